This is an optimization exercise on Yosys and OpenROAD, whose aim is a short achievable clock period and few clock cycles, not a production implementation.
RTL that was checked went through simulation tests only; none was proved equivalent to the original.
Runs are listed by start time; runs that overlapped did not see each other's results, and the first one shown may already differ from the original design.
Not every run is shown, and edits may drop behaviour that the tests do not exercise.
No functional check of the RTL was part of runs 3 and 6.
Power is estimated from default activity; no workload was simulated.

[flow/design.v]
module smm(input clk, reset,
           input [7:0] readdata,
           output we,
           output [15:0] address,
           output [7:0] writedata);
  reg s_op, s_hi, s_lo, s_ld, s_st;
  reg k_ld, k_st;           
  reg [15:0] A;             
  reg [15:0] P;             
  reg [7:0] H;              
  reg [7:0] AC, R;
  reg we_q;
  wire [7:0] op = readdata;
  wire valid = (op[7:4] == 4'h0);
  wire z = (AC == 8'h00);
  wire [15:0] A1 = A + 16'd1;
  wire [15:0] A3 = A + 16'd3;
  wire o_ld = valid & (op[3:0] == 4'h1);
  wire o_st = valid & (op[3:0] == 4'h2);
  wire o_jp = valid & (op[3:0] == 4'h5);
  wire o_jz = valid & (op[3:0] == 4'h6);
  wire o_jn = valid & (op[3:0] == 4'h7);
  wire three = o_ld | o_st | o_jp | (o_jz & z) | (o_jn & ~z);
  wire nt = (o_jz & ~z) | (o_jn & z);
  wire simple = valid & ~three & ~nt;
  reg [7:0] acs;
  always @(*)
    case (op[3:0])
      4'h4: acs = R;
      4'h8: acs = AC + R;
      4'h9: acs = AC - R;
      4'hA: acs = AC + 8'd1;
      4'hB: acs = 8'h00;
      4'hC: acs = AC & R;
      4'hD: acs = AC | R;
      4'hE: acs = AC ^ R;
      4'hF: acs = ~AC;
      default: acs = AC;
    endcase
  always @(posedge clk, posedge reset)
    if (reset) begin
      s_op <= 1'b1; s_hi <= 1'b0; s_lo <= 1'b0; s_ld <= 1'b0; s_st <= 1'b0;
      k_ld <= 1'b0; k_st <= 1'b0;
      A <= 16'h0000; P <= 16'h0000; H <= 8'h00;
      AC <= 8'h00; R <= 8'h00; we_q <= 1'b0;
    end else begin
      s_op <= (s_op & (simple | nt)) | (s_lo & ~k_ld & ~k_st) | s_ld | s_st;
      s_hi <= s_op & three;
      s_lo <= s_hi;
      s_ld <= s_lo & k_ld;
      s_st <= s_lo & k_st;
      we_q <= s_lo & k_st;
      if (s_op & three) begin
        k_ld <= o_ld;
        k_st <= o_st;
      end
      if (s_op & (simple | three)) A <= A1;
      else if (s_op & nt) A <= A3;
      else if (s_hi) A <= A1;
      else if (s_lo) A <= {H, readdata};
      else if (s_ld | s_st) A <= P;
      if (s_hi) H <= readdata;
      if (s_lo) P <= A1;
      if (s_op & simple) AC <= acs;
      else if (s_ld) AC <= readdata;
      if (s_op & simple & (op[3:0] == 4'h3)) R <= AC;
    end
  assign we = we_q;
  assign address = A;
  assign writedata = AC;
endmodule
[flow/run.sh]
#!/bin/bash
# synth_recipe.tcl (not shown) runs the flow's synth.tcl, then flattens the netlist and writes it again
# the make line also repeats each setting of config.mk as NAME=value (left out here)
make -C /OpenROAD-flow-scripts/flow DESIGN_CONFIG=/design/flow/config.mk WORK_HOME=/design/flow/orfs CLKGATE_MAP_FILE= SYNTH_SCRIPT=/design/flow/synth_recipe.tcl finish
[flow/config.mk]
export PLATFORM = sky130hd
export DESIGN_NAME = smm
export DESIGN_NICKNAME = smm
export VERILOG_FILES = /design/flow/design.v
export SDC_FILE = /design/flow/constraint.sdc
export NUM_CORES = 4
export LEC_CHECK = 0
export CAP_MARGIN = 20
export CORE_MARGIN = 2
export CORE_UTILIZATION = 40
export PLACE_DENSITY = 0.6
export SLEW_MARGIN = 20
[flow/constraint.sdc]
create_clock -name core_clock -period 5.0 [get_ports {clk}]
set_input_delay 1.0000 -clock core_clock [delete_from_list [all_inputs] [get_ports {clk}]]
set_output_delay 1.0000 -clock core_clock [all_outputs]
set_load 0.01 [all_outputs]
==> impl_metrics.yaml, run 1 <==
run_status:
  status: "complete, no violations"
grt:
  grt_max_degree: 55
  grt_usage_pct: 22.1
  grt_pass1_wl_mm: 22.0
  grt_pass1_vias: 3988
  antenna_found_initial: 0
  grt-ovfl-total: 0
clocking:
  path_clk_slew_ns: 0.06
  hold_buffers: 0
  root_buffer: "clkbuf_16"
  cts_max_level: 3
  cts_tree: "yes"
  postCtsSetupBuffers: 0
  cts_resized: 0
  clock_path_buffers: 2
  cts_inserted_buffers: 9
  clock_latency_ns: 0.34
  clock_sinks: 63
yosys:
  synth_seq_cells: 63
  synthCells: 536
  muxShareOfSynthArea_pct: 8.95
  synth_area_leaders: "dfrtp_1 (33%), ha_1 (6.9%), a21oi_1 (4.5%)"
  synth_most_common_cell: "dfrtp_1"
  synth_async_sr_flop_share_pct: 100
  syn_area_per_cell_um2: 8.77
  synth_top_cell_by_area: "dfrtp_1"
  synthXorXnorAreaFrac_pct: 5.22
  synth_compound_area_share_pct: 21.2
  synthDistinctLibCells: 63
  synth_common_cells: "dfrtp_1 (62), a21oi_1 (42), nor2_1 (42)"
  synth_edf_count: 0
  synthSimpleGateAreaFrac_pct: 17.8
  yosys_warnings: 1
  synth_top_family_by_area: "compound AO/OA/AOI/OAI gates"
  ys.flop_type: "dfrtp_1"
  mappedNetlistArea_mm2: 0.00470
  synth_fa_ha_area_share_pct: 7.35
  synth_top_area_share_pct: 33.0
  ys_seq_area_share_pct: 33.6
floorplan:
  start_util_pct: 41.2
  dieWidth_um: 112
  pin_count: 35
  die_y_um: 112
  core_mm2: 0.0114
  dieArea_mm2: 0.0126
  rows: 39
timing:
  finalHoldViolations: 0
  slew_headroom_pct: 36.7
  fin_crit_ns: 4.01
  holdWs_ns: 0.500
  final_max_slew_viol_count: 0
  post-route-period-util_pct: 80.2
  tightest_slew_ns: 0.941
  tns_ns: 0
  finClkSkew_ns: 0.00810
  rsz0062_at_grt: "no"
  setup_viol: 0
  max_freq_mhz: 249
power_and_ir_drop:
  swShare_pct: 24.9
  power_frac_clock_pct: 50.4
  p_seq_share_pct: 38.7
  p_sw_uw: 349
  vdd_drop_max_mv: 0.162
  p_int_uw: 1050
  combPwrFrac_pct: 10.9
  p_per_area_mw_per_mm2: 256
  leakagePower_uw: 0.00218
layout:
  drive_above_1_share_pct: 10.3
  nFillCells: 1113
  synthToLayoutAreaGrowth_pct: 16.7
  nNetsFinal: 593
  stdcell_count: 704
  diodes: 0
  fin_util_pct: 48.0
detailed_routing:
  num_vias: 4176
  postRouteWirelength_mm: 13.4
  avgViaCountPerCell: 5.93
  wl_per_cell_um: 19.0
  drtPass1Iterations: 5
  drtIter0Drc: 389
  drcViolationCount: 0
  antenna_left: 0
run:
  maxCapViolations: 0
setup_path:
  path_class: "primary input to flip-flop"
  cp-start-kind: "primary input"
  worstPathArrival_ns: 4.24
  cp_slowest_stage_delay_ns: 0.73
  crit_required_ns: 5.23
  end_kind: "flip-flop"
  cp_max_fo: 13
  slowest_stage: "clkdlybuf4s50_1"
  cp_cell_sequence: "clkdlybuf4s50_1, nand4bb_1, and2_0, a22o_1, ha_1, a21oi_1, o2111ai_1, xor2_1, a221oi_1, o32ai_1, a21o_1"
placement:
  dp.cells: 688
  io_buffer_count: 34
  place_congestion: 0.873
  hpwl_mm: 9.28
hold_path:
  hold_class: "flip-flop to flip-flop"
-- cells in the final DEF (no fill, tap or decap), types with 4 or more instances in the layout --
master | synthesis | layout
dfrtp_1 | 62 | 62
ha_1 | 26 | 26
xnor2_1 | 14 | 14
o211ai_1 | 6 | 6
or2_2 | 4 | 4
mux4_2 | 4 | 4
nand4_1 | 7 | 7
nor2_1 | 42 | 42
nand3_1 | 18 | 18
clkdlybuf4s50_1 | 0 | 34
nor3_1 | 9 | 9
buf_4 | 0 | 10
mux2i_1 | 15 | 15
o221ai_1 | 4 | 4
and3_1 | 4 | 4
o32ai_1 | 4 | 4
a21oi_1 | 42 | 42
nor2b_1 | 5 | 5
nand2_1 | 39 | 39
a31oi_1 | 5 | 5
a22oi_1 | 10 | 10
a221oi_1 | 6 | 6
xor2_1 | 14 | 14
nor4_1 | 6 | 6
o21ai_0 | 30 | 30
inv_1 | 36 | 35
clkbuf_16 | 0 | 9
mux2_2 | 16 | 16
and2_1 | 7 | 7
a211oi_1 | 4 | 4
o22ai_1 | 5 | 5
-- critical path, delay by kind of cell --
family | cells | cell delay [ns]
compound gates | 6 | 1.23
xor+xnor | 1 | 0.17
fa+ha+maj | 1 | 0.28
buf+inv | 1 | 0.73
simple gates | 2 | 0.82
-- metal layers --
layer	routed length, µm	global-route usage, %	up-vias
met5	0	0	-
met3	803	4.37	26
met4	228	6.91	0
li1	-	-	2001
met1	6470	33.6	2019
met2	5850	31.6	130
-- registers in the layout, summed over array words and instances (netlist names), 8 cells and up --
name and count:
P 16, R 8, H 8, AC 8
A 16
-- logic make-up after synthesis --
logic type               count (synthesis)
AND/OR/NAND/NOR                        162
AO/OA/AOI/OAI                          150
buffers and inverters                   71
flip-flops                              63
multiplexers                            35
XOR/XNOR                                28
adder cells (fa/ha/maj)                 27
-- power by group through the flow --
stage | sequential [µW] | combinational [µW] | clock [µW]
after floorplan | 547 | 94.2 | 0
final | 543 | 153 | 707
after global placement | 551 | 151 | 0
after detailed placement | 551 | 152 | 0
after CTS | 542 | 154 | 717
after global routing | 545 | 168 | 739
-- per-stage QoR --
step | worst slack, ns | cell area (µm²) | power (µW)
2_1_floorplan | 1.40 | 4700 | 641
3_3_place_gp | 0.777 | 5150 | 702
3_5_place_dp | 0.688 | 5150 | 704
4_1_cts | 1.06 | 5480 | 1410
5_1_grt | 0.779 | 5480 | 1450
6_report | 0.990 | 5480 | 1400
-- path summary, 6_finish.rpt --
path                                  start     to  slack, ns  cells past startpoint
worst max-delay path            readdata[0]  AC[5]       0.99                     11
worst min-delay path                   k_ld   s_ld       0.50                      1
worst max register to register        AC[5]  A[13]       1.95                      7
worst min register to register         k_ld   s_ld       0.50                      1
max in group asynchronous             reset   s_op       2.89                      3
min in group asynchronous             reset  AC[4]       1.16                      2
-- final cells by class --
type                            count  area, µm²  share of cell area [%]
Timing Repair Buffer               44        415                    7.57
Tap cell                          143        179                    3.26
Multi-Input combinational cell    402       2840                    51.9
Clock inverter                      4       76.3                    1.39
Sequential cell                    63       1580                    28.8
Inverter                           36        135                    2.46
Clock buffer                       12        256                    4.68
Testbench counts, summed over its fixed seeds: cycles 73,420.
==> inputs of run 2 (changes only) <==
--- a/flow/config.mk
+++ b/flow/config.mk
@@ -5,8 +5,11 @@
 export SDC_FILE = /design/flow/constraint.sdc
 export NUM_CORES = 4
 export LEC_CHECK = 0
+export ABC_CLOCK_PERIOD_IN_PS = 2000
 export CAP_MARGIN = 20
 export CORE_MARGIN = 2
 export CORE_UTILIZATION = 40
 export PLACE_DENSITY = 0.6
+export SETUP_SLACK_MARGIN = 3.0
 export SLEW_MARGIN = 20
+export TNS_END_PERCENT = 100
==> impl_metrics.yaml, run 2 <==
placement:
  io_buffer_count: 34
  hpwl_mm: 9.66
  place_congestion: 0.878
power_and_ir_drop:
  p_per_area_mw_per_mm2: 210
  combPwrFrac_pct: 16.1
  p_sw_uw: 383
  swShare_pct: 26.9
  p_int_uw: 1040
  power_frac_clock_pct: 46.6
  p_seq_share_pct: 37.3
  leakagePower_uw: 0.00277
  vdd_drop_max_mv: 0.158
detailed_routing:
  postRouteWirelength_mm: 16.6
  avgViaCountPerCell: 5.94
  num_vias: 4736
  drtIter0Drc: 437
  drtPass1Iterations: 6
  antenna_left: 0
  wl_per_cell_um: 20.8
  drcViolationCount: 0
grt:
  grt_max_degree: 55
  grt_pass1_vias: 4583
  grt_pass1_wl_mm: 25.2
  grt-ovfl-total: 0
  grt_usage_pct: 25.7
  antenna_found_initial: 0
timing:
  fin_crit_ns: 3.02
  tightest_slew_ns: 0.907
  tns_ns: 0
  post-route-period-util_pct: 60.3
  slew_headroom_pct: 39.2
  setup_viol: 0
  rsz0062_at_grt: "yes"
  final_max_slew_viol_count: 0
  finalHoldViolations: 0
  holdWs_ns: 0.482
  max_freq_mhz: 331
  finClkSkew_ns: 0.00821
layout:
  drive_above_1_share_pct: 39.6
  nNetsFinal: 686
  synthToLayoutAreaGrowth_pct: 44.3
  nFillCells: 1003
  diodes: 0
  final_common_cell: "buf_4"
  final_cell_mix: "buf_4 (67), dfrtp_1 (41), nand2_1 (37)"
  reg.largest.list: "A (16), P (16)"
clocking:
  root_buffer: "clkbuf_16"
  clock_sinks: 63
  path_clk_slew_ns: 0.06
  cts_max_level: 3
  cts_tree: "yes"
  cts_inserted_buffers: 9
  clock_latency_ns: 0.34
  clock_path_buffers: 2
  hold_buffers: 0
setup_path:
  cp-start-kind: "primary input"
  worstPathArrival_ns: 3.24
  reg2regPathDepth: 11
  slowest_stage: "ha_2"
  end_kind: "flip-flop"
  cp_slowest_stage_delay_ns: 0.42
  crit_required_ns: 5.22
  path_class: "primary input to flip-flop"
  cp_max_fo: 8
  cp_cell_sequence: "buf_12, nand4bb_4, o211ai_1, o31ai_1, ha_2, o21a_1, o31a_1, a21oi_1, a221o_1, a211oi_2, a21oi_1"
  crit_path_frequent_cell: "a21oi_1"
run_status:
  status: "complete, no violations"
yosys:
  syn_area_per_cell_um2: 8.77
  synth_seq_cells: 63
  synth_edf_count: 0
  mappedNetlistArea_mm2: 0.00470
  synthCells: 536
  synth_top_cell_by_area: "dfrtp_1"
  ys.flop_type: "dfrtp_1"
  yosys_warnings: 1
  ys_seq_area_share_pct: 33.6
  synthDistinctLibCells: 63
  synth_area_leaders: "dfrtp_1 (33%), ha_1 (6.9%), a21oi_1 (4.5%)"
  synth_common_cells: "dfrtp_1 (62), a21oi_1 (42), nor2_1 (42)"
  synth_most_common_cell: "dfrtp_1"
  synth_top_area_share_pct: 33.0
  synth_async_sr_flop_share_pct: 100
floorplan:
  core_mm2: 0.0114
  dieWidth_um: 112
  pin_count: 35
  dieArea_mm2: 0.0126
  die_y_um: 112
  rows: 39
  start_util_pct: 41.2
run:
  maxCapViolations: 0
hold_path:
  min_path_cells: 1
  hold_class: "flip-flop to flip-flop"
==> run 2: cell counts after synthesis <==
Identical to the previous run, type by type.
==> run 2: area by class of cell <==
cell class / count / area (µm²) / area share [%]
clock buffers: 12 / 256 / 3.78
clock inverters: 4 / 53.8 / 0.793
inverters: 36 / 146 / 2.16
multi-input cells: 403 / 3230 / 47.6
flip-flops and latches: 63 / 1600 / 23.7
well taps: 143 / 179 / 2.64
repair buffers: 135 / 1310 / 19.3
repair inverters: 1 / 5.00 / 0.0738
==> run 2: logic make-up after synthesis <==
logic type / count (synthesis) / share of synthesized area, %
and+or+nand+nor: 162 / 17.8
AOI/OAI and AO/OA: 150 / 21.2
buffers and inverters: 71 / 5.91
DFF: 63 / 33.6
muxes: 35 / 8.95
xor gates and xnor gates: 28 / 5.22
adders and majority gates: 27 / 7.35
==> run 2: what timing repair did <==
item	4_1_cts	5_1_grt
setup endpoints to repair	97	85
pin swaps	42	36
setup buffers	75	15
resized for setup	217	52
cloned	2	2
==> run 2: through the flow <==
step / total power, µW / instances / instance area, µm² / util (%) / worst slack [ns]
after CTS: 1410 / 780 / 6520 / 57.1 / 2.08
after global placement: 706 / 687 / 5220 / 45.7 / 0.962
final: 1420 / 797 / 6780 / 59.4 / 1.98
after floorplan: 651 / 536 / 4880 / - / 1.83
after detailed placement: 708 / 687 / 5220 / 45.7 / 0.981
after global routing: 1470 / 797 / 6780 / 59.4 / 1.95
==> run 2: routing by layer <==
metal / up-vias / wire, µm / track usage (%)
li1: 2189 / - / -
met1: 2310 / 7660 / 37.1
met2: 186 / 7300 / 38.6
met3: 51 / 1090 / 4.54
met4: 0 / 520 / 9.67
met5: - / 0 / 0
==> run 2: power by group through the flow <==
stage,sequential (µW),combinational (µW),clock (µW)
2_1_floorplan,548,104,0
3_3_place_gp,552,154,0
3_5_place_dp,552,156,0
4_1_cts,531,210,669
5_1_grt,532,245,692
6_report,531,229,664
==> run 2: final timing paths <==
check                      slack, ns    end   startpoint
min reg2reg                     0.48   s_ld         k_ld
min in group asynchronous       1.14  AC[6]        reset
min                             0.48   s_ld         k_ld
max in group asynchronous       3.17   s_op        reset
max reg2reg                     2.21  AC[5]         R[0]
max                             1.98  AC[4]  readdata[1]
==> run 2: worst max-delay path, delay by kind of cell <==
family	cells	cell delay, ns
fa+ha+maj	1	0.42
buf+inv	1	0.11
simple gates	1	0.30
compound gates	8	1.39
==> inputs of run 3 (changes only) <==
==> flow/design.v (replaced) <==
module smm #(parameter N = 32, parameter LN = 5)
          (input clk, reset,
           input [7:0] readdata,
           output we,
           output [15:0] address,
           output [7:0] writedata);
  reg s_f, s_hi, s_lo, s_ld, s_st;
  reg k_ld, k_st;           
  reg [2:0] kj;             
  reg [15:0] PC;            
  reg [15:0] A;             
  reg [7:0] H;              
  reg [7:0] AC, R;
  reg we_q;
  reg hq;                   
  reg [2:0] kq;             
  reg [15:0] tq;            
  reg [N-1:0] cv;
  reg [15:0] ctag [0:N-1];
  reg [2:0] cop [0:N-1];
  reg [15:0] caddr [0:N-1];
  reg [LN-1:0] ptr;
  wire [7:0] op = readdata;
  wire valid = (op[7:4] == 4'h0);
  wire z = (AC == 8'h00);
  wire [15:0] PC1 = PC + 16'd1;
  wire [15:0] PC2 = PC + 16'd2;
  wire [15:0] PC3 = PC + 16'd3;
  wire o_ld = valid & (op[3:0] == 4'h1);
  wire o_st = valid & (op[3:0] == 4'h2);
  wire o_jp = valid & (op[3:0] == 4'h5);
  wire o_jz = valid & (op[3:0] == 4'h6);
  wire o_jn = valid & (op[3:0] == 4'h7);
  wire three = o_ld | o_st | o_jp | (o_jz & z) | (o_jn & ~z);
  wire nt = (o_jz & ~z) | (o_jn & z);
  wire simple = valid & ~three & ~nt;
  wire c_ld = (kq == 3'd1);
  wire c_st = (kq == 3'd2);
  wire c_tk = (kq == 3'd5) | ((kq == 3'd6) & z) | ((kq == 3'd7) & ~z);
  reg [7:0] acs;
  always @(*)
    case (op[3:0])
      4'h4: acs = R;
      4'h8: acs = AC + R;
      4'h9: acs = AC - R;
      4'hA: acs = AC + 8'd1;
      4'hB: acs = 8'h00;
      4'hC: acs = AC & R;
      4'hD: acs = AC | R;
      4'hE: acs = AC ^ R;
      4'hF: acs = ~AC;
      default: acs = AC;
    endcase
  wire [15:0] npc_hit = c_tk ? tq : PC3;
  wire [15:0] lpc = (s_f & hq) ? npc_hit : (s_f ? PC1 : PC3);
  wire [15:0] Am1 = A - 16'd1;
  wire [15:0] Am2 = A - 16'd2;
  reg [N-1:0] inv, m;
  integer i;
  always @(*)
    for (i = 0; i < N; i = i + 1) begin
      inv[i] = we_q & ((ctag[i] == A) | (ctag[i] == Am1) | (ctag[i] == Am2));
      m[i] = cv[i] & ~inv[i] & (ctag[i] == lpc);
    end
  reg [2:0] lop;
  reg [15:0] laddr;
  always @(*) begin
    lop = 3'd0; laddr = 16'h0000;
    for (i = 0; i < N; i = i + 1) begin
      lop = lop | ({3{m[i]}} & cop[i]);
      laddr = laddr | ({16{m[i]}} & caddr[i]);
    end
  end
  wire lhit = |m;
  wire lmem = lhit & ((lop == 3'd1) | (lop == 3'd2));
  wire use_l = (s_f & (hq | simple)) | s_ld | s_st;
  wire [15:0] npc = s_f ? (hq ? npc_hit : (nt ? PC3 : PC1)) : PC3;
  wire fill = s_lo;
  always @(posedge clk, posedge reset)
    if (reset) begin
      s_f <= 1'b1; s_hi <= 1'b0; s_lo <= 1'b0; s_ld <= 1'b0; s_st <= 1'b0;
      k_ld <= 1'b0; k_st <= 1'b0; kj <= 3'd0;
      PC <= 16'h0000; A <= 16'h0000; H <= 8'h00;
      AC <= 8'h00; R <= 8'h00; we_q <= 1'b0;
      hq <= 1'b0; kq <= 3'd0; tq <= 16'h0000;
      cv <= {N{1'b0}}; ptr <= {LN{1'b0}};
    end else begin
      s_f <= (s_f & (hq | simple | nt)) | (s_lo & ~k_ld & ~k_st) | s_ld | s_st;
      s_hi <= s_f & ~hq & three;
      s_lo <= s_hi;
      s_ld <= s_lo & k_ld;
      s_st <= s_lo & k_st;
      we_q <= (s_lo & k_st) | (use_l & lhit & (lop == 3'd2));
      if (s_f & ~hq & three) begin
        k_ld <= o_ld;
        k_st <= o_st;
        kj <= op[2:0];
      end
      if (use_l) begin
        hq <= lhit;
        kq <= lop;
        tq <= laddr;
        PC <= npc;
        A <= lmem ? laddr : npc;
      end else if (s_f & ~hq & nt) begin
        hq <= 1'b0;
        PC <= PC3;
        A <= PC3;
      end else if (s_f & ~hq & three) begin
        A <= PC1;
      end else if (s_hi) begin
        A <= PC2;
      end else if (s_lo) begin
        hq <= 1'b0;
        A <= {H, readdata};
        if (~k_ld & ~k_st) PC <= {H, readdata};
      end
      if (s_hi) H <= readdata;
      if (s_f & ~hq & simple) AC <= acs;
      else if (s_ld | (s_f & hq & c_ld)) AC <= readdata;
      if (s_f & ~hq & simple & (op[3:0] == 4'h3)) R <= AC;
      for (i = 0; i < N; i = i + 1)
        cv[i] <= (fill & (ptr == i)) | (cv[i] & ~inv[i]);
      if (fill) ptr <= ptr + 1'b1;
    end
  always @(posedge clk)
    if (fill) begin
      ctag[ptr] <= PC;
      cop[ptr] <= kj;
      caddr[ptr] <= {H, readdata};
    end
  assign we = we_q;
  assign address = A;
  assign writedata = AC;
endmodule
==> impl_metrics.yaml, run 3 <==
detailed_routing:
  wl_per_cell_um: 39.9
  drtIter0Drc: 11100
  num_vias: 68900
  antenna_left: 0
  avgViaCountPerCell: 6.53
  drtPass1Iterations: 8
  postRouteWirelength_mm: 421
  drcViolationCount: 0
hold_path:
  hold_class: "flip-flop to flip-flop"
run:
  maxCapViolations: 0
yosys:
  synthDistinctLibCells: 110
  synth_common_cells: "edfxtp_1 (1120), xnor2_1 (855), xor2_1 (819)"
  mappedNetlistArea_mm2: 0.0741
  synth_edf_count: 1120
  synth_top_area_share_pct: 45.4
  synth_seq_cells: 1244
  synthCells: 6595
  yosys_warnings: 1
  synth_area_leaders: "edfxtp_1 (45%), xnor2_1 (10%), xor2_1 (9.7%)"
  ys_seq_area_share_pct: 49.5
  syn_area_per_cell_um2: 11.2
  synth_most_common_cell: "edfxtp_1"
  ys.flop_type: "edfxtp_1"
  synth_async_sr_flop_share_pct: 9.97
  synth_top_cell_by_area: "edfxtp_1"
timing:
  setup_viol: 24
  tightest_slew_ns: 1.20
  finClkSkew_ns: 0.0588
  tns_ns: -6.90
  finalHoldViolations: 0
  post-route-period-util_pct: 110
  fin_crit_ns: 5.51
  rsz0062_at_grt: "yes"
  holdWs_ns: 0.510
  max_freq_mhz: 181
  final_max_slew_viol_count: 0
  slew_headroom_pct: 20.1
  timing.final.ws_setup_ns: -0.510
grt:
  grt_max_degree: 50
  grt_pass1_wl_mm: 557
  grt_pass1_vias: 64500
  grt-ovfl-total: 0
  grt_usage_pct: 43.5
  antenna_found_initial: 29
clocking:
  root_buffer: "clkbuf_16"
  cts_max_level: 4
  cts_tree: "yes"
  clock_sinks: 1244
  clock_latency_ns: 0.86
  clock_path_buffers: 3
  path_clk_slew_ns: 0.06
  cts_inserted_buffers: 147
layout:
  final_common_cell: "buf_4"
  final_cell_mix: "buf_4 (1203), edfxtp_1 (1120), xnor2_1 (828)"
  regArea_mm2: 0.0368
  fin_area_mm2: 0.101
  synthToLayoutAreaGrowth_pct: 36.2
  nFillCells: 15700
  multi_input_area_mm2: 0.0390
  drive_above_1_share_pct: 32.1
  fin_util_pct: 54.6
  reg.largest.list: "caddr (512), ctag (512), cop (96)"
  nNetsFinal: 7979
floorplan:
  dieArea_mm2: 0.189
  dieWidth_um: 435
  die_y_um: 435
  start_util_pct: 40.1
  pin_count: 35
  rows: 158
  core_mm2: 0.185
placement:
  io_buffer_count: 34
  place_area_mm2: 0.0892
  hpwl_mm: 296
  place_congestion: 1.05
setup_path:
  worstPathArrival_ns: 6.20
  cp-start-kind: "flip-flop"
  path_class: "flip-flop to flip-flop"
  end_kind: "flip-flop"
  crit_required_ns: 5.69
  cp_max_fo: 11
run_status:
  status: "failed layout checks"
  so.violations: "negative setup slack"
[run 3: repair_timing]
item / CTS / global route
pin swaps: 148 / 138
resized for setup: 598 / 305
endpoints found under the setup margin: 1253 / 1214
gates cloned: 13 / 3
hold buffers: 0 / 0
buffers inserted: 149 / 81
[run 3: cell type report]
class | instances | area share (%)
diodes | 23 | 0.0570
clock buffers | 179 | 3.86
clock inverters | 91 | 0.953
inverters | 89 | 0.342
multi-input cells | 4791 | 38.6
flip-flops and latches | 1244 | 36.5
well taps | 2480 | 3.07
repair buffers | 1659 | 16.6
[run 3: routing by layer]
layer | wire (µm) | part of all wire (%) | track usage (%) | vias to the layer above
met3 | 52400 | 12 | 11.6 | 1586
met5 | 20 | 0.0047 | 0 | -
li1 | - | - | - | 27300
met2 | 177000 | 42 | 63.7 | 5641
met4 | 39700 | 9.4 | 32.9 | 4
met1 | 152000 | 36 | 54.9 | 34400
[run 3: worst paths after layout]
kind / slack, ns / endpoint / startpoint / cells past startpoint
max in group asynchronous: 3.26 / A[9] / reset / 3
min: 0.51 / kj[2] / kj[2] / 2
max reg2reg: -0.51 / A[0] / AC[4] / 20
max: -0.51 / A[0] / AC[4] / 20
min in group asynchronous: 0.79 / A[1] / reset / 2
min reg2reg: 0.51 / kj[2] / kj[2] / 2
[run 3: logic make-up (layout without fill, tap and decap cells)]
family | count (synthesis) | count (layout) | synth area share, %
simple gates | 1767 | 1767 | 13.0
xor+xnor | 1700 | 1700 | 20.5
flops | 1244 | 1244 | 49.5
compound gates | 1208 | 1208 | 11.7
buf+inv | 560 | 2018 | 3.45
mux | 79 | 79 | 1.20
fa+ha+maj | 37 | 37 | 0.634
other cells | 0 | 23 | 0
[run 3: per-stage QoR]
stage | cells | worst slack [ns]
final | 10600 | -0.510
after global routing | 10500 | -0.574
after CTS | 10400 | -0.314
after detailed placement | 10000 | -1.50
after global placement | 10000 | -1.57
after floorplan | 6595 | 0.306
[run 3: critical path: stages, from the launching register on]
cell      delay, ns
dfrtp_1        0.38
or4_4          0.55
o311a_4        0.38
buf_4          0.21
o21ai_4        0.20
o221ai_4       0.21
buf_12         0.21
buf_4          0.14
xor2_1         0.16
nor4_4         0.78
buf_4          0.27
buf_6          0.11
nand3_4        0.07
o32ai_4        0.25
nor4_4         0.09
nand4_4        0.15
xor2_4         0.24
nand2_8        0.09
buf_8          0.14
mux2_4         0.31
a221oi_4       0.40
Power of run 3 is not shown: the default activity estimate is doubtful for this run.
==> inputs of run 4 (changes only) <==
==> flow/design.v (replaced) <==
module smm(input clk, reset,
           input [7:0] readdata,
           output we,
           output [15:0] address,
           output [7:0] writedata);
  reg s_op, s_hi, s_lo, s_ld, s_st;
  reg k_ld, k_st;           
  reg [15:0] A;             
  reg [15:0] P;             
  reg [7:0] H;              
  reg [7:0] AC, R;
  reg we_q;
  wire [7:0] op = readdata;
  wire valid = (op[7:4] == 4'h0);
  wire z = (AC == 8'h00);
  wire [15:0] A1 = A + 16'd1;
  wire [15:0] A3 = A + 16'd3;
  wire o_ld = valid & (op[3:0] == 4'h1);
  wire o_st = valid & (op[3:0] == 4'h2);
  wire o_jp = valid & (op[3:0] == 4'h5);
  wire o_jz = valid & (op[3:0] == 4'h6);
  wire o_jn = valid & (op[3:0] == 4'h7);
  wire three = o_ld | o_st | o_jp | (o_jz & z) | (o_jn & ~z);
  wire nt = (o_jz & ~z) | (o_jn & z);
  wire simple = valid & ~three & ~nt;
  wire [7:0] r_add, r_sub, r_inc, r_and, r_or, r_xor, r_not;
  smm_alu alu(.ac(AC), .r(R), .add(r_add), .sub(r_sub), .inc(r_inc),
              .and_(r_and), .or_(r_or), .xor_(r_xor), .not_(r_not));
  reg [7:0] acs;
  always @(*)
    case (op[3:0])
      4'h4: acs = R;
      4'h8: acs = r_add;
      4'h9: acs = r_sub;
      4'hA: acs = r_inc;
      4'hB: acs = 8'h00;
      4'hC: acs = r_and;
      4'hD: acs = r_or;
      4'hE: acs = r_xor;
      4'hF: acs = r_not;
      default: acs = AC;
    endcase
  always @(posedge clk, posedge reset)
    if (reset) begin
      s_op <= 1'b1; s_hi <= 1'b0; s_lo <= 1'b0; s_ld <= 1'b0; s_st <= 1'b0;
      k_ld <= 1'b0; k_st <= 1'b0;
      A <= 16'h0000; P <= 16'h0000; H <= 8'h00;
      AC <= 8'h00; R <= 8'h00; we_q <= 1'b0;
    end else begin
      s_op <= (s_op & (simple | nt)) | (s_lo & ~k_ld & ~k_st) | s_ld | s_st;
      s_hi <= s_op & three;
      s_lo <= s_hi;
      s_ld <= s_lo & k_ld;
      s_st <= s_lo & k_st;
      we_q <= s_lo & k_st;
      if (s_op & three) begin
        k_ld <= o_ld;
        k_st <= o_st;
      end
      if (s_op & (simple | three)) A <= A1;
      else if (s_op & nt) A <= A3;
      else if (s_hi) A <= A1;
      else if (s_lo) A <= {H, readdata};
      else if (s_ld | s_st) A <= P;
      if (s_hi) H <= readdata;
      if (s_lo) P <= A1;
      if (s_op & simple) AC <= acs;
      else if (s_ld) AC <= readdata;
      if (s_op & simple & (op[3:0] == 4'h3)) R <= AC;
    end
  assign we = we_q;
  assign address = A;
  assign writedata = AC;
endmodule
module smm_alu(input [7:0] ac, r,
               output [7:0] add, sub, inc, and_, or_, xor_, not_);
  assign add = ac + r;
  assign sub = ac - r;
  assign inc = ac + 8'd1;
  assign and_ = ac & r;
  assign or_ = ac | r;
  assign xor_ = ac ^ r;
  assign not_ = ~ac;
endmodule
--- a/flow/config.mk
+++ b/flow/config.mk
@@ -12,4 +12,5 @@
 export PLACE_DENSITY = 0.6
 export SETUP_SLACK_MARGIN = 3.0
 export SLEW_MARGIN = 20
+export SYNTH_HIERARCHICAL = 1
 export TNS_END_PERCENT = 100
==> impl_metrics.yaml, run 4 <==
clocking:
  clock_path_buffers: 2
  clock_sinks: 63
  path_clk_slew_ns: 0.05
  clock_latency_ns: 0.34
  cts_inserted_buffers: 9
  root_buffer: "clkbuf_16"
  hold_buffers: 0
  cts_tree: "yes"
  cts_max_level: 3
timing:
  holdWs_ns: 0.513
  fin_crit_ns: 2.76
  rsz0062_at_grt: "yes"
  post-route-period-util_pct: 55.1
  tightest_slew_ns: 1.36
  tns_ns: 0
  finalHoldViolations: 0
  setup_viol: 0
  slew_headroom_pct: 9.21
  final_max_slew_viol_count: 0
  finClkSkew_ns: 0.00730
  max_freq_mhz: 363
setup_path:
  cpLargestDelayFamily: "compound AO/OA/AOI/OAI gates"
  worstPathArrival_ns: 3.02
  crit_buf_inv: 3
  end_kind: "flip-flop"
  startpoint: "AC[0]"
  cp-start-kind: "flip-flop"
  cp_max_fo: 3
  cp_slowest_stage_delay_ns: 0.41
  r2r-start: "AC[0]"
  slowest_stage: "dfrtp_2"
  path_class: "flip-flop to flip-flop"
  crit_required_ns: 5.26
  cp_cell_sequence: "buf_4, buf_6, ha_4, inv_2, fa_2, nor2b_2, nor3_2, o21bai_1, a21oi_1, xnor2_1, mux2i_1, o21ai_2, a21oi_2, a211oi_2, nor2_1, o21ai_1"
yosys:
  synth_most_common_cell: "dfrtp_1"
  synth_area_leaders: "dfrtp_1 (30%), ha_1 (6.5%), a21oi_1 (4.6%)"
  ys_seq_area_share_pct: 30.4
  synth_common_cells: "dfrtp_1 (62), nor2_1 (51), a21oi_1 (48)"
  synthDistinctLibCells: 73
  synth_top_cell_by_area: "dfrtp_1"
  mappedNetlistArea_mm2: 0.00520
  synth_seq_cells: 63
  synth_edf_count: 0
  yosys_warnings: 7
  ys.flop_type: "dfrtp_1"
  syn_area_per_cell_um2: 8.58
  synth_async_sr_flop_share_pct: 100
  synthCells: 606
  synth_top_area_share_pct: 29.9
power_and_ir_drop:
  leakagePower_uw: 0.00332
  vdd_drop_max_mv: 0.148
  p_per_area_mw_per_mm2: 173
detailed_routing:
  drtIter0Drc: 544
  drtPass1Iterations: 7
  drcViolationCount: 0
  antenna_left: 0
  avgViaCountPerCell: 5.79
  postRouteWirelength_mm: 17.4
  num_vias: 5173
  wl_per_cell_um: 19.5
placement:
  hpwl_mm: 9.78
  io_buffer_count: 34
  place_congestion: 0.852
hold_path:
  min-delay-start: "H[7]"
  hold_class: "flip-flop to flip-flop"
floorplan:
  start_util_pct: 41.0
  rows: 41
  dieArea_mm2: 0.0139
  die_y_um: 118
  dieWidth_um: 118
  pin_count: 35
  core_mm2: 0.0127
layout:
  drive_above_1_share_pct: 39.8
  final_common_cell: "buf_4"
  reg.largest.list: "A (16), P (16)"
  nNetsFinal: 756
  final_cell_mix: "buf_4 (63), nor2_1 (47), dfrtp_1 (38), buf_6 (38), a21oi_1 (37)"
  synthToLayoutAreaGrowth_pct: 44.5
  diodes: 0
grt:
  grt_pass1_wl_mm: 24.8
  grt_pass1_vias: 4727
  grt_usage_pct: 22.2
  antenna_found_initial: 0
  grt-ovfl-total: 0
  grt_max_degree: 54
run:
  maxCapViolations: 0
run_status:
  status: "complete, no violations"
run 4: cell types whose count changed in the layout (fill, tap and decap cells not counted), sizes merged, moves of 175 or more:
cell / delta
buf: -1512
nor4: -214
a22oi: -199
nand4: -175
nand2: -278
nor2: -272
edfxtp: -1120
nand3: -220
xnor2: -829
xor2: -801
run 4: final timing paths:
check                             end  slack [ns]  cells after the start
min in group asynchronous        A[5]        1.12                      2
max in group asynchronous        s_op        3.19                      3
worst min-delay path             H[7]        0.51                      1
worst max register to register  AC[6]        2.24                     16
worst min register to register   H[7]        0.51                      1
worst max-delay path            AC[6]        2.24                     16
run 4: per-module statistics from Yosys, one instance, submodules excluded:
module	cells	area (µm²)
smm	484	4320
smm_alu	122	876
run 4: where the power goes:
group	leakage, µW	switching [µW]	internal (µW)
Clock	0.000129	226	345
Combinational	0.00239	113	87.5
Sequential	0.000794	7.04	520
run 4: per-stage QoR:
stage,setup WS [ns],std cells,utilization (%),total power (µW),instance area [µm²]
2_1_floorplan,2.41,606,-,637,5420
3_3_place_gp,1.34,772,45.4,685,5750
3_5_place_dp,1.30,772,45.4,685,5750
4_1_cts,2.21,844,52.5,1270,6650
5_1_grt,2.09,893,59.3,1340,7510
6_report,2.24,893,59.3,1300,7510
run 4: final cells by class:
class	instances	area (µm²)
Multi-Input combinational cell	457	3810
Timing Repair inverter	1	5.00
Clock inverter	2	10.0
Inverter	40	161
Fill cell	1030	5160
Timing Repair Buffer	145	1450
Tap cell	172	215
Sequential cell	63	1610
Clock buffer	13	250
run 4: per-layer routing:
| metal | vias to the layer above | global-route usage (%) | routed length [µm] |
|---|---|---|---|
| li1 | 2365 | - | - |
| met1 | 2545 | 30.5 | 7500 |
| met2 | 225 | 35.5 | 8270 |
| met3 | 38 | 4.41 | 1190 |
| met4 | 0 | 6.33 | 416 |
| met5 | - | 0 | 0 |
run 4: worst register-to-register path, stage by stage, from the launching register on:
cell and delay (ns):
dfrtp_2 0.41, buf_4 0.13, buf_6 0.10, ha_4 0.15
inv_2 0.04, fa_2 0.36, nor2b_2 0.16, nor3_2 0.06
o21bai_1 0.22, a21oi_1 0.12, xnor2_1 0.14, mux2i_1 0.09
o21ai_2 0.14, a21oi_2 0.08, a211oi_2 0.29, nor2_1 0.07
o21ai_1 0.13
run 4: kinds of logic after synthesis:
kind of cell	synth area share, %
flip-flops	30.4
AND/OR/NAND/NOR	17.8
AO/OA/AOI/OAI	20.6
XOR/XNOR	7.75
buffers and inverters	6.98
adder cells (fa/ha/maj)	7.27
multiplexers	9.20
run 4: timing repair:
item,CTS,global route
pin swaps,18,51
endpoints found under the setup margin,102,86
resized for setup,148,143
buffers inserted,55,44
gates cloned,2,5
Testbench counts for the RTL of run 4, summed over its fixed seeds: cycles 73,420.
==> inputs of run 5 (changes only) <==
==> flow/design.v (replaced) <==
module smm #(parameter N = 16, parameter LN = 4)
          (input clk, reset,
           input [7:0] readdata,
           output we,
           output [15:0] address,
           output [7:0] writedata);
  reg s_f, s_hi, s_lo, s_ld, s_st;
  reg k_ld, k_st;           
  reg [4:0] kj;             
  reg [15:0] PC;            
  reg [15:0] PC1, PC3;      
  reg [15:0] A;             
  reg [7:0] H;              
  reg [7:0] AC, R;
  reg zq;                   
  reg we_q;
  reg hq;                   
  reg [4:0] kq;             
  reg [15:0] tq;            
  reg [N-1:0] cv;
  reg [15:0] ctag [0:N-1];
  reg [21:0] cdat [0:N-1];  
  reg [LN-1:0] ptr;
  wire [7:0] op = readdata;
  wire valid = (op[7:4] == 4'h0);
  wire z = zq;
  wire o_ld = valid & (op[3:0] == 4'h1);
  wire o_st = valid & (op[3:0] == 4'h2);
  wire o_jp = valid & (op[3:0] == 4'h5);
  wire o_jz = valid & (op[3:0] == 4'h6);
  wire o_jn = valid & (op[3:0] == 4'h7);
  wire three = o_ld | o_st | o_jp | (o_jz & z) | (o_jn & ~z);
  wire nt = (o_jz & ~z) | (o_jn & z);
  wire simple = valid & ~three & ~nt;
  wire c_ld = kq[0];
  wire c_tk = kq[2] | (kq[3] & z) | (kq[4] & ~z);
  wire [7:0] r_add, r_sub, r_inc, r_and, r_or, r_xor, r_not;
  wire z_r, z_add, z_sub, z_inc, z_and, z_or, z_xor, z_not;
  smm_alu alu(.ac(AC), .r(R), .add(r_add), .sub(r_sub), .inc(r_inc),
              .and_(r_and), .or_(r_or), .xor_(r_xor), .not_(r_not),
              .z_r(z_r), .z_add(z_add), .z_sub(z_sub), .z_inc(z_inc),
              .z_and(z_and), .z_or(z_or), .z_xor(z_xor), .z_not(z_not));
  reg [7:0] acs;
  reg zs;
  always @(*)
    case (op[3:0])
      4'h4: begin acs = R;     zs = z_r;   end
      4'h8: begin acs = r_add; zs = z_add; end
      4'h9: begin acs = r_sub; zs = z_sub; end
      4'hA: begin acs = r_inc; zs = z_inc; end
      4'hB: begin acs = 8'h00; zs = 1'b1;  end
      4'hC: begin acs = r_and; zs = z_and; end
      4'hD: begin acs = r_or;  zs = z_or;  end
      4'hE: begin acs = r_xor; zs = z_xor; end
      4'hF: begin acs = r_not; zs = z_not; end
      default: begin acs = AC; zs = zq;    end
    endcase
  wire [16*N-1:0] tags;
  wire [22*N-1:0] dats;
  genvar g;
  generate
    for (g = 0; g < N; g = g + 1) begin : pk
      assign tags[16*g +: 16] = ctag[g];
      assign dats[22*g +: 22] = cdat[g];
    end
  endgenerate
  wire haz;
  smm_haz hz(.a(A), .b(PC3), .we(we_q), .haz(haz));
  wire h1, h3, ht;
  wire [21:0] d1, d3, dt;
  smm_look #(N) l1(.tags(tags), .v(cv), .dats(dats), .a(PC1), .kill(1'b0), .hit(h1), .d(d1));
  smm_look #(N) l3(.tags(tags), .v(cv), .dats(dats), .a(PC3), .kill(haz), .hit(h3), .d(d3));
  smm_look #(N) lt(.tags(tags), .v(cv), .dats(dats), .a(tq), .kill(1'b0), .hit(ht), .d(dt));
  wire [15:0] a1 = (h1 & d1[21]) ? d1[15:0] : PC1;
  wire [15:0] a3 = (h3 & d3[21]) ? d3[15:0] : PC3;
  wire [15:0] at = (ht & dt[21]) ? dt[15:0] : tq;
  wire sel_t = s_f & hq & c_tk;
  wire sel_1 = s_f & ~hq & ~nt;
  wire lhit = sel_t ? ht : (sel_1 ? h1 : h3);
  wire [21:0] ldat = sel_t ? dt : (sel_1 ? d1 : d3);
  wire [15:0] anext = sel_t ? at : (sel_1 ? a1 : a3);
  wire [15:0] npc = sel_t ? tq : (sel_1 ? PC1 : PC3);
  wire [15:0] Am1 = A - 16'd1;
  wire [15:0] Am2 = A - 16'd2;
  reg [N-1:0] inv;
  integer i;
  always @(*)
    for (i = 0; i < N; i = i + 1)
      inv[i] = we_q & ((ctag[i] == A) | (ctag[i] == Am1) | (ctag[i] == Am2));
  wire use_l = (s_f & (hq | simple | nt)) | s_ld | s_st;
  wire fill = s_lo;
  wire [15:0] jt = {H, readdata};
  always @(posedge clk, posedge reset)
    if (reset) begin
      s_f <= 1'b1; s_hi <= 1'b0; s_lo <= 1'b0; s_ld <= 1'b0; s_st <= 1'b0;
      k_ld <= 1'b0; k_st <= 1'b0; kj <= 5'd0;
      PC <= 16'h0000; PC1 <= 16'h0001; PC3 <= 16'h0003;
      A <= 16'h0000; H <= 8'h00;
      AC <= 8'h00; R <= 8'h00; zq <= 1'b1; we_q <= 1'b0;
      hq <= 1'b0; kq <= 5'd0; tq <= 16'h0000;
      cv <= {N{1'b0}}; ptr <= {LN{1'b0}};
    end else begin
      s_f <= (s_f & (hq | simple | nt)) | (s_lo & ~k_ld & ~k_st) | s_ld | s_st;
      s_hi <= s_f & ~hq & three;
      s_lo <= s_hi;
      s_ld <= s_lo & k_ld;
      s_st <= s_lo & k_st;
      we_q <= (s_lo & k_st) | (use_l & lhit & ldat[17]);
      if (s_f & ~hq & three) begin
        k_ld <= o_ld;
        k_st <= o_st;
        kj <= {o_jn, o_jz, o_jp, o_st, o_ld};
      end
      if (use_l) begin
        hq <= lhit;
        kq <= ldat[20:16];
        tq <= ldat[15:0];
        PC <= npc;
        PC1 <= sel_t ? tq + 16'd1 : (sel_1 ? PC + 16'd2 : PC + 16'd4);
        PC3 <= sel_t ? tq + 16'd3 : (sel_1 ? PC + 16'd4 : PC + 16'd6);
        A <= anext;
      end else if (s_f & ~hq & three) begin
        A <= PC1;
      end else if (s_hi) begin
        A <= PC + 16'd2;
      end else if (s_lo) begin
        hq <= 1'b0;
        A <= jt;
        if (~k_ld & ~k_st) begin
          PC <= jt;
          PC1 <= jt + 16'd1;
          PC3 <= jt + 16'd3;
        end
      end
      if (s_hi) H <= readdata;
      if (s_f & ~hq & simple) begin
        AC <= acs;
        zq <= zs;
      end else if (s_ld | (s_f & hq & c_ld)) begin
        AC <= readdata;
        zq <= (readdata == 8'h00);
      end
      if (s_f & ~hq & simple & (op[3:0] == 4'h3)) R <= AC;
      for (i = 0; i < N; i = i + 1)
        cv[i] <= (fill & (ptr == i)) | (cv[i] & ~inv[i]);
      if (fill) ptr <= ptr + 1'b1;
    end
  always @(posedge clk)
    if (fill) begin
      ctag[ptr] <= PC;
      cdat[ptr] <= {kj[1] | kj[0], kj, jt};
    end
  assign we = we_q;
  assign address = A;
  assign writedata = AC;
endmodule
module smm_alu(input [7:0] ac, r,
               output [7:0] add, sub, inc, and_, or_, xor_, not_,
               output z_r, z_add, z_sub, z_inc, z_and, z_or, z_xor, z_not);
  assign add = ac + r;
  assign sub = ac - r;
  assign inc = ac + 8'd1;
  assign and_ = ac & r;
  assign or_ = ac | r;
  assign xor_ = ac ^ r;
  assign not_ = ~ac;
  assign z_r = (r == 8'h00);
  assign z_add = ((ac ^ r) == {ac[6:0] | r[6:0], 1'b0});
  assign z_sub = (ac == r);
  assign z_inc = (ac == 8'hFF);
  assign z_and = ((ac & r) == 8'h00);
  assign z_or = ((ac | r) == 8'h00);
  assign z_xor = (ac == r);
  assign z_not = (ac == 8'hFF);
endmodule
module smm_haz(input [15:0] a, b, input we, output haz);
  wire [15:0] d = a - b;
  assign haz = we & (d[15:2] == 14'd0) & (d[1:0] != 2'd3);
endmodule
module smm_look #(parameter N = 16)
                (input [16*N-1:0] tags, input [N-1:0] v,
                 input [22*N-1:0] dats, input [15:0] a, input kill,
                 output hit, output reg [21:0] d);
  reg [N-1:0] m;
  integer i;
  always @(*) begin
    d = 22'd0;
    for (i = 0; i < N; i = i + 1) begin
      m[i] = v[i] & (tags[16*i +: 16] == a);
      d = d | ({22{m[i]}} & dats[22*i +: 22]);
    end
  end
  assign hit = (|m) & ~kill;
endmodule
==> impl_metrics.yaml, run 5 <==
detailed_routing:
  wl_per_cell_um: 36.1
  drtPass1Iterations: 11
  drcViolationCount: 0
  avgViaCountPerCell: 6.62
  drtIter0Drc: 10800
  postRouteWirelength_mm: 348
  antenna_left: 0
  num_vias: 63800
setup_path:
  crit_buf_inv: 2
  cp_cell_sequence: "buf_4, xor2_1, nor4_2, nand4_2, buf_6, nor3_1, a2111oi_0, nand4_1, a21oi_1, o21ai_1"
  cpLargestDelayFamily: "compound AO/OA/AOI/OAI gates"
  path_class: "flip-flop to flip-flop"
  reg2regPathDepth: 10
  end_kind: "flip-flop"
  worstPathArrival_ns: 4.46
  crit_required_ns: 5.56
  r2r_setup_slack_ns: 1.09
  cp-start-kind: "flip-flop"
  cp_max_fo: 15
  r2r-start: "tq[9]"
  reg2reg_to: "kq[2]"
  cp_slowest_stage_delay_ns: 0.84
  slowest_stage: "a2111oi_0"
floorplan:
  rows: 143
  die_y_um: 395
  core_mm2: 0.152
  dieWidth_um: 395
  dieArea_mm2: 0.156
  pin_count: 35
  start_util_pct: 40.3
clocking:
  cts_max_level: 3
  root_buffer: "clkbuf_16"
  clock_latency_ns: 0.75
  hold_buffers: 0
  cts_tree: "yes"
  cts_inserted_buffers: 90
  clock_sinks: 748
  clock_path_buffers: 3
  path_clk_slew_ns: 0.06
power_and_ir_drop:
  leakagePower_uw: 0.0319
  vdd_drop_max_mv: 0.238
  p_per_area_mw_per_mm2: 207
timing:
  finClkSkew_ns: 0.0616
  post-route-period-util_pct: 78.1
  finalHoldViolations: 0
  max_freq_mhz: 256
  fin_crit_ns: 3.91
  holdWs_ns: 0.482
  tightest_slew_ns: 1.14
  slew_headroom_pct: 23.8
  rsz0062_at_grt: "yes"
  final_max_slew_viol_count: 0
  tns_ns: 0
  setup_viol: 0
grt:
  grt_pass1_vias: 59500
  grt_max_degree: 141
  grt_usage_pct: 42.6
  grt.busiest_layer: "met2"
  grt-ovfl-total: 0
  use_met2_pct: 60.5
  grt_use_met1_pct: 52.4
  grt.met3_usage_pct: 13.7
  antenna_found_initial: 22
  grt_pass1_wl_mm: 473
yosys:
  mappedNetlistArea_mm2: 0.0613
  ys_seq_area_share_pct: 35.5
  yosys_warnings: 8
  synth_common_cells: "xor2_1 (886), inv_1 (880), nor3_1 (879)"
  synth_area_leaders: "edfxtp_1 (30%), xor2_1 (13%), xnor2_1 (8.9%)"
  synth_top_area_share_pct: 29.8
  synth_seq_cells: 748
  synth_most_common_cell: "xor2_1"
  synth_top_cell_by_area: "edfxtp_1"
  synthDistinctLibCells: 105
  ys.flop_type: "edfxtp_1"
  synth_async_sr_flop_share_pct: 18.7
  synth_edf_count: 608
  synthCells: 6951
  syn_area_per_cell_um2: 8.82
run_status:
  status: "complete, no violations"
layout:
  largest_register_ffs: 352
  reg.largest.list: "cdat (352), ctag (256)"
  stdcell_count: 9640
  nNetsFinal: 7595
  final_cell_mix: "xor2_1 (883), nor3_1 (861), inv_1 (850)"
  drive_above_1_share_pct: 22.8
  registers.top_by_ff_count: "cdat"
  final_common_cell: "xor2_1"
  synthToLayoutAreaGrowth_pct: 27.2
run:
  maxCapViolations: 0
placement:
  place_congestion: 1.05
  dp.cells: 9041
  io_buffer_count: 34
  hpwl_mm: 229
hold_path:
  min-delay-start: "kq[0]"
  min_path_cells: 2
  hold_class: "flip-flop to flip-flop"
  hold_path_end: "kq[0]"
-- run 5: kinds of logic (layout without fill, tap and decap cells) --
group           after synthesis  count (layout)  synth area share (%)
buf+inv                    1410            2052                  10.2
xor+xnor                   1519            1519                  21.9
simple gates               2230            2232                  19.0
other cells                   1              11               0.00612
fa+ha+maj                    62              62                  1.30
compound gates              925             930                  11.1
mux                          56              56                 0.972
flops                       748             748                  35.5
-- run 5: metrics by stage --
step | util, % | power [µW] | worst slack [ns] | area, µm²
after detailed placement | 43.9 | 8610 | 0.492 | 66800
after global placement | 43.9 | 8610 | 0.364 | 66700
final | 51.3 | 16200 | 1.09 | 78000
after global routing | 51.3 | 16400 | 1.01 | 78000
after CTS | 49.9 | 15900 | 1.17 | 75900
after floorplan | - | 7940 | 1.78 | 62400
-- run 5: final cells by class --
class	count	area [µm²]
Clock inverter	54	644
Multi-Input combinational cell	4801	36600
Timing Repair Buffer	1002	10500
Inverter	881	3360
Clock buffer	115	2470
Fill cell	13900	74100
Sequential cell	748	21900
Tap cell	2030	2540
Antenna cell	9	22.5
-- run 5: worst register-to-register path, delay by kind of cell (launching register included) --
| kind | cells | cell delay (ns) |
|---|---|---|
| flip-flops | 1 | 0.64 |
| AO/OA/AOI/OAI | 3 | 1.58 |
| AND/OR/NAND/NOR | 4 | 0.66 |
| buffers and inverters | 2 | 0.59 |
| XOR/XNOR | 1 | 0.27 |
-- run 5: routing by layer --
| layer | up-vias | wire (µm) |
|---|---|---|
| met5 | - | 207 |
| met4 | 22 | 37300 |
| met3 | 1789 | 48300 |
| met2 | 5710 | 140000 |
| met1 | 30600 | 122000 |
| li1 | 25600 | - |
-- run 5: where the power goes --
group	total [µW]	switching, µW	internal [µW]
sequential	6790	79.7	6710
combinational	2250	1390	858
clock	7120	2980	4130
total	16200	4460	11700
-- run 5: how the worst max path moves through the flow --
stage	end	slack (ns)	cells past startpoint	start
final	kq[2]	1.09	10	tq[9]
after global routing	A[15]	1.01	18	A[1]
after CTS	A[13]	1.17	16	PC1[0]
after detailed placement	tq[2]	0.49	9	readdata[1]
after global placement	A[10]	0.36	13	PC3[2]
after floorplan	A[2]	1.78	18	A[0]
-- run 5: repair_timing --
item	in CTS	in global routing
resized for setup	809	292
setup endpoints to repair	753	312
cloned	27	7
setup buffers	299	88
pin swaps	159	144
-- run 5: per-module statistics from Yosys (local to each module, per instance), excerpt --
module | flip-flops and latches | cells
smm_haz | 0 | 140
smm_alu | 0 | 158
smm | 748 | 3368
Testbench counts for the RTL of run 5, summed over its fixed seeds: cycles 46,254.
==> inputs of run 6 (changes only) <==
--- a/flow/design.v
+++ b/flow/design.v
@@ -8,7 +8,6 @@
   reg k_ld, k_st;           
   reg [4:0] kj;             
   reg [15:0] PC;            
-  reg [15:0] PC1, PC3;      
   reg [15:0] A;             
   reg [7:0] H;              
   reg [7:0] AC, R;
@@ -17,10 +16,30 @@
   reg hq;                   
   reg [4:0] kq;             
   reg [15:0] tq;            
+  reg hzq;                  
+  reg [N-1:0] E;            
   reg [N-1:0] cv;
   reg [15:0] ctag [0:N-1];
-  reg [21:0] cdat [0:N-1];  
+  reg [22:0] cdat [0:N-1];  
   reg [LN-1:0] ptr;
+  reg [N-1:0] R1, R3;       
+  reg [N*N-1:0] ST;         
+  function [15:0] add16(input [15:0] a, b, input cin);
+    reg [15:0] g, p, pp;
+    integer k, s;
+    begin
+      g = a & b;
+      p = a ^ b;
+      pp = p;
+      g[0] = g[0] | (p[0] & cin);
+      for (s = 1; s < 16; s = s * 2)
+        for (k = 15; k >= s; k = k - 1) begin
+          g[k] = g[k] | (pp[k] & g[k-s]);
+          pp[k] = pp[k] & pp[k-s];
+        end
+      add16 = p ^ {g[14:0], cin};
+    end
+  endfunction
   wire [7:0] op = readdata;
   wire valid = (op[7:4] == 4'h0);
   wire z = zq;
@@ -56,49 +75,76 @@
       default: begin acs = AC; zs = zq;    end
     endcase
   wire [16*N-1:0] tags;
-  wire [22*N-1:0] dats;
+  wire [16*N-1:0] addrs;
+  wire [23*N-1:0] dats;
   genvar g;
   generate
     for (g = 0; g < N; g = g + 1) begin : pk
       assign tags[16*g +: 16] = ctag[g];
-      assign dats[22*g +: 22] = cdat[g];
+      assign addrs[16*g +: 16] = cdat[g][15:0];
+      assign dats[23*g +: 23] = cdat[g];
     end
   endgenerate
-  wire haz;
-  smm_haz hz(.a(A), .b(PC3), .we(we_q), .haz(haz));
+  wire [15:0] PC1 = add16(PC, 16'd1, 1'b0);
+  wire [15:0] PC3 = add16(PC, 16'd3, 1'b0);
+  wire haz = we_q & hzq;
+  wire [N-1:0] rt;
+  smm_row #(N) rowt(.e(E), .st(ST), .row(rt));
   wire h1, h3, ht;
-  wire [21:0] d1, d3, dt;
-  smm_look #(N) l1(.tags(tags), .v(cv), .dats(dats), .a(PC1), .kill(1'b0), .hit(h1), .d(d1));
-  smm_look #(N) l3(.tags(tags), .v(cv), .dats(dats), .a(PC3), .kill(haz), .hit(h3), .d(d3));
-  smm_look #(N) lt(.tags(tags), .v(cv), .dats(dats), .a(tq), .kill(1'b0), .hit(ht), .d(dt));
+  wire [22:0] d1, d3, dt;
+  wire [N-1:0] m1 = R1 & cv;
+  wire [N-1:0] m3 = R3 & cv & {N{~haz}};
+  wire [N-1:0] mt = rt & cv;
+  smm_sel #(N) l1(.m(m1), .dats(dats), .hit(h1), .d(d1));
+  smm_sel #(N) l3(.m(m3), .dats(dats), .hit(h3), .d(d3));
+  smm_sel #(N) lt(.m(mt), .dats(dats), .hit(ht), .d(dt));
   wire [15:0] a1 = (h1 & d1[21]) ? d1[15:0] : PC1;
   wire [15:0] a3 = (h3 & d3[21]) ? d3[15:0] : PC3;
   wire [15:0] at = (ht & dt[21]) ? dt[15:0] : tq;
   wire sel_t = s_f & hq & c_tk;
   wire sel_1 = s_f & ~hq & ~nt;
   wire lhit = sel_t ? ht : (sel_1 ? h1 : h3);
-  wire [21:0] ldat = sel_t ? dt : (sel_1 ? d1 : d3);
+  wire [22:0] ldat = sel_t ? dt : (sel_1 ? d1 : d3);
+  wire [N-1:0] lm = sel_t ? mt : (sel_1 ? m1 : m3);
   wire [15:0] anext = sel_t ? at : (sel_1 ? a1 : a3);
   wire [15:0] npc = sel_t ? tq : (sel_1 ? PC1 : PC3);
-  wire [15:0] Am1 = A - 16'd1;
-  wire [15:0] Am2 = A - 16'd2;
+  wire [N-1:0] q_t1, q_t3, q_p2, q_p3, q_p4, q_p6;
+  smm_cmp #(N) ct1(.tags(tags), .a(add16(tq, 16'd1, 1'b0)), .m(q_t1));
+  smm_cmp #(N) ct3(.tags(tags), .a(add16(tq, 16'd3, 1'b0)), .m(q_t3));
+  smm_cmp #(N) cp2(.tags(tags), .a(add16(PC, 16'd2, 1'b0)), .m(q_p2));
+  smm_cmp #(N) cp3(.tags(tags), .a(PC3), .m(q_p3));
+  smm_cmp #(N) cp4(.tags(tags), .a(add16(PC, 16'd4, 1'b0)), .m(q_p4));
+  smm_cmp #(N) cp6(.tags(tags), .a(add16(PC, 16'd6, 1'b0)), .m(q_p6));
+  wire r_1 = s_f & ~hq & simple;
+  wire r_w = (s_f & ~hq & three) | s_hi | s_lo;
+  wire [N-1:0] fmask = s_lo ? ~({{(N-1){1'b0}}, 1'b1} << ptr) : {N{1'b1}};
+  wire [N-1:0] r1n = (sel_t ? q_t1 : (r_1 ? q_p2 : q_p4)) & fmask;
+  wire [N-1:0] r3n = (sel_t ? q_t3 : (r_1 ? q_p4 : (r_w ? q_p3 : q_p6))) & fmask;
+  wire [15:0] jt = {H, readdata};
+  wire [N-1:0] col, rown;
+  smm_cmp #(N) cc(.tags(addrs), .a(PC), .m(col));
+  smm_cmp #(N) cr(.tags(tags), .a(jt), .m(rown));
+  wire self = (jt == PC);
+  wire [15:0] jd = add16(jt, ~PC, 1'b1);
+  wire hzf = k_st & (jd[15:3] == 13'd0) & ((jd[2:0] == 3'd3) | (jd[2:0] == 3'd4) | (jd[2:0] == 3'd5));
+  wire [15:0] Am1 = add16(A, 16'hFFFF, 1'b0);
+  wire [15:0] Am2 = add16(A, 16'hFFFE, 1'b0);
   reg [N-1:0] inv;
-  integer i;
+  integer i, j;
   always @(*)
     for (i = 0; i < N; i = i + 1)
       inv[i] = we_q & ((ctag[i] == A) | (ctag[i] == Am1) | (ctag[i] == Am2));
   wire use_l = (s_f & (hq | simple | nt)) | s_ld | s_st;
   wire fill = s_lo;
-  wire [15:0] jt = {H, readdata};
   always @(posedge clk, posedge reset)
     if (reset) begin
       s_f <= 1'b1; s_hi <= 1'b0; s_lo <= 1'b0; s_ld <= 1'b0; s_st <= 1'b0;
       k_ld <= 1'b0; k_st <= 1'b0; kj <= 5'd0;
-      PC <= 16'h0000; PC1 <= 16'h0001; PC3 <= 16'h0003;
-      A <= 16'h0000; H <= 8'h00;
+      PC <= 16'h0000; A <= 16'h0000; H <= 8'h00;
       AC <= 8'h00; R <= 8'h00; zq <= 1'b1; we_q <= 1'b0;
-      hq <= 1'b0; kq <= 5'd0; tq <= 16'h0000;
+      hq <= 1'b0; kq <= 5'd0; tq <= 16'h0000; E <= {N{1'b0}}; hzq <= 1'b0;
       cv <= {N{1'b0}}; ptr <= {LN{1'b0}};
+      R1 <= {N{1'b0}}; R3 <= {N{1'b0}};
     end else begin
       s_f <= (s_f & (hq | simple | nt)) | (s_lo & ~k_ld & ~k_st) | s_ld | s_st;
       s_hi <= s_f & ~hq & three;
@@ -111,26 +157,30 @@
         k_st <= o_st;
         kj <= {o_jn, o_jz, o_jp, o_st, o_ld};
       end
+      if (s_lo & ~k_ld & ~k_st) begin
+        R1 <= {N{1'b0}};
+        R3 <= {N{1'b0}};
+      end else begin
+        R1 <= r1n;
+        R3 <= r3n;
+      end
       if (use_l) begin
         hq <= lhit;
         kq <= ldat[20:16];
         tq <= ldat[15:0];
+        hzq <= ldat[22];
+        E <= lm;
         PC <= npc;
-        PC1 <= sel_t ? tq + 16'd1 : (sel_1 ? PC + 16'd2 : PC + 16'd4);
-        PC3 <= sel_t ? tq + 16'd3 : (sel_1 ? PC + 16'd4 : PC + 16'd6);
         A <= anext;
       end else if (s_f & ~hq & three) begin
         A <= PC1;
       end else if (s_hi) begin
-        A <= PC + 16'd2;
+        A <= add16(PC, 16'd2, 1'b0);
       end else if (s_lo) begin
         hq <= 1'b0;
+        hzq <= hzf;
         A <= jt;
-        if (~k_ld & ~k_st) begin
-          PC <= jt;
-          PC1 <= jt + 16'd1;
-          PC3 <= jt + 16'd3;
-        end
+        if (~k_ld & ~k_st) PC <= jt;
       end
       if (s_hi) H <= readdata;
       if (s_f & ~hq & simple) begin
@@ -148,7 +198,12 @@
   always @(posedge clk)
     if (fill) begin
       ctag[ptr] <= PC;
-      cdat[ptr] <= {kj[1] | kj[0], kj, jt};
+      cdat[ptr] <= {hzf, kj[1] | kj[0], kj, jt};
+      for (i = 0; i < N; i = i + 1)
+        for (j = 0; j < N; j = j + 1)
+          if (i == ptr && j == ptr) ST[N*i+j] <= self;
+          else if (i == ptr) ST[N*i+j] <= rown[j];
+          else if (j == ptr) ST[N*i+j] <= col[i];
     end
   assign we = we_q;
   assign address = A;
@@ -157,9 +212,25 @@
 module smm_alu(input [7:0] ac, r,
                output [7:0] add, sub, inc, and_, or_, xor_, not_,
                output z_r, z_add, z_sub, z_inc, z_and, z_or, z_xor, z_not);
-  assign add = ac + r;
-  assign sub = ac - r;
-  assign inc = ac + 8'd1;
+  function [7:0] add8(input [7:0] a, b, input cin);
+    reg [7:0] g, p, pp;
+    integer k, s;
+    begin
+      g = a & b;
+      p = a ^ b;
+      pp = p;
+      g[0] = g[0] | (p[0] & cin);
+      for (s = 1; s < 8; s = s * 2)
+        for (k = 7; k >= s; k = k - 1) begin
+          g[k] = g[k] | (pp[k] & g[k-s]);
+          pp[k] = pp[k] & pp[k-s];
+        end
+      add8 = p ^ {g[6:0], cin};
+    end
+  endfunction
+  assign add = add8(ac, r, 1'b0);
+  assign sub = add8(ac, ~r, 1'b1);
+  assign inc = add8(ac, 8'd0, 1'b1);
   assign and_ = ac & r;
   assign or_ = ac | r;
   assign xor_ = ac ^ r;
@@ -173,22 +244,32 @@
   assign z_xor = (ac == r);
   assign z_not = (ac == 8'hFF);
 endmodule
-module smm_haz(input [15:0] a, b, input we, output haz);
-  wire [15:0] d = a - b;
-  assign haz = we & (d[15:2] == 14'd0) & (d[1:0] != 2'd3);
-endmodule
-module smm_look #(parameter N = 16)
-                (input [16*N-1:0] tags, input [N-1:0] v,
-                 input [22*N-1:0] dats, input [15:0] a, input kill,
-                 output hit, output reg [21:0] d);
-  reg [N-1:0] m;
+module smm_cmp #(parameter N = 16)
+               (input [16*N-1:0] tags, input [15:0] a, output [N-1:0] m);
+  genvar g;
+  generate
+    for (g = 0; g < N; g = g + 1) begin : c
+      assign m[g] = (tags[16*g +: 16] == a);
+    end
+  endgenerate
+endmodule
+module smm_row #(parameter N = 16)
+               (input [N-1:0] e, input [N*N-1:0] st, output reg [N-1:0] row);
   integer i;
   always @(*) begin
-    d = 22'd0;
-    for (i = 0; i < N; i = i + 1) begin
-      m[i] = v[i] & (tags[16*i +: 16] == a);
-      d = d | ({22{m[i]}} & dats[22*i +: 22]);
-    end
+    row = {N{1'b0}};
+    for (i = 0; i < N; i = i + 1)
+      row = row | ({N{e[i]}} & st[N*i +: N]);
   end
-  assign hit = (|m) & ~kill;
-endmodule
+endmodule
+module smm_sel #(parameter N = 16)
+               (input [N-1:0] m, input [23*N-1:0] dats,
+                output hit, output reg [22:0] d);
+  integer i;
+  assign hit = |m;
+  always @(*) begin
+    d = 23'd0;
+    for (i = 0; i < N; i = i + 1)
+      d = d | ({23{m[i]}} & dats[23*i +: 23]);
+  end
+endmodule
--- a/flow/config.mk
+++ b/flow/config.mk
@@ -5,7 +5,6 @@
 export SDC_FILE = /design/flow/constraint.sdc
 export NUM_CORES = 4
 export LEC_CHECK = 0
-export ABC_CLOCK_PERIOD_IN_PS = 2000
 export CAP_MARGIN = 20
 export CORE_MARGIN = 2
 export CORE_UTILIZATION = 40
==> impl_metrics.yaml, run 6 <==
run_status:
  status: "complete, no violations"
timing:
  finClkSkew_ns: 0.0897
  final_max_slew_viol_count: 0
  rsz0062_at_grt: "yes"
  max_freq_mhz: 256
  tightest_slew_ns: 1.35
  post-route-period-util_pct: 78.2
  finalHoldViolations: 0
  setup_viol: 0
  fin_crit_ns: 3.91
  tns_ns: 0
  slew_headroom_pct: 9.70
yosys:
  synth_top_area_share_pct: 30.8
  synth_async_sr_flop_share_pct: 15.2
  synth_edf_count: 880
  synth_seq_cells: 1038
  mappedNetlistArea_mm2: 0.0859
  ys_seq_area_share_pct: 35.4
  synth_most_common_cell: "xnor2_1"
  yosys_warnings: 10
  syn_area_per_cell_um2: 10.1
  synth_common_cells: "xnor2_1 (2529), edfxtp_1 (880), nand4_1 (667)"
  synth_area_leaders: "edfxtp_1 (31%), xnor2_1 (26%), nand4_1 (4.9%)"
  synthCells: 8469
  synth_top_cell_by_area: "edfxtp_1"
  synthDistinctLibCells: 97
  ys.flop_type: "edfxtp_1"
detailed_routing:
  highest-signal-layer: "met5"
  num_vias: 92600
  postRouteWirelength_mm: 583
  avgViaCountPerCell: 7.35
  route.met2.wl_mm: 218
  drtPass1Iterations: 17
  met1Wirelength_mm: 190
  wl_per_cell_um: 46.3
  drcViolationCount: 0
  drtIter0Drc: 18600
  routed-wl-met3_mm: 103
  antenna_left: 0
layout:
  synthToLayoutAreaGrowth_pct: 38.8
  largest_register_ffs: 368
  reg.largest.list: "cdat (368), ST (256), ctag (256)"
  final_cell_mix: "xnor2_1 (2335), buf_4 (913), edfxtp_1 (880)"
  stdcell_count: 12600
  registers.top_by_ff_count: "cdat"
  final_common_cell: "xnor2_1"
  nNetsFinal: 9657
  drive_above_1_share_pct: 33.8
  fin_area_mm2: 0.119
floorplan:
  pin_count: 35
  dieWidth_um: 467
  core_mm2: 0.214
  die_y_um: 467
  rows: 170
  start_util_pct: 40.1
  dieArea_mm2: 0.218
grt:
  antenna_found_initial: 57
  grt_usage_pct: 50.2
  grt_pass1_wl_mm: 744
  grt-ovfl-total: 0
  grt_max_degree: 56
  grt_pass1_vias: 82300
setup_path:
  startpoint: "PC[8]"
  cp-start-kind: "flip-flop"
  cp_max_fo: 4
  worstPathArrival_ns: 4.66
  path_class: "flip-flop to flip-flop"
  reg2regPathDepth: 14
  end_kind: "flip-flop"
  crit_required_ns: 5.75
  r2r-start: "PC[8]"
placement:
  place_congestion: 1.09
  dp.cells: 11200
  io_buffer_count: 34
  hpwl_mm: 341
  place_area_mm2: 0.0913
clocking:
  cts_max_level: 3
  clock_path_buffers: 3
  clock_latency_ns: 0.87
  clock_sinks: 1038
  cts_tree: "yes"
  path_clk_slew_ns: 0.07
  hold_buffers: 0
  root_buffer: "clkbuf_16"
  cts_inserted_buffers: 120
power_and_ir_drop:
  leakagePower_uw: 0.0418
  p_seq_share_pct: 34.4
  p_sw_uw: 9310
  vdd_drop_max_mv: 0.338
  combPwrFrac_pct: 29.9
  swShare_pct: 33.9
  power_frac_clock_pct: 35.8
  p_per_area_mw_per_mm2: 230
  p_int_uw: 18100
hold_path:
  min_path_cells: 1
  hold_class: "primary input to flip-flop"
  min-delay-start: "readdata[5]"
run:
  maxCapViolations: 0
-- run 6: cell count changes after synthesis, sizes merged, moves of 272 or more --
cell,before,now
a2111oi,292,13
a221oi,18,349
a22o,10,345
edfxtp,608,880
inv,881,114
nand4,233,667
nor3,882,69
xnor2,624,2529
xor2,886,291
-- run 6: final cells by class --
cell class	count	area [µm²]
timing repair buffer	1731	21500
multi-input combinational	6575	58400
tap	2838	3550
inverter	119	773
timing repair inverter	1	6.26
fill	17800	94800
clock inverter	83	1010
clock buffer	142	3250
antenna	66	165
sequential	1038	30600
-- run 6: path summary, 6_finish.rpt --
path	end	slack [ns]
worst min register to register	kq[4]	0.49
worst max register to register	R3[1]	1.09
worst min-delay path	cdat[7][5]	0.45
min in group asynchronous	AC[7]	0.61
max in group asynchronous	E[6]	3.14
worst max-delay path	R3[1]	1.09
-- run 6: metrics by stage --
| step | power (µW) | util (%) | hold WS [ns] | setup WS [ns] |
|---|---|---|---|---|
| after CTS | 26300 | 52.6 | 0.437 | 1.58 |
| after global routing | 27600 | 55.7 | 0.402 | 1.20 |
| after global placement | 15300 | 42.6 | 0.465 | 0.521 |
| after floorplan | 13400 | - | 0.407 | 1.50 |
| after detailed placement | 15300 | 42.7 | 0.471 | 0.563 |
| final | 27500 | 55.7 | 0.451 | 1.09 |
-- run 6: repair_timing --
item / 4_1_cts / 5_1_grt
pin swaps: 449 / 317
setup endpoints to repair: 1318 / 1163
resized for setup: 1797 / 643
buffers inserted: 729 / 276
gates cloned: 90 / 43
endpoints found under the hold margin: 0 / 0
-- run 6: cells by family after synthesis --
group | after synthesis | synth area share [%]
multiplexers | 107 | 1.33
XOR/XNOR | 2820 | 28.8
buffers and inverters | 865 | 6.50
AO/OA/AOI/OAI | 1597 | 14.2
AND/OR/NAND/NOR | 1981 | 12.9
flip-flops | 1038 | 35.4
adder cells (fa/ha/maj) | 61 | 0.915
-- run 6: per-layer routing --
| metal | global-route usage, % | vias up |
|---|---|---|
| li1 | - | 33600 |
| met1 | 57.2 | 45000 |
| met2 | 66.6 | 10300 |
| met3 | 27.5 | 3590 |
| met4 | 44.3 | 48 |
| met5 | 3.82 | - |
-- run 6: critical path, cell delays in order, from the launching register on --
cell and delay, ns:
dfrtp_4 0.45, buf_12 0.12, inv_6 0.03, or4_4 0.58
nor4_4 0.27, xnor2_2 0.21, inv_2 0.09, buf_12 0.15
xnor2_4 0.12, nand4_1 0.79, nor4_2 0.41, mux2i_1 0.15
o21ai_1 0.16, nand2_1 0.09, a21oi_2 0.19
-- run 6: per-module statistics from Yosys, one instance, submodules excluded, excerpt --
module   copies in the design  cell area [µm²]  cells  flops+latches
smm                         1            52000   4458           1038
smm_alu                     1             1130    159              0
-- run 6: power groups by stage --
stage / Combinational, µW / Sequential, µW / Clock, µW
final: 8190 / 9440 / 9820
after global routing: 8140 / 9430 / 10000
after CTS: 7170 / 9430 / 9690
after detailed placement: 5650 / 9680 / 0
after global placement: 5610 / 9680 / 0
after floorplan: 3800 / 9600 / 0
==> inputs of run 7 (changes only) <==
--- a/flow/design.v
+++ b/flow/design.v
@@ -1,4 +1,4 @@
-module smm #(parameter N = 16, parameter LN = 4)
+module smm #(parameter N = 12, parameter LN = 4)
           (input clk, reset,
            input [7:0] readdata,
            output we,
@@ -17,13 +17,16 @@
   reg [4:0] kq;             
   reg [15:0] tq;            
   reg hzq;                  
-  reg [N-1:0] E;            
+  reg [N-1:0] RT;           
   reg [N-1:0] cv;
   reg [15:0] ctag [0:N-1];
   reg [22:0] cdat [0:N-1];  
   reg [LN-1:0] ptr;
   reg [N-1:0] R1, R3;       
   reg [N*N-1:0] ST;         
+  reg [N*N-1:0] SI;         
+  reg [N-1:0] INV;          
+  reg [15:0] PC1, PC3;      
   function [15:0] add16(input [15:0] a, b, input cin);
     reg [15:0] g, p, pp;
     integer k, s;
@@ -85,19 +88,21 @@
       assign dats[23*g +: 23] = cdat[g];
     end
   endgenerate
-  wire [15:0] PC1 = add16(PC, 16'd1, 1'b0);
-  wire [15:0] PC3 = add16(PC, 16'd3, 1'b0);
   wire haz = we_q & hzq;
-  wire [N-1:0] rt;
-  smm_row #(N) rowt(.e(E), .st(ST), .row(rt));
-  wire h1, h3, ht;
+  wire h1, h3r, ht;
   wire [22:0] d1, d3, dt;
-  wire [N-1:0] m1 = R1 & cv;
-  wire [N-1:0] m3 = R3 & cv & {N{~haz}};
-  wire [N-1:0] mt = rt & cv;
-  smm_sel #(N) l1(.m(m1), .dats(dats), .hit(h1), .d(d1));
-  smm_sel #(N) l3(.m(m3), .dats(dats), .hit(h3), .d(d3));
-  smm_sel #(N) lt(.m(mt), .dats(dats), .hit(ht), .d(dt));
+  smm_sel #(N) l1(.m(R1), .dats(dats), .hit(h1), .d(d1));
+  smm_sel #(N) l3(.m(R3), .dats(dats), .hit(h3r), .d(d3));
+  smm_sel #(N) lt(.m(RT), .dats(dats), .hit(ht), .d(dt));
+  wire h3 = h3r & ~haz;
+  wire [N-1:0] t1, t3, tt;
+  smm_row #(N) rw1(.e(R1), .st(ST), .row(t1));
+  smm_row #(N) rw3(.e(R3), .st(ST), .row(t3));
+  smm_row #(N) rwt(.e(RT), .st(ST), .row(tt));
+  wire [N-1:0] i1, i3, it;
+  smm_row #(N) ri1(.e(R1), .st(SI), .row(i1));
+  smm_row #(N) ri3(.e(R3), .st(SI), .row(i3));
+  smm_row #(N) rit(.e(RT), .st(SI), .row(it));
   wire [15:0] a1 = (h1 & d1[21]) ? d1[15:0] : PC1;
   wire [15:0] a3 = (h3 & d3[21]) ? d3[15:0] : PC3;
   wire [15:0] at = (ht & dt[21]) ? dt[15:0] : tq;
@@ -105,7 +110,8 @@
   wire sel_1 = s_f & ~hq & ~nt;
   wire lhit = sel_t ? ht : (sel_1 ? h1 : h3);
   wire [22:0] ldat = sel_t ? dt : (sel_1 ? d1 : d3);
-  wire [N-1:0] lm = sel_t ? mt : (sel_1 ? m1 : m3);
+  wire [N-1:0] rtn = sel_t ? tt : (sel_1 ? t1 : t3);
+  wire [N-1:0] invc = sel_t ? it : (sel_1 ? i1 : i3);
   wire [15:0] anext = sel_t ? at : (sel_1 ? a1 : a3);
   wire [15:0] npc = sel_t ? tq : (sel_1 ? PC1 : PC3);
   wire [N-1:0] q_t1, q_t3, q_p2, q_p3, q_p4, q_p6;
@@ -113,38 +119,56 @@
   smm_cmp #(N) ct3(.tags(tags), .a(add16(tq, 16'd3, 1'b0)), .m(q_t3));
   smm_cmp #(N) cp2(.tags(tags), .a(add16(PC, 16'd2, 1'b0)), .m(q_p2));
   smm_cmp #(N) cp3(.tags(tags), .a(PC3), .m(q_p3));
-  smm_cmp #(N) cp4(.tags(tags), .a(add16(PC, 16'd4, 1'b0)), .m(q_p4));
+  smm_cmp #(N) cp4(.tags(tags), .a(PC4), .m(q_p4));
   smm_cmp #(N) cp6(.tags(tags), .a(add16(PC, 16'd6, 1'b0)), .m(q_p6));
   wire r_1 = s_f & ~hq & simple;
   wire r_w = (s_f & ~hq & three) | s_hi | s_lo;
   wire [N-1:0] fmask = s_lo ? ~({{(N-1){1'b0}}, 1'b1} << ptr) : {N{1'b1}};
   wire [N-1:0] r1n = (sel_t ? q_t1 : (r_1 ? q_p2 : q_p4)) & fmask;
   wire [N-1:0] r3n = (sel_t ? q_t3 : (r_1 ? q_p4 : (r_w ? q_p3 : q_p6))) & fmask;
+  wire use_l = (s_f & (hq | simple | nt)) | s_ld | s_st;
+  wire fill = s_lo;
   wire [15:0] jt = {H, readdata};
+  wire [7:0] H1 = H + 8'd1;
+  wire [8:0] jl1 = {1'b0, readdata} + 9'd1;
+  wire [8:0] jl3 = {1'b0, readdata} + 9'd3;
+  wire [15:0] jt1 = {jl1[8] ? H1 : H, jl1[7:0]};
+  wire [15:0] jt3 = {jl3[8] ? H1 : H, jl3[7:0]};
   wire [N-1:0] col, rown;
   smm_cmp #(N) cc(.tags(addrs), .a(PC), .m(col));
   smm_cmp #(N) cr(.tags(tags), .a(jt), .m(rown));
   wire self = (jt == PC);
-  wire [15:0] jd = add16(jt, ~PC, 1'b1);
-  wire hzf = k_st & (jd[15:3] == 13'd0) & ((jd[2:0] == 3'd3) | (jd[2:0] == 3'd4) | (jd[2:0] == 3'd5));
-  wire [15:0] Am1 = add16(A, 16'hFFFF, 1'b0);
-  wire [15:0] Am2 = add16(A, 16'hFFFE, 1'b0);
-  reg [N-1:0] inv;
+  wire [15:0] PC2 = add16(PC, 16'd2, 1'b0);
+  wire [15:0] PC4 = add16(PC, 16'd4, 1'b0);
+  wire [15:0] PC5 = add16(PC, 16'd5, 1'b0);
+  wire hzf = k_st & ((jt == PC3) | (jt == PC4) | (jt == PC5));
+  wire [N-1:0] q_j1, q_j3;
+  smm_jcmp #(N, 1) cj1(.tags(tags), .h(H), .l(readdata), .m(q_j1));
+  smm_jcmp #(N, 3) cj3(.tags(tags), .h(H), .l(readdata), .m(q_j3));
+  wire [N-1:0] wrow, c0, c1, c2;
+  smm_wcmp #(N) cw(.tags(tags), .h(H), .l(readdata), .m(wrow));
+  smm_cmp #(N) cc0(.tags(addrs), .a(PC), .m(c0));
+  smm_cmp #(N) cc1(.tags(addrs), .a(PC1), .m(c1));
+  smm_cmp #(N) cc2(.tags(addrs), .a(PC2), .m(c2));
+  wire [N-1:0] wcol = c0 | c1 | c2;
+  wire wself = (jt == PC) | (jt == PC1) | (jt == PC2);
+  reg [N-1:0] cvn;
   integer i, j;
   always @(*)
     for (i = 0; i < N; i = i + 1)
-      inv[i] = we_q & ((ctag[i] == A) | (ctag[i] == Am1) | (ctag[i] == Am2));
-  wire use_l = (s_f & (hq | simple | nt)) | s_ld | s_st;
-  wire fill = s_lo;
+      cvn[i] = (fill & (ptr == i)) | (cv[i] & ~(we_q & INV[i]));
+  wire [N-1:0] pmask = {{(N-1){1'b0}}, 1'b1} << ptr;
+  wire [N-1:0] invs = (wrow & ~pmask) | (wself ? pmask : {N{1'b0}});
   always @(posedge clk, posedge reset)
     if (reset) begin
       s_f <= 1'b1; s_hi <= 1'b0; s_lo <= 1'b0; s_ld <= 1'b0; s_st <= 1'b0;
       k_ld <= 1'b0; k_st <= 1'b0; kj <= 5'd0;
       PC <= 16'h0000; A <= 16'h0000; H <= 8'h00;
       AC <= 8'h00; R <= 8'h00; zq <= 1'b1; we_q <= 1'b0;
-      hq <= 1'b0; kq <= 5'd0; tq <= 16'h0000; E <= {N{1'b0}}; hzq <= 1'b0;
+      hq <= 1'b0; kq <= 5'd0; tq <= 16'h0000; RT <= {N{1'b0}}; hzq <= 1'b0;
       cv <= {N{1'b0}}; ptr <= {LN{1'b0}};
-      R1 <= {N{1'b0}}; R3 <= {N{1'b0}};
+      R1 <= {N{1'b0}}; R3 <= {N{1'b0}}; INV <= {N{1'b0}};
+      PC1 <= 16'h0001; PC3 <= 16'h0003;
     end else begin
       s_f <= (s_f & (hq | simple | nt)) | (s_lo & ~k_ld & ~k_st) | s_ld | s_st;
       s_hi <= s_f & ~hq & three;
@@ -158,29 +182,37 @@
         kj <= {o_jn, o_jz, o_jp, o_st, o_ld};
       end
       if (s_lo & ~k_ld & ~k_st) begin
-        R1 <= {N{1'b0}};
-        R3 <= {N{1'b0}};
+        R1 <= q_j1 & fmask & cvn;
+        R3 <= q_j3 & fmask & cvn;
       end else begin
-        R1 <= r1n;
-        R3 <= r3n;
+        R1 <= r1n & cvn;
+        R3 <= r3n & cvn;
       end
       if (use_l) begin
         hq <= lhit;
         kq <= ldat[20:16];
         tq <= ldat[15:0];
         hzq <= ldat[22];
-        E <= lm;
+        RT <= rtn & fmask & cvn;
         PC <= npc;
+        PC1 <= sel_t ? add16(tq, 16'd1, 1'b0) : (sel_1 ? PC2 : PC3 + 16'd1);
+        PC3 <= sel_t ? add16(tq, 16'd3, 1'b0) : (sel_1 ? PC4 : add16(PC, 16'd6, 1'b0));
+        INV <= invc;
         A <= anext;
       end else if (s_f & ~hq & three) begin
         A <= PC1;
       end else if (s_hi) begin
-        A <= add16(PC, 16'd2, 1'b0);
+        A <= PC2;
       end else if (s_lo) begin
         hq <= 1'b0;
         hzq <= hzf;
         A <= jt;
-        if (~k_ld & ~k_st) PC <= jt;
+        INV <= invs;
+        if (~k_ld & ~k_st) begin
+          PC <= jt;
+          PC1 <= jt1;
+          PC3 <= jt3;
+        end
       end
       if (s_hi) H <= readdata;
       if (s_f & ~hq & simple) begin
@@ -191,9 +223,8 @@
         zq <= (readdata == 8'h00);
       end
       if (s_f & ~hq & simple & (op[3:0] == 4'h3)) R <= AC;
-      for (i = 0; i < N; i = i + 1)
-        cv[i] <= (fill & (ptr == i)) | (cv[i] & ~inv[i]);
-      if (fill) ptr <= ptr + 1'b1;
+      cv <= cvn;
+      if (fill) ptr <= (ptr == N - 1) ? {LN{1'b0}} : ptr + 1'b1;
     end
   always @(posedge clk)
     if (fill) begin
@@ -204,6 +235,11 @@
           if (i == ptr && j == ptr) ST[N*i+j] <= self;
           else if (i == ptr) ST[N*i+j] <= rown[j];
           else if (j == ptr) ST[N*i+j] <= col[i];
+      for (i = 0; i < N; i = i + 1)
+        for (j = 0; j < N; j = j + 1)
+          if (i == ptr && j == ptr) SI[N*i+j] <= wself;
+          else if (i == ptr) SI[N*i+j] <= wrow[j];
+          else if (j == ptr) SI[N*i+j] <= wcol[i];
     end
   assign we = we_q;
   assign address = A;
@@ -244,6 +280,40 @@
   assign z_xor = (ac == r);
   assign z_not = (ac == 8'hFF);
 endmodule
+module smm_wcmp #(parameter N = 16)
+                (input [16*N-1:0] tags, input [7:0] h, l, output [N-1:0] m);
+  genvar g;
+  generate
+    for (g = 0; g < N; g = g + 1) begin : c
+      wire [7:0] tl = tags[16*g +: 8];
+      wire [7:0] th = tags[16*g+8 +: 8];
+      wire [7:0] tl1 = tl + 8'd1;
+      wire [7:0] tl2 = tl + 8'd2;
+      wire hs = (h == th);
+      wire hp = (h == th + 8'd1);
+      wire m0 = (l == tl) & hs;
+      wire m1 = (l == tl1) & ((l == 8'd0) ? hp : hs);
+      wire m2 = (l == tl2) & ((l <= 8'd1) ? hp : hs);
+      assign m[g] = m0 | m1 | m2;
+    end
+  endgenerate
+endmodule
+module smm_jcmp #(parameter N = 16, parameter K = 1)
+                (input [16*N-1:0] tags, input [7:0] h, l, output [N-1:0] m);
+  localparam [7:0] LIM = 256 - K;
+  wire [7:0] h1 = h + 8'd1;
+  genvar g;
+  generate
+    for (g = 0; g < N; g = g + 1) begin : c
+      wire [7:0] tl = tags[16*g +: 8];
+      wire [7:0] th = tags[16*g+8 +: 8];
+      wire [7:0] tlk = tl - K;
+      wire hs = (th == h);
+      wire hp = (th == h1);
+      assign m[g] = (l == tlk) & ((l >= LIM) ? hp : hs);
+    end
+  endgenerate
+endmodule
 module smm_cmp #(parameter N = 16)
                (input [16*N-1:0] tags, input [15:0] a, output [N-1:0] m);
   genvar g;
--- a/flow/config.mk
+++ b/flow/config.mk
@@ -7,9 +7,9 @@
 export LEC_CHECK = 0
 export CAP_MARGIN = 20
 export CORE_MARGIN = 2
-export CORE_UTILIZATION = 40
-export PLACE_DENSITY = 0.6
-export SETUP_SLACK_MARGIN = 3.0
+export CORE_UTILIZATION = 50
+export PLACE_DENSITY = 0.65
+export SETUP_SLACK_MARGIN = 2.0
 export SLEW_MARGIN = 20
 export SYNTH_HIERARCHICAL = 1
 export TNS_END_PERCENT = 100
==> impl_metrics.yaml, run 7 <==
detailed_routing:
  drtPass1Iterations: 16
  postRouteWirelength_mm: 598
  num_vias: 109000
  wl_per_cell_um: 43.6
  antenna_left: 0
  avgViaCountPerCell: 7.95
  drtIter0Drc: 23300
  drcViolationCount: 0
power_and_ir_drop:
  power_uw: 21500
  vdd_drop_max_mv: 0.371
  p_per_area_mw_per_mm2: 182
  leakagePower_uw: 0.0413
yosys:
  syn_area_per_cell_um2: 9.25
  synth_async_sr_flop_share_pct: 19.7
  synth_top_cell_by_area: "xnor2_1"
  synth_most_common_cell: "xnor2_1"
  synthCells: 10300
  synth_area_leaders: "xnor2_1 (24%), edfxtp_1 (24%), dfrtp_1 (4.7%)"
  synth_top_area_share_pct: 24.2
  mappedNetlistArea_mm2: 0.0954
  ys_seq_area_share_pct: 28.7
  yosys_warnings: 10
  synth_seq_cells: 942
  synth_common_cells: "xnor2_1 (2640), nand2_1 (851), edfxtp_1 (756)"
  ys.flop_type: "edfxtp_1"
  synthDistinctLibCells: 116
  synth_edf_count: 756
hold_path:
  min-delay-start: "cv[3]"
  min_path_cells: 2
  hold_path_end: "cv[3]"
  hold_class: "flip-flop to flip-flop"
run_status:
  status: "complete, no violations"
floorplan:
  core_mm2: 0.190
  die_y_um: 441
  rows: 160
  dieArea_mm2: 0.194
  dieWidth_um: 441
  pin_count: 35
  start_util_pct: 50.3
layout:
  drive_above_1_share_pct: 23.7
  nNetsFinal: 11100
  final_common_cell: "xnor2_1"
  synthToLayoutAreaGrowth_pct: 23.8
  final_cell_mix: "xnor2_1 (2520), buf_4 (885), edfxtp_1 (756)"
  reg.largest.list: "cdat (276), ctag (192)"
  registers.top_by_ff_count: "cdat"
  largest_register_ffs: 276
  nFillCells: 15300
timing:
  final_max_slew_viol_count: 0
  post-route-period-util_pct: 72.1
  rsz0062_at_grt: "yes"
  tightest_slew_ns: 1.37
  slew_headroom_pct: 8.48
  finClkSkew_ns: 0.0815
  max_freq_mhz: 277
  setup_viol: 0
  fin_crit_ns: 3.60
  finalHoldViolations: 0
  tns_ns: 0
placement:
  place_congestion: 1.18
  io_buffer_count: 34
  hpwl_mm: 357
setup_path:
  reg2regPathDepth: 17
  end_kind: "flip-flop"
  path_class: "flip-flop to flip-flop"
  r2r_setup_slack_ns: 1.40
  crit_path_frequent_cell: "buf_6"
  cp-start-kind: "flip-flop"
  cp_cell_sequence: "clkinvlp_4, buf_6, buf_6, nor4_2, buf_4, buf_6, buf_6, xor2_4, buf_12, buf_4, xnor2_1, nand4_1, nor4_2, nor2_1, a211oi_2, a21oi_2, nor2_1"
  r2r-start: "tq[0]"
  reg2reg_to: "R1[9]"
  cp_max_fo: 6
  slowest_stage: "dfrtp_2"
  worstPathArrival_ns: 4.36
  cp_slowest_stage_delay_ns: 0.40
  crit_required_ns: 5.76
grt:
  grt_pass1_vias: 97500
  grt-ovfl-total: 0
  grt_max_degree: 91
  grt_pass1_wl_mm: 792
  antenna_found_initial: 66
  grt_usage_pct: 58.4
clocking:
  hold_buffers: 0
  root_buffer: "clkbuf_16"
  cts_tree: "yes"
  clock_path_buffers: 3
  path_clk_slew_ns: 0.07
  clock_latency_ns: 0.92
  clock_sinks: 942
  cts_max_level: 3
  cts_inserted_buffers: 115
run:
  maxCapViolations: 0
-- run 7: area by class of cell --
class / instances / area (µm²) / share of cell area, %
flip-flops and latches: 942 / 27500 / 23.3
diodes: 80 / 200 / 0.170
clock buffers: 137 / 3040 / 2.58
repair buffers: 1376 / 14900 / 12.6
clock inverters: 81 / 943 / 0.799
well taps: 2511 / 3140 / 2.66
inverters: 136 / 614 / 0.520
multi-input cells: 8451 / 67700 / 57.3
-- run 7: routing by layer --
| metal | vias to the layer above | share of wire [%] | track usage, % |
|---|---|---|---|
| li1 | 39700 | - | - |
| met5 | - | 0.38 | 7.67 |
| met4 | 79 | 13 | 51.3 |
| met1 | 51600 | 31 | 63.9 |
| met3 | 4941 | 20 | 38.7 |
| met2 | 12800 | 36 | 75.2 |
-- run 7: worst max-delay path by stage --
| stage | from | slack, ns | cells past startpoint | to |
|---|---|---|---|---|
| after CTS | readdata[2] | 1.65 | 13 | SI[36] |
| after detailed placement | readdata[7] | 0.27 | 12 | SI[27] |
| after global routing | tq[2] | 1.50 | 16 | R1[11] |
| after floorplan | reset | 1.41 | 1 | PC[0] |
| final | tq[0] | 1.40 | 17 | R1[9] |
| after global placement | readdata[7] | 0.19 | 12 | SI[27] |
-- run 7: timing repair --
item | CTS | global route
pin swaps | 320 | 210
resized for setup | 892 | 415
endpoints found under the hold margin | 0 | 0
buffers inserted | 519 | 166
endpoints found under the setup margin | 839 | 568
cloned | 26 | 10
-- run 7: stage by stage --
step / cell area (µm²) / hold WS, ns / setup slack [ns] / cells / util [%]
6_report: 118000 / 0.471 / 1.40 / 13700 / 62.2
5_1_grt: 118000 / 0.491 / 1.50 / 13700 / 62.1
4_1_cts: 114000 / 0.473 / 1.65 / 13500 / 60.3
3_5_place_dp: 101000 / 0.459 / 0.268 / 12700 / 53.0
3_3_place_gp: 101000 / 0.453 / 0.192 / 12700 / 53.0
2_1_floorplan: 96200 / 0.352 / 1.41 / 10300 / -
-- run 7: kinds of logic after synthesis --
group	synth area share, %
AOI/OAI and AO/OA	17.7
muxes	0.906
buffers and inverters	5.67
adders and majority gates	1.48
and+or+nand+nor	16.9
DFF	28.7
xor gates and xnor gates	28.7
-- run 7: critical path, delay by kind of cell, from the launching register on --
kind                   cells  cell delay, ns
buffers and inverters      8            1.41
AND/OR/NAND/NOR            5            0.92
flip-flops                 1            0.40
AO/OA/AOI/OAI              2            0.40
XOR/XNOR                   2            0.34
-- run 7: Yosys stat by module (local to each module, per instance), excerpt --
module | flops+latches | area (µm²)
smm | 942 | 41100
smm_alu | 0 | 1130
-- run 7: report_power, final --
group | switching, µW | internal, µW | leakage, µW
Combinational | 2360 | 1320 | 0.0298
Clock | 4210 | 5090 | 0.00192
Sequential | 89.3 | 8450 | 0.00950
Testbench counts for the RTL of run 7, summed over its fixed seeds: cycles 46,810.
==> inputs of run 8 (changes only) <==
--- a/flow/design.v
+++ b/flow/design.v
@@ -115,12 +115,12 @@
   wire [15:0] anext = sel_t ? at : (sel_1 ? a1 : a3);
   wire [15:0] npc = sel_t ? tq : (sel_1 ? PC1 : PC3);
   wire [N-1:0] q_t1, q_t3, q_p2, q_p3, q_p4, q_p6;
-  smm_cmp #(N) ct1(.tags(tags), .a(add16(tq, 16'd1, 1'b0)), .m(q_t1));
-  smm_cmp #(N) ct3(.tags(tags), .a(add16(tq, 16'd3, 1'b0)), .m(q_t3));
-  smm_cmp #(N) cp2(.tags(tags), .a(add16(PC, 16'd2, 1'b0)), .m(q_p2));
+  smm_jcmp #(N, 1) ct1(.tags(tags), .h(tq[15:8]), .l(tq[7:0]), .m(q_t1));
+  smm_jcmp #(N, 3) ct3(.tags(tags), .h(tq[15:8]), .l(tq[7:0]), .m(q_t3));
+  smm_jcmp #(N, 2) cp2(.tags(tags), .h(PC[15:8]), .l(PC[7:0]), .m(q_p2));
   smm_cmp #(N) cp3(.tags(tags), .a(PC3), .m(q_p3));
-  smm_cmp #(N) cp4(.tags(tags), .a(PC4), .m(q_p4));
-  smm_cmp #(N) cp6(.tags(tags), .a(add16(PC, 16'd6, 1'b0)), .m(q_p6));
+  smm_jcmp #(N, 4) cp4(.tags(tags), .h(PC[15:8]), .l(PC[7:0]), .m(q_p4));
+  smm_jcmp #(N, 6) cp6(.tags(tags), .h(PC[15:8]), .l(PC[7:0]), .m(q_p6));
   wire r_1 = s_f & ~hq & simple;
   wire r_w = (s_f & ~hq & three) | s_hi | s_lo;
   wire [N-1:0] fmask = s_lo ? ~({{(N-1){1'b0}}, 1'b1} << ptr) : {N{1'b1}};
@@ -149,7 +149,7 @@
   smm_wcmp #(N) cw(.tags(tags), .h(H), .l(readdata), .m(wrow));
   smm_cmp #(N) cc0(.tags(addrs), .a(PC), .m(c0));
   smm_cmp #(N) cc1(.tags(addrs), .a(PC1), .m(c1));
-  smm_cmp #(N) cc2(.tags(addrs), .a(PC2), .m(c2));
+  smm_jcmp #(N, 2) cc2(.tags(addrs), .h(PC[15:8]), .l(PC[7:0]), .m(c2));
   wire [N-1:0] wcol = c0 | c1 | c2;
   wire wself = (jt == PC) | (jt == PC1) | (jt == PC2);
   reg [N-1:0] cvn;
==> impl_metrics.yaml, run 8 <==
floorplan:
  core_mm2: 0.217
  dieWidth_um: 471
  die_y_um: 471
  pin_count: 35
  rows: 171
  dieArea_mm2: 0.221
  start_util_pct: 50.2
yosys:
  synth_seq_cells: 942
  ys.flop_type: "edfxtp_1"
  synth_async_sr_flop_share_pct: 19.7
  yosys_warnings: 10
  synth_area_leaders: "edfxtp_1 (21%), xnor2_1 (17%), xor2_1 (8.5%)"
  syn_area_per_cell_um2: 8.79
  synth_top_cell_by_area: "edfxtp_1"
  synth_common_cells: "xnor2_1 (2137), xor2_1 (1052), nand2_1 (1000)"
  mappedNetlistArea_mm2: 0.109
  synth_most_common_cell: "xnor2_1"
  synthDistinctLibCells: 122
  ys_seq_area_share_pct: 25.1
  synth_top_area_share_pct: 20.9
  synthCells: 12400
  synth_edf_count: 756
hold_path:
  hold_path_end: "cv[2]"
  min_path_cells: 2
  hold_class: "flip-flop to flip-flop"
  min-delay-start: "cv[2]"
grt:
  grt_usage_pct: 64.0
  use_met2_pct: 81.4
  grt_pass1_wl_mm: 989
  antenna_found_initial: 66
  grt_max_degree: 123
  grt_use_met1_pct: 70.2
  grt.busiest_layer: "met2"
  grt_pass1_vias: 118000
  grt.met3_usage_pct: 41.3
  grt-ovfl-total: 0
detailed_routing:
  drcViolationCount: 0
  postRouteWirelength_mm: 761
  wl_per_cell_um: 45.7
  antenna_left: 0
  num_vias: 134000
  drtPass1Iterations: 17
  drtIter0Drc: 28300
  avgViaCountPerCell: 8.04
layout:
  nFillCells: 17500
  multi_input_area_mm2: 0.0813
  synthToLayoutAreaGrowth_pct: 28.2
  largest_register_ffs: 276
  drive_above_1_share_pct: 24.7
  final_cell_mix: "xnor2_1 (2087), buf_4 (1295), xor2_1 (1009)"
  reg.largest.list: "cdat (276), ctag (192)"
  regArea_mm2: 0.0276
  stdcell_count: 16600
  nNetsFinal: 13800
  registers.top_by_ff_count: "cdat"
  fin_area_mm2: 0.140
  final_common_cell: "xnor2_1"
setup_path:
  r2r_setup_slack_ns: 1.53
  r2r-start: "H[4]"
  reg2reg_to: "SI[24]"
  reg2regPathDepth: 11
  crit_required_ns: 5.76
  worstPathArrival_ns: 4.26
  path_class: "primary input to flip-flop"
  startpoint: "readdata[6]"
  cp_max_fo: 11
  cp-start-kind: "primary input"
  end_kind: "flip-flop"
clocking:
  clock_path_buffers: 3
  cts_max_level: 3
  path_clk_slew_ns: 0.07
  clock_latency_ns: 0.92
  cts_inserted_buffers: 117
  clock_sinks: 942
  cts_tree: "yes"
  root_buffer: "clkbuf_16"
timing:
  tightest_slew_ns: 1.32
  fin_crit_ns: 3.51
  holdWs_ns: 0.484
  slew_headroom_pct: 11.8
  setup_viol: 0
  tns_ns: 0
  final_max_slew_viol_count: 0
  rsz0062_at_grt: "yes"
  post-route-period-util_pct: 70.1
  finClkSkew_ns: 0.0675
  finalHoldViolations: 0
  max_freq_mhz: 285
placement:
  place_area_mm2: 0.115
  place_congestion: 1.15
  io_buffer_count: 34
  dp.cells: 15200
  hpwl_mm: 470
run:
  maxCapViolations: 0
power_and_ir_drop:
  vdd_drop_max_mv: 0.360
  leakagePower_uw: 0.0511
  p_per_area_mw_per_mm2: 162
run_status:
  status: "complete, no violations"
## run 8: cell count changes after synthesis, sizes merged, moves of 91 or more
cell,delta
nor3,+182
o21ai,+172
nor2,+123
nand4,-189
nand3,+118
buf,+91
xnor2,-464
inv,+170
xor2,+608
nand2,+150
a21oi,+177
## run 8: Yosys stat by module (local to each module, per instance), a selection
module / copies in the design / flops+latches / cell area [µm²] / cells
smm: 1 / 942 / 40900 / 3386
smm_alu: 1 / 0 / 1130 / 159
## run 8: what timing repair did
action,in CTS,in global routing
pin swaps,304,312
endpoints found under the hold margin,0,0
setup endpoints to repair,739,571
resized for setup,999,748
hold buffers,0,0
buffers inserted,722,329
cloned,32,31
## run 8: per-stage QoR
stage | total power (µW) | setup slack [ns] | utilization, %
floorplan | 10400 | 1.45 | -
global placement | 11400 | -0.176 | 53.2
detailed placement | 11500 | -0.203 | 53.2
CTS | 21800 | 1.61 | 61.1
global route | 22600 | 1.55 | 64.4
finish | 22600 | 1.49 | 64.4
## run 8: where the power goes
| part | total, µW | internal, µW | switching (µW) |
|---|---|---|---|
| Sequential | 8550 | 8450 | 100 |
| Clock | 10200 | 5770 | 4390 |
| Combinational | 3890 | 1440 | 2460 |
| Total | 22600 | 15700 | 6950 |
## run 8: cell type report
class,count,share of cell area (%)
multi-input combinational,10300,58.3
clock inverter,78,0.860
inverter,307,0.909
timing repair buffer,1973,15.2
antenna,74,0.133
tap,2854,2.56
sequential,942,19.8
clock buffer,145,2.27
## run 8: logic make-up after synthesis
family / Yosys count / synth area share, %
AND/OR/NAND/NOR: 3745 / 18.7
AO/OA/AOI/OAI: 2952 / 20.3
adder cells (fa/ha/maj): 191 / 2.20
flip-flops: 942 / 25.1
XOR/XNOR: 3257 / 26.9
buffers and inverters: 1194 / 5.68
multiplexers: 108 / 1.03
## run 8: worst max path at each step
stage / to / slack, ns / cells after the start
after floorplan: SI[107] / 1.45 / 11
after global placement: SI[128] / -0.18 / 11
after detailed placement: SI[140] / -0.20 / 11
after CTS: SI[140] / 1.61 / 12
after global routing: R3[4] / 1.55 / 17
final: SI[24] / 1.49 / 13
## run 8: routing by layer
layer / routed length, µm / up-vias
met5: 3090 / -
met4: 103000 / 90
met3: 150000 / 6227
met2: 269000 / 15600
met1: 236000 / 63200
li1: - / 48600
## run 8: worst max-delay path: stages
cell	delay, ns
buf_16	0.19
or4_4	0.46
or4_4	0.47
nor2_8	0.25
buf_12	0.16
buf_8	0.13
o2111ai_2	0.13
nor3_2	0.24
a211oi_2	0.13
o21ai_4	0.57
buf_6	0.24
o21ai_1	0.08
o22ai_1	0.16
Testbench counts for the RTL of run 8, summed over its fixed seeds: cycles 46,810.
==> inputs of run 9 (changes only) <==
--- a/flow/config.mk
+++ b/flow/config.mk
@@ -7,8 +7,8 @@
 export LEC_CHECK = 0
 export CAP_MARGIN = 20
 export CORE_MARGIN = 2
-export CORE_UTILIZATION = 50
-export PLACE_DENSITY = 0.65
+export CORE_UTILIZATION = 45
+export PLACE_DENSITY = 0.6
 export SETUP_SLACK_MARGIN = 2.0
 export SLEW_MARGIN = 20
 export SYNTH_HIERARCHICAL = 1
==> impl_metrics.yaml, run 9 <==
yosys:
  synth_most_common_cell: "xnor2_1"
  synthDistinctLibCells: 122
  synth_area_leaders: "edfxtp_1 (21%), xnor2_1 (17%), xor2_1 (8.5%)"
  syn_area_per_cell_um2: 8.79
  synth_edf_count: 756
  mappedNetlistArea_mm2: 0.109
  ys_seq_area_share_pct: 25.1
  synth_top_area_share_pct: 20.9
  synthCells: 12400
  synth_common_cells: "xnor2_1 (2137), xor2_1 (1052), nand2_1 (1000)"
  ys.flop_type: "edfxtp_1"
  synth_seq_cells: 942
  yosys_warnings: 10
  synth_top_cell_by_area: "edfxtp_1"
  synth_async_sr_flop_share_pct: 19.7
detailed_routing:
  postRouteWirelength_mm: 758
  avgViaCountPerCell: 7.56
  wl_per_cell_um: 44.7
  drcViolationCount: 0
  num_vias: 128000
  antenna_left: 0
  drtIter0Drc: 24500
  drtPass1Iterations: 13
grt:
  grt_pass1_vias: 116000
  grt-ovfl-total: 0
  grt_pass1_wl_mm: 989
  grt_usage_pct: 58.2
  grt_max_degree: 110
  antenna_found_initial: 69
power_and_ir_drop:
  p_sw_uw: 6790
  power_frac_clock_pct: 44.0
  p_int_uw: 15200
  p_per_area_mw_per_mm2: 157
  leakagePower_uw: 0.0509
  combPwrFrac_pct: 17.1
  p_seq_share_pct: 38.9
  vdd_drop_max_mv: 0.304
  swShare_pct: 30.9
  power_uw: 22000
setup_path:
  path_class: "flip-flop to flip-flop"
  cp_slowest_stage_delay_ns: 0.45
  slowest_stage: "nor4_1"
  reg2regPathDepth: 11
  end_kind: "flip-flop"
  crit_required_ns: 5.77
  cp_cell_sequence: "buf_12, buf_4, buf_4, nand4_1, nor4_4, xnor2_4, xor2_1, nand3_1, nor4_1, a21oi_1, nor2_1"
  cp_max_fo: 6
  crit_path_frequent_cell: "buf_4"
  cp-start-kind: "flip-flop"
  worstPathArrival_ns: 4.22
clocking:
  clock_sinks: 942
  path_clk_slew_ns: 0.06
  clock_latency_ns: 0.92
  hold_buffers: 0
  cts_inserted_buffers: 116
  cts_max_level: 3
  clock_path_buffers: 3
  root_buffer: "clkbuf_16"
  cts_tree: "yes"
placement:
  io_buffer_count: 34
  hpwl_mm: 488
  dp_slack_ns: 0.111
  place_area_mm2: 0.116
  dp.cells: 15600
  place_congestion: 1.13
timing:
  tightest_slew_ns: 1.38
  rsz0062_at_grt: "yes"
  finalHoldViolations: 0
  max_freq_mhz: 290
  finClkSkew_ns: 0.118
  tns_ns: 0
  setup_viol: 0
  final_max_slew_viol_count: 0
  fin_crit_ns: 3.45
  post-route-period-util_pct: 69.0
  slew_headroom_pct: 7.92
  timing.final.ws_setup_ns: 1.55
hold_path:
  hold_class: "flip-flop to flip-flop"
  min_path_cells: 2
floorplan:
  dieWidth_um: 496
  rows: 180
  pin_count: 35
  start_util_pct: 45.3
  die_y_um: 496
  dieArea_mm2: 0.246
  core_mm2: 0.241
layout:
  final_common_cell: "xnor2_1"
  synthToLayoutAreaGrowth_pct: 28.6
  registers.top_by_ff_count: "cdat"
  drive_above_1_share_pct: 25.4
  nFillCells: 20900
  final_cell_mix: "xnor2_1 (2083), buf_4 (1322), xor2_1 (992)"
  largest_register_ffs: 276
  stdcell_count: 17000
  reg.largest.list: "cdat (276), ctag (192)"
  regArea_mm2: 0.0276
  nNetsFinal: 13800
  fin_area_mm2: 0.140
  multi_input_area_mm2: 0.0820
run_status:
  status: "complete, no violations"
run:
  maxCapViolations: 0
==> run 9: cell counts after synthesis <==
No cell type changed its count.
==> run 9: critical path: cells and delay by family, from the launching register on <==
| kind | cells | cell delay, ns |
|---|---|---|
| and+or+nand+nor | 5 | 1.41 |
| buffers and inverters | 3 | 0.72 |
| xor gates and xnor gates | 2 | 0.66 |
| DFF | 1 | 0.44 |
| AOI/OAI and AO/OA | 1 | 0.13 |
==> run 9: layer usage <==
| metal | share of wire [%] | track usage (%) | vias to the layer above |
|---|---|---|---|
| li1 | - | - | 48600 |
| met1 | 33 | 66.3 | 61500 |
| met5 | 0.12 | 0.483 | - |
| met2 | 38 | 78.0 | 13300 |
| met3 | 17 | 28.9 | 4715 |
| met4 | 13 | 55.1 | 48 |
==> run 9: kinds of logic (layout without fill, tap and decap cells) <==
group | count (synthesis) | after routing | share of synthesized area [%]
muxes | 108 | 108 | 1.03
adders and majority gates | 191 | 191 | 2.20
buffers and inverters | 1194 | 2517 | 5.68
DFF | 942 | 942 | 25.1
AOI/OAI and AO/OA | 2952 | 2956 | 20.3
xor gates and xnor gates | 3257 | 3258 | 26.9
and+or+nand+nor | 3745 | 3748 | 18.7
other | 0 | 51 | 0
==> run 9: path summary, 6_finish.rpt <==
check / startpoint / endpoint / slack, ns
min in group asynchronous: reset / R3[10] / 0.60
max in group asynchronous: reset / H[3] / 3.14
worst max-delay path: H[4] / R1[7] / 1.55
worst min-delay path: cv[7] / cv[7] / 0.47
worst max register to register: H[4] / R1[7] / 1.55
worst min register to register: cv[7] / cv[7] / 0.47
==> run 9: repair_timing <==
item / 4_1_cts / 5_1_grt
setup endpoints to repair: 757 / 583
gates resized for setup: 1108 / 721
cloned: 26 / 12
buffers inserted: 751 / 289
pin swaps: 330 / 365
==> run 9: final cells by class <==
| cell class | count | share of cell area, % |
|---|---|---|
| Multi-Input combinational cell | 10300 | 58.6 |
| Sequential cell | 942 | 19.7 |
| Timing Repair Buffer | 1988 | 14.9 |
| Tap cell | 3185 | 2.85 |
| Clock buffer | 153 | 2.34 |
| Inverter | 307 | 0.889 |
| Clock inverter | 69 | 0.636 |
| Antenna cell | 51 | 0.0911 |
==> run 9: Yosys stat by module (local to each module, per instance), a selection <==
module   cells  area, µm²  flops+latches  times used
smm       3386      40900            942           1
smm_alu    159       1130              0           1
==> run 9: through the flow <==
stage                     util, %  hold slack (ns)
after floorplan                 -            0.352
after global placement       48.3            0.449
after detailed placement     48.3            0.460
after CTS                    55.5            0.474
after global routing         58.2            0.499
final                        58.2            0.474
==> run 9: power groups by stage <==
| stage | registers, µW | logic [µW] | clock network, µW |
|---|---|---|---|
| after global routing | 8530 | 3760 | 9780 |
| after floorplan | 8690 | 1720 | 0 |
| after global placement | 8780 | 2710 | 0 |
| after detailed placement | 8790 | 2740 | 0 |
| after CTS | 8530 | 3350 | 9510 |
| final | 8540 | 3760 | 9660 |

-- static timing again, ports no longer ideal --
How much do the figures lean on ideal ports? The routed layouts below were timed once more, with nothing changed but the port constraints. Step 1 (the two cells are an assumption about what drives the block):
set clk [get_ports {clk}]
set_driving_cell -lib_cell sky130_fd_sc_hd__clkbuf_16 $clk
set_driving_cell -lib_cell sky130_fd_sc_hd__buf_2 [delete_from_list [all_inputs] $clk]
Step 2, shift: input delay + t, output delay - t, t = (earliest + latest rising clock arrival at the registers) / 2. This alone moves slack from input paths to output paths. Three values: ideal, step 1, step 2; two values: the first two.
| run | shift t [ns] | setup WS [ns] | worst setup path after step 2 | slew at the worst register clock pin (ns) | worst data-port slew with drivers (ns) |
|---|---|---|---|---|---|
| run 1 | 0.372 | 0.990 / 1.004 / 0.632 | input to register | 0.06 / 0.06 | 0.03 |
| run 2 | 0.378 | 1.983 / 1.976 / 1.598 | input to register | 0.06 / 0.06 | 0.06 |
| run 3 | 0.918 | -0.510 / -0.510 / -0.510 | register to register | 0.08 / 0.08 | 0.12 |
| run 4 | 0.377 | 2.244 / 2.244 / 2.181 | input to register | 0.05 / 0.05 | 0.05 |
| run 5 | 0.813 | 1.094 / 1.094 / 1.094 | register to register | 0.07 / 0.07 | 0.08 |
| run 6 | 0.930 | 1.089 / 1.089 / 0.985 | input to register | 0.08 / 0.08 | 0.27 |
| run 7 | 0.990 | 1.396 / 1.396 / 0.622 | input to register | 0.07 / 0.07 | 0.13 |
| run 8 | 1.010 | 1.494 / 1.384 / 0.374 | input to register | 0.08 / 0.08 | 0.38 |
| run 9 | 0.984 | 1.548 / 1.548 / 0.594 | input to register | 0.08 / 0.08 | 0.29 |
The setup slack of run 8, which loses most, moves by -0.110 ns with the drivers and by -1.120 ns with both steps.
